This design comes from an exercise in tuning for small area on the open sky130 flow, not from production work. In this exercise RTL edits were held to simulation tests only and were not proved equivalent to the original. Order is by start time. A run may have started before the one above it ended, and the first run may already hold edits. Some runs may be left out. An edit can pass the tests and still lose a function that they never use.

### flow/design.v
module i2c_slave (
    input clk,
    input rst,
    input sda_in,
    output reg sda_oe,
    input scl,
    output reg start,
    output reg stop,
    output reg write,
    output reg [7:0] rx_data,
    output reg rx_valid,
    output reg next,
    input tx_enable,
    input [7:0] tx_data,
    output reg ack,
    output reg enabled
  );
  localparam DEVICE_ID = 7'h50;
  reg [0:0] IO_sda_enable;
  wire [0:0] IO_sda_read;
  reg [0:0] IO_sda_write;
  assign IO_sda_read = sda_in;
  always @* sda_oe = IO_sda_enable;
  localparam IDLE_state = 4'd0;
  localparam WAIT_ID_state = 4'd1;
  localparam WAIT_STOP_state = 4'd2;
  localparam READ_BYTE_state = 4'd3;
  localparam WRITE_BYTE_state = 4'd4;
  localparam ACK_state = 4'd5;
  localparam ACK_WAIT_state = 4'd6;
  localparam READ_ACK_state = 4'd7;
  localparam READ_ACK_WAIT_state = 4'd8;
  reg [3:0] M_state_d, M_state_q;
  reg [2:0] M_sda_sync_d, M_sda_sync_q;
  reg [2:0] M_scl_sync_d, M_scl_sync_q;
  reg [2:0] M_bit_ctr_d, M_bit_ctr_q;
  reg [7:0] M_data_d, M_data_q;
  reg M_tx_flag_d, M_tx_flag_q;
  reg M_valid_d, M_valid_q;
  reg M_capture_tx_d, M_capture_tx_q;
  reg clk_rise;
  reg clk_fall;
  always @* begin
    M_state_d = M_state_q;
    M_capture_tx_d = M_capture_tx_q;
    M_valid_d = M_valid_q;
    M_tx_flag_d = M_tx_flag_q;
    M_data_d = M_data_q;
    M_sda_sync_d = M_sda_sync_q;
    M_bit_ctr_d = M_bit_ctr_q;
    M_scl_sync_d = M_scl_sync_q;
    start = 1'h0;
    stop = 1'h0;
    write = 1'h0;
    rx_data = M_data_q;
    rx_valid = M_valid_q;
    next = 1'h0;
    ack = 1'h0;
    IO_sda_enable = 1'h0;
    IO_sda_write = 1'h0;
    M_valid_d = 1'h0;
    enabled = 1'h0;
    M_sda_sync_d = {M_sda_sync_q[0+1-:2], IO_sda_read};
    M_scl_sync_d = {M_scl_sync_q[0+1-:2], scl};
    clk_rise = M_scl_sync_q[1+0-:1] && !M_scl_sync_q[2+0-:1];
    clk_fall = !M_scl_sync_q[1+0-:1] && M_scl_sync_q[2+0-:1];
    case (M_state_q)
      WAIT_ID_state: begin
        if (clk_rise) begin
          M_data_d = {M_data_q[0+6-:7], M_sda_sync_q[2+0-:1]};
          M_bit_ctr_d = M_bit_ctr_q + 1'h1;
          if (M_bit_ctr_q == 3'h7) begin
            if (M_data_q[0+6-:7] == 7'h50) begin
              start = 1'h1;
              M_capture_tx_d = 1'h1;
              write = ~M_sda_sync_q[2+0-:1];
              M_state_d = ACK_state;
            end else begin
              M_state_d = WAIT_STOP_state;
            end
          end
        end
      end
      ACK_state: begin
        if (clk_fall) begin
          M_state_d = ACK_WAIT_state;
        end
      end
      ACK_WAIT_state: begin
        if (clk_fall) begin
          M_state_d = M_tx_flag_q ? WRITE_BYTE_state : READ_BYTE_state;
        end
        IO_sda_enable = 1'h1;
        enabled = 1'h1;
      end
      READ_BYTE_state: begin
        if (clk_rise) begin
          M_data_d = {M_data_q[0+6-:7], M_sda_sync_q[2+0-:1]};
          M_bit_ctr_d = M_bit_ctr_q + 1'h1;
          if (M_bit_ctr_q == 3'h7) begin
            M_state_d = ACK_state;
            next = 1'h1;
            M_capture_tx_d = 1'h1;
            M_valid_d = 1'h1;
          end
        end
      end
      WRITE_BYTE_state: begin
        IO_sda_enable = ~M_data_q[7+0-:1];
        enabled = ~M_data_q[7+0-:1];
        if (clk_fall) begin
          M_bit_ctr_d = M_bit_ctr_q + 1'h1;
          M_data_d = {M_data_q[0+6-:7], 1'b0};
          if (M_bit_ctr_q == 3'h7) begin
            M_state_d = READ_ACK_state;
          end
        end
      end
      READ_ACK_state: begin
        if (clk_rise) begin
          ack = M_sda_sync_q[2+0-:1];
          next = 1'h1;
          M_capture_tx_d = 1'h1;
          M_state_d = READ_ACK_WAIT_state;
        end
      end
      READ_ACK_WAIT_state: begin
        if (clk_fall) begin
          M_state_d = M_tx_flag_q ? WRITE_BYTE_state : READ_BYTE_state;
        end
      end
    endcase
    if (M_capture_tx_q) begin
      M_capture_tx_d = 1'h0;
      M_tx_flag_d = tx_enable;
      if (tx_enable) begin
        M_data_d = tx_data;
      end
    end
    if (M_scl_sync_q[2+0-:1]) begin
      if (M_sda_sync_q[2+0-:1] && !M_sda_sync_q[1+0-:1]) begin
        M_state_d = WAIT_ID_state;
        M_bit_ctr_d = 1'h0;
      end else begin
        if (!M_sda_sync_q[2+0-:1] && M_sda_sync_q[1+0-:1]) begin
          M_state_d = IDLE_state;
          stop = 1'h1;
        end
      end
    end
  end
  always @(posedge clk) begin
    M_sda_sync_q <= M_sda_sync_d;
    M_scl_sync_q <= M_scl_sync_d;
    M_bit_ctr_q <= M_bit_ctr_d;
    M_data_q <= M_data_d;
    M_tx_flag_q <= M_tx_flag_d;
    M_valid_q <= M_valid_d;
    M_capture_tx_q <= M_capture_tx_d;
    if (rst == 1'b1) begin
      M_state_q <= 1'h0;
    end else begin
      M_state_q <= M_state_d;
    end
  end
endmodule
module edid_rom (
    input clk,
    input rst,
    input sda_in,
    output sda_oe,
    input scl
  );
  wire [1-1:0] M_i2c_start;
  wire [1-1:0] M_i2c_stop;
  wire [1-1:0] M_i2c_write;
  wire [8-1:0] M_i2c_rx_data;
  wire [1-1:0] M_i2c_rx_valid;
  wire [1-1:0] M_i2c_next;
  wire [1-1:0] M_i2c_ack;
  wire [1-1:0] M_i2c_enabled;
  reg [1-1:0] M_i2c_tx_enable;
  reg [8-1:0] M_i2c_tx_data;
  i2c_slave i2c (
    .clk(clk),
    .rst(rst),
    .sda_in(sda_in),
    .sda_oe(sda_oe),
    .scl(scl),
    .tx_enable(M_i2c_tx_enable),
    .tx_data(M_i2c_tx_data),
    .start(M_i2c_start),
    .stop(M_i2c_stop),
    .write(M_i2c_write),
    .rx_data(M_i2c_rx_data),
    .rx_valid(M_i2c_rx_valid),
    .next(M_i2c_next),
    .ack(M_i2c_ack),
    .enabled(M_i2c_enabled)
  );
  reg [7:0] M_addr_d, M_addr_q;
  reg M_tx_enable_d, M_tx_enable_q;
  always @* begin
    M_tx_enable_d = M_tx_enable_q;
    M_addr_d = M_addr_q;
    if (M_i2c_start) begin
      M_tx_enable_d = !M_i2c_write;
    end
    if (M_i2c_next) begin
      M_addr_d = M_addr_q + 1'h1;
    end
    if (M_i2c_rx_valid) begin
      M_addr_d = M_i2c_rx_data[0+6-:7];
    end
    M_i2c_tx_enable = M_tx_enable_q;
    M_i2c_tx_data = 8'hff;
    case (M_addr_q)
      8'h00: begin
        M_i2c_tx_data = 8'h00;
      end
      8'h01: begin
        M_i2c_tx_data = 8'hff;
      end
      8'h02: begin
        M_i2c_tx_data = 8'hff;
      end
      8'h03: begin
        M_i2c_tx_data = 8'hff;
      end
      8'h04: begin
        M_i2c_tx_data = 8'hff;
      end
      8'h05: begin
        M_i2c_tx_data = 8'hff;
      end
      8'h06: begin
        M_i2c_tx_data = 8'hff;
      end
      8'h07: begin
        M_i2c_tx_data = 8'h00;
      end
      8'h08: begin
        M_i2c_tx_data = 8'h04;
      end
      8'h09: begin
        M_i2c_tx_data = 8'h69;
      end
      8'h0a: begin
        M_i2c_tx_data = 8'ha3;
      end
      8'h0b: begin
        M_i2c_tx_data = 8'h28;
      end
      8'h0c: begin
        M_i2c_tx_data = 8'h4c;
      end
      8'h0d: begin
        M_i2c_tx_data = 8'h00;
      end
      8'h0e: begin
        M_i2c_tx_data = 8'h01;
      end
      8'h0f: begin
        M_i2c_tx_data = 8'h00;
      end
      8'h10: begin
        M_i2c_tx_data = 8'h18;
      end
      8'h11: begin
        M_i2c_tx_data = 8'h18;
      end
      8'h12: begin
        M_i2c_tx_data = 8'h01;
      end
      8'h13: begin
        M_i2c_tx_data = 8'h03;
      end
      8'h14: begin
        M_i2c_tx_data = 8'ha5;
      end
      8'h15: begin
        M_i2c_tx_data = 8'h3e;
      end
      8'h16: begin
        M_i2c_tx_data = 8'h22;
      end
      8'h17: begin
        M_i2c_tx_data = 8'h78;
      end
      8'h18: begin
        M_i2c_tx_data = 8'h3a;
      end
      8'h19: begin
        M_i2c_tx_data = 8'h1c;
      end
      8'h1a: begin
        M_i2c_tx_data = 8'hb5;
      end
      8'h1b: begin
        M_i2c_tx_data = 8'ha3;
      end
      8'h1c: begin
        M_i2c_tx_data = 8'h57;
      end
      8'h1d: begin
        M_i2c_tx_data = 8'h4f;
      end
      8'h1e: begin
        M_i2c_tx_data = 8'ha0;
      end
      8'h1f: begin
        M_i2c_tx_data = 8'h27;
      end
      8'h20: begin
        M_i2c_tx_data = 8'h0d;
      end
      8'h21: begin
        M_i2c_tx_data = 8'h50;
      end
      8'h22: begin
        M_i2c_tx_data = 8'h54;
      end
      8'h23: begin
        M_i2c_tx_data = 8'h00;
      end
      8'h24: begin
        M_i2c_tx_data = 8'h00;
      end
      8'h25: begin
        M_i2c_tx_data = 8'h00;
      end
      8'h26: begin
        M_i2c_tx_data = 8'h81;
      end
      8'h27: begin
        M_i2c_tx_data = 8'hc0;
      end
      8'h28: begin
        M_i2c_tx_data = 8'h01;
      end
      8'h29: begin
        M_i2c_tx_data = 8'h01;
      end
      8'h2a: begin
        M_i2c_tx_data = 8'h01;
      end
      8'h2b: begin
        M_i2c_tx_data = 8'h01;
      end
      8'h2c: begin
        M_i2c_tx_data = 8'h01;
      end
      8'h2d: begin
        M_i2c_tx_data = 8'h01;
      end
      8'h2e: begin
        M_i2c_tx_data = 8'h01;
      end
      8'h2f: begin
        M_i2c_tx_data = 8'h01;
      end
      8'h30: begin
        M_i2c_tx_data = 8'h01;
      end
      8'h31: begin
        M_i2c_tx_data = 8'h01;
      end
      8'h32: begin
        M_i2c_tx_data = 8'h01;
      end
      8'h33: begin
        M_i2c_tx_data = 8'h01;
      end
      8'h34: begin
        M_i2c_tx_data = 8'h01;
      end
      8'h35: begin
        M_i2c_tx_data = 8'h01;
      end
      8'h36: begin
        M_i2c_tx_data = 8'h00;
      end
      8'h37: begin
        M_i2c_tx_data = 8'h00;
      end
      8'h38: begin
        M_i2c_tx_data = 8'h00;
      end
      8'h39: begin
        M_i2c_tx_data = 8'hfe;
      end
      8'h3a: begin
        M_i2c_tx_data = 8'h00;
      end
      8'h3b: begin
        M_i2c_tx_data = 7'h44;
      end
      8'h3c: begin
        M_i2c_tx_data = 7'h75;
      end
      8'h3d: begin
        M_i2c_tx_data = 7'h6d;
      end
      8'h3e: begin
        M_i2c_tx_data = 7'h6d;
      end
      8'h3f: begin
        M_i2c_tx_data = 7'h79;
      end
      8'h40: begin
        M_i2c_tx_data = 6'h20;
      end
      8'h41: begin
        M_i2c_tx_data = 7'h54;
      end
      8'h42: begin
        M_i2c_tx_data = 7'h65;
      end
      8'h43: begin
        M_i2c_tx_data = 7'h78;
      end
      8'h44: begin
        M_i2c_tx_data = 7'h74;
      end
      8'h45: begin
        M_i2c_tx_data = 8'h0a;
      end
      8'h46: begin
        M_i2c_tx_data = 8'h20;
      end
      8'h47: begin
        M_i2c_tx_data = 8'h20;
      end
      8'h48: begin
        M_i2c_tx_data = 8'h00;
      end
      8'h49: begin
        M_i2c_tx_data = 8'h00;
      end
      8'h4a: begin
        M_i2c_tx_data = 8'h00;
      end
      8'h4b: begin
        M_i2c_tx_data = 8'hff;
      end
      8'h4c: begin
        M_i2c_tx_data = 8'h00;
      end
      8'h4d: begin
        M_i2c_tx_data = 8'h41;
      end
      8'h4e: begin
        M_i2c_tx_data = 8'h53;
      end
      8'h4f: begin
        M_i2c_tx_data = 8'h55;
      end
      8'h50: begin
        M_i2c_tx_data = 8'h53;
      end
      8'h51: begin
        M_i2c_tx_data = 8'h20;
      end
      8'h52: begin
        M_i2c_tx_data = 8'h50;
      end
      8'h53: begin
        M_i2c_tx_data = 8'h42;
      end
      8'h54: begin
        M_i2c_tx_data = 8'h32;
      end
      8'h55: begin
        M_i2c_tx_data = 8'h38;
      end
      8'h56: begin
        M_i2c_tx_data = 8'h37;
      end
      8'h57: begin
        M_i2c_tx_data = 8'h51;
      end
      8'h58: begin
        M_i2c_tx_data = 8'h0a;
      end
      8'h59: begin
        M_i2c_tx_data = 8'h20;
      end
      8'h5a: begin
        M_i2c_tx_data = 8'h00;
      end
      8'h5b: begin
        M_i2c_tx_data = 8'h00;
      end
      8'h5c: begin
        M_i2c_tx_data = 8'h00;
      end
      8'h5d: begin
        M_i2c_tx_data = 8'hfd;
      end
      8'h5e: begin
        M_i2c_tx_data = 8'h00;
      end
      8'h5f: begin
        M_i2c_tx_data = 8'h1e;
      end
      8'h60: begin
        M_i2c_tx_data = 8'h50;
      end
      8'h61: begin
        M_i2c_tx_data = 8'h18;
      end
      8'h62: begin
        M_i2c_tx_data = 8'ha0;
      end
      8'h63: begin
        M_i2c_tx_data = 8'h09;
      end
      8'h64: begin
        M_i2c_tx_data = 8'h00;
      end
      8'h65: begin
        M_i2c_tx_data = 8'h0a;
      end
      8'h66: begin
        M_i2c_tx_data = 8'h20;
      end
      8'h67: begin
        M_i2c_tx_data = 8'h20;
      end
      8'h68: begin
        M_i2c_tx_data = 8'h20;
      end
      8'h69: begin
        M_i2c_tx_data = 8'h20;
      end
      8'h6a: begin
        M_i2c_tx_data = 8'h20;
      end
      8'h6b: begin
        M_i2c_tx_data = 8'h20;
      end
      8'h6c: begin
        M_i2c_tx_data = 8'h00;
      end
      8'h6d: begin
        M_i2c_tx_data = 8'h00;
      end
      8'h6e: begin
        M_i2c_tx_data = 8'h00;
      end
      8'h6f: begin
        M_i2c_tx_data = 8'hfc;
      end
      8'h70: begin
        M_i2c_tx_data = 8'h00;
      end
      8'h71: begin
        M_i2c_tx_data = 7'h4d;
      end
      8'h72: begin
        M_i2c_tx_data = 7'h6f;
      end
      8'h73: begin
        M_i2c_tx_data = 7'h6a;
      end
      8'h74: begin
        M_i2c_tx_data = 7'h6f;
      end
      8'h75: begin
        M_i2c_tx_data = 6'h20;
      end
      8'h76: begin
        M_i2c_tx_data = 7'h4d;
      end
      8'h77: begin
        M_i2c_tx_data = 7'h6f;
      end
      8'h78: begin
        M_i2c_tx_data = 7'h6e;
      end
      8'h79: begin
        M_i2c_tx_data = 7'h69;
      end
      8'h7a: begin
        M_i2c_tx_data = 7'h74;
      end
      8'h7b: begin
        M_i2c_tx_data = 7'h6f;
      end
      8'h7c: begin
        M_i2c_tx_data = 7'h72;
      end
      8'h7d: begin
        M_i2c_tx_data = 8'h0a;
      end
      8'h7e: begin
        M_i2c_tx_data = 8'h00;
      end
      8'h7f: begin
        M_i2c_tx_data = 8'hfa;
      end
    endcase
  end
  always @(posedge clk) begin
    if (rst == 1'b1) begin
      M_addr_q <= 1'h0;
      M_tx_enable_q <= 1'h0;
    end else begin
      M_addr_q <= M_addr_d;
      M_tx_enable_q <= M_tx_enable_d;
    end
  end
endmodule
### flow/run.sh
#!/bin/bash
# synth_recipe.tcl (not shown) runs the flow's synth.tcl, then flattens the netlist and writes it again
# the make line also repeats each setting of config.mk as NAME=value (left out here)
make -C /OpenROAD-flow-scripts/flow DESIGN_CONFIG=/design/flow/config.mk WORK_HOME=/design/flow/orfs CLKGATE_MAP_FILE= SYNTH_SCRIPT=/design/flow/synth_recipe.tcl finish
### flow/config.mk
export PLATFORM = sky130hd
export DESIGN_NAME = edid_rom
export DESIGN_NICKNAME = edid_rom
export VERILOG_FILES = /design/flow/design.v
export SDC_FILE = /design/flow/constraint.sdc
export NUM_CORES = 4
export LEC_CHECK = 0
export CAP_MARGIN = 20
export CORE_MARGIN = 2
export CORE_UTILIZATION = 40
export SLEW_MARGIN = 20
### flow/constraint.sdc
create_clock -name core_clock -period 5.0 [get_ports {clk}]
set_input_delay 1.0000 -clock core_clock [delete_from_list [all_inputs] [get_ports {clk}]]
set_output_delay 1.0000 -clock core_clock [all_outputs]
set_load 0.01 [all_outputs]
==> impl_metrics.toml, run 1 <==
[detailed_routing]
routed.top_layer = "met4"
wirelength_met1_um = 4780
wl_met3_um = 926
routed-via-count = 3645
first_pass_iters = 5
wl_per_cell_um = 21.4
wl_um = 11500
route.detailed.drc = 0
wl_met2_um = 5200
via_per_inst = 6.81
drt_iter0_drc = 398
postRouteAntennaNets = 0

[logic_synthesis]
synth-seq-cells = 41
synth.avg_cell_area_um2 = 7.76
yosysSeqAreaShare_pct = 24.1
syn_area_um2 = 3450
synth_top_flop_cell = "dfxtp_1"
yosysWarnings = 2
async_flop_share_pct = 0
synth_cell_types = 80
syn_nets = 460
netlist_instances = 445
synth_edf_count = 1

[sta]
setup_tns_ns = 0
timing.fmax_ghz = 0.242
min_period_ns = 4.14
rsz0062_at_grt = "no"
slew_violations = 0
tightest_slew_ns = 0.955
slew_headroom_pct = 36.3
worst_slack_ns = 0.861
period_share_pct = 82.8
setup_viol = 0
hold_viol_final = 0
fin_worst_skew_ns = 0.00601

[final_layout]
design_area_um2 = 3600
final_cell_mix = "40 x dfxtp_1, 37 x a21oi_1, 36 x nand2_1"
nets = 444
num_antenna_cells = 0
area_growth_pct = 4.35
final_common_cell = "dfxtp_1"
stdcell_count = 535
drive_gt1_share_pct = 7.67

[clocking]
cts_buffers = 5
clock_latency_ns = 0.29
clk_transition_reported_paths_ns = 0.08
clockRootBuffer = "clkbuf_8"
h-tree-depth = 2
clockBufferDepth = 2
cts_tree = "built"
cts_setup_buffers = 0
cts_sinks = 41
postCtsHoldBufs = 0
cts_resized = 0

[critical_path]
end_kind = "flop"
cp_max_fo = 10
ff2ff_setup_slack_ns = 0.86
cp_data_required_time_ns = 5.19
r2r_cells = 13
timing.rr.start = "i2c.M_bit_ctr_q[0]"
crit_arrival_ns = 4.33
cp-startpoint = "i2c.M_bit_ctr_q[0]"
crit_path_start_kind = "flop"
critPathKind = "reg -> reg"

[place]
dp_slack_ns = 0.866
io_buffers = 4
place_congestion = 1.06
dp_cells = 527
post-dp-hpwl_um = 7970
place_area_um2 = 3480

[global_routing]
grt_pass1_vias = 3351
antenna_found_initial = 0
grtUsageTotal_pct = 23.9
grt_first_pass_wirelength_um = 18500
grt_overflow = 0
grt_max_degree = 29

[floorplan]
rows = 33
num_io_pins = 5
start_util_pct = 41.6
dieArea_um2 = 9390
coreArea_um2 = 8300
die_width_um = 96.9
dieHeight_um = 96.9

[min_path]
hold_class = "reg -> reg"

[status]
status = "complete, no violations"

[run]
maxCapViolations = 0
-- metal layers --
metal  vias to the layer above  GRT usage, %
met3                        46          2.89
met5                         -             0
met1                      1695          32.3
met4                         0          10.3
met2                       223          38.4
li1                       1681             -
-- layout make-up --
| class | count | area (um2) |
|---|---|---|
| Sequential cell | 41 | 831 |
| Timing Repair Buffer | 9 | 77.6 |
| Inverter | 16 | 62.6 |
| Fill cell | 878 | 4700 |
| Tap cell | 105 | 131 |
| Clock buffer | 7 | 86.3 |
| Multi-Input combinational cell | 356 | 2380 |
| Clock inverter | 1 | 30.0 |
-- synth_stat cells (4+ instances only) --
| library cell | count | share of area, % |
|---|---|---|
| nor2_1 | 30 | 3.3 |
| and2_1 | 4 | 0.72 |
| nor2b_1 | 9 | 1.6 |
| inv_1 | 11 | 1.2 |
| nor4_1 | 7 | 1.3 |
| buf_2 | 10 | 1.4 |
| a21o_1 | 7 | 1.5 |
| nand2b_1 | 10 | 1.8 |
| dfxtp_1 | 40 | 23 |
| nand2_1 | 36 | 3.9 |
| a32oi_1 | 4 | 1.0 |
| o221ai_1 | 5 | 1.3 |
| o31ai_1 | 5 | 1.1 |
| a31oi_1 | 11 | 2.0 |
| o22ai_1 | 4 | 0.72 |
| clkbuf_1 | 11 | 1.2 |
| nand3_1 | 16 | 2.3 |
| or3_1 | 4 | 0.72 |
| a211oi_1 | 5 | 1.1 |
| mux2i_1 | 13 | 3.8 |
| buf_4 | 6 | 1.3 |
| o32ai_1 | 5 | 1.3 |
| o211ai_1 | 7 | 1.5 |
| nor3_1 | 23 | 3.3 |
| a21oi_1 | 37 | 5.4 |
| o21ai_0 | 22 | 3.2 |
| ha_1 | 11 | 4.0 |
| a311oi_1 | 5 | 1.3 |
-- through the flow --
stage / hold slack [ns] / utilization, %
2_1_floorplan: 0.310 / -
4_1_cts: 0.328 / 43.4
3_3_place_gp: 0.310 / 42.0
5_1_grt: 0.332 / 43.4
6_report: 0.325 / 43.4
3_5_place_dp: 0.314 / 42.0
-- cell families (layout without fill, tap and decap cells) --
family,count (synthesis),count (layout),share of synthesized area [%]
buf+inv,48,33,6.96
fa+ha+maj,11,11,3.99
flops,41,41,24.1
compound gates,163,163,34.7
simple gates,163,163,24.5
xor+xnor,4,4,1.01
mux,15,15,4.75
-- critical path: stages, from the launching register on --
cell	delay, ns
dfxtp_1	0.33
ha_1	0.20
ha_1	0.26
nor2_1	0.43
nor4_1	0.16
a221oi_4	0.57
nand2_1	0.15
buf_4	0.22
ha_1	0.51
nand2_1	0.19
o211ai_1	0.22
a21boi_0	0.36
o211ai_1	0.15
a211oi_1	0.30
-- worst min-delay path by stage --
stage	startpoint	end	slack, ns	cells past startpoint
final	i2c.M_scl_sync_q[0]	i2c.M_scl_sync_q[1]	0.32	0
after global routing	i2c.M_scl_sync_q[0]	i2c.M_scl_sync_q[1]	0.33	0
after detailed placement	i2c.M_scl_sync_q[0]	i2c.M_scl_sync_q[1]	0.31	0
after CTS	i2c.M_scl_sync_q[0]	i2c.M_scl_sync_q[1]	0.33	0
after global placement	i2c.M_scl_sync_q[0]	i2c.M_scl_sync_q[1]	0.31	0
after floorplan	i2c.M_scl_sync_q[0]	i2c.M_scl_sync_q[1]	0.31	0
Power of run 1 is not shown: the default activity estimate is doubtful for this run.
==> inputs of run 2 (changes only) <==
==> flow/design.v (replaced) <==
module i2c_slave (
    input clk,
    input rst,
    input sda_in,
    input scl,
    output reg [7:0] addr,    
    output tx,                
    output [2:0] bitk,        
    output ackdrv             
  );
  localparam [1:0] M_ID = 2'd0, M_RX = 2'd1, M_TX = 2'd2, M_MISC = 2'd3;
  localparam [2:0] S_IDLE = 3'd0,    
                   S_PV   = 3'd1,    
                   S_ACKW = 3'd2,    
                   S_AWW  = 3'd3,    
                   S_ACKR = 3'd4,    
                   S_AWR  = 3'd5,    
                   S_RACK = 3'd6,    
                   S_RAW  = 3'd7;    
  reg [2:0] scl_s, sda_s;
  reg [6:0] rx;
  reg [1:0] m;
  reg [2:0] c;
  wire rise = scl_s[1] & ~scl_s[2];
  wire fall = ~scl_s[1] & scl_s[2];
  wire sb = sda_s[2];
  wire start_c = scl_s[2] & sda_s[2] & ~sda_s[1];
  wire stop_c = scl_s[2] & ~sda_s[2] & sda_s[1];
  wire [6:0] rx_n = rise ? {rx[5:0], sb} : rx;
  reg [1:0] nm;
  reg [2:0] nc;
  reg ld, inc;
  always @* begin
    nm = m;
    nc = c;
    ld = 1'b0;
    inc = 1'b0;
    case (m)
      M_ID: if (rise) begin
        nc = c + 3'd1;
        if (c == 3'd7) begin
          nm = M_MISC;
          nc = (rx == 7'h50) ? (sb ? S_ACKR : S_ACKW) : S_IDLE;
        end
      end
      M_RX: if (rise) begin
        nc = c + 3'd1;
        if (c == 3'd7) begin
          nm = M_MISC;
          nc = S_ACKW;
          ld = 1'b1;
        end
      end
      M_TX: if (fall) begin
        nc = c + 3'd1;
        if (c == 3'd7) begin
          nm = M_MISC;
          nc = S_RACK;
        end
      end
      default: case (c)
        S_PV: begin
          nc = S_IDLE;
          ld = 1'b1;
        end
        S_ACKW, S_ACKR: if (fall) nc = c + 3'd1;
        S_AWW: if (fall) begin
          nm = M_RX;
          nc = 3'd0;
        end
        S_AWR, S_RAW: if (fall) begin
          nm = M_TX;
          nc = 3'd0;
        end
        S_RACK: if (rise) begin
          nc = S_RAW;
          inc = 1'b1;
        end
        default: ;
      endcase
    endcase
    if (start_c) begin
      nm = M_ID;
      nc = 3'd0;
    end else if (stop_c) begin
      nm = M_MISC;
      nc = S_IDLE;
    end
  end
  always @(posedge clk) begin
    scl_s <= {scl_s[1:0], scl};
    sda_s <= {sda_s[1:0], sda_in};
    rx <= rx_n;
    if (rst) begin
      m <= M_MISC;
      c <= (m == M_RX && c == 3'd7 && rise) ? S_PV : S_IDLE;
      addr <= 8'd0;
    end else begin
      m <= nm;
      c <= nc;
      if (ld)
        addr <= {1'b0, rx_n};
      else if (inc)
        addr <= addr + 8'd1;
    end
  end
  assign tx = (m == M_TX);
  assign bitk = c;
  assign ackdrv = (m == M_MISC) && (c == S_AWW || c == S_AWR);
endmodule
module edid_rom (
    input clk,
    input rst,
    input sda_in,
    output sda_oe,
    input scl
  );
  wire [7:0] addr;
  wire tx;
  wire [2:0] bitk;
  wire ackdrv;
  i2c_slave i2c (
    .clk(clk),
    .rst(rst),
    .sda_in(sda_in),
    .scl(scl),
    .addr(addr),
    .tx(tx),
    .bitk(bitk),
    .ackdrv(ackdrv)
  );
  localparam [1023:0] EDID = 1024'h5f00504ef62e9676f6b204f656f6b2003f00000004040404040450009005180a7800bf00000004508aec1c4c420a04caaaca8200ff0000000404502e1ea62a049eb6b6ae22007f000000808080808080808080808080808003810000002a0ab0e405f2eac5ad385c1e447ca5c08018180080003214c5962000ffffffffffff00;
  wire bit_q = addr[7] | EDID[{addr[6:0], bitk}];
  assign sda_oe = ackdrv | (tx & ~bit_q);
endmodule
==> run 2 against run 1 <==
Compared with the run above: worst hold slack improved by 0.0080 ns; utilization fell by 0.35 points; still clean on timing, DRC and antenna; area after synthesis fell by 28%; worst setup slack got worse by 0.30 ns; cell count fell by 23%; critical path type is now reg -> out.
==> impl_metrics.toml, run 2 <==
[final_layout]
num_antenna_cells = 0
largest_reg_flops = 8
final_common_cell = "nand2_1"
final_cell_mix = "55 x nand2_1, 45 x nor2_1, 25 x a21oi_1"
area_growth_pct = 3.27
nets = 356
reg_top3 = "i2c.addr: 8 flops, i2c.rx: 7 flops"
largest_register = "i2c.addr"
drive_gt1_share_pct = 5.62
stdcell_count = 413

[run]
maxCapViolations = 0

[logic_synthesis]
synth_top_cell_area_share_pct = 18.5
syn_nets = 372
synth-seq-cells = 26
yosys-top-cells-count = "55 x nand2_1, 45 x nor2_1, 25 x a21oi_1, 23 x dfxtp_1, 23 x o21ai_0"
synth.top_cells.by_area = "dfxtp_1 19%, nand2_1 8.3%, nor2_1 6.8%, ha_1 6.5%, a21oi_1 5.0%"
synth.avg_cell_area_um2 = 7.00
syn_area_um2 = 2480
netlist_instances = 355
synth_top_flop_cell = "dfxtp_1"
async_flop_share_pct = 0
synth.most_common_cell = "nand2_1"
yosysSeqAreaShare_pct = 22.2
synth_edf_count = 3
synth_cell_types = 60
yosys.area.top_type = "dfxtp_1"
yosysWarnings = 1

[global_routing]
antenna_found_initial = 0
grt_pass1_vias = 2450
grtUsageTotal_pct = 22.9
grt_overflow = 0
grt_max_degree = 24
grt_first_pass_wirelength_um = 12000

[critical_path]
critPathKind = "reg -> out"
crit_arrival_ns = 3.44
cp_max_fo = 16
cp_data_required_time_ns = 4.00
crit_path_start_kind = "flop"
end_kind = "output pin"

[sta]
setup_tns_ns = 0
fin_worst_skew_ns = 0.00377
slew_violations = 0
tightest_slew_ns = 0.781
slew_headroom_pct = 47.8
timing.fmax_ghz = 0.225
rsz0062_at_grt = "no"
setup_viol = 0
period_share_pct = 88.9
hold_viol_final = 0
min_period_ns = 4.44
whs_ns = 0.333

[clocking]
postCtsHoldBufs = 0
cts_buffers = 3
clk_transition_reported_paths_ns = 0.08
cts_setup_buffers = 0
h-tree-depth = 1
clockBufferDepth = 2
cts_sinks = 26
cts_tree = "built"
cts_resized = 0
clock_latency_ns = 0.27
clockRootBuffer = "clkbuf_8"

[detailed_routing]
postRouteAntennaNets = 0
route.detailed.drc = 0
first_pass_iters = 5
via_per_inst = 6.45
wl_per_cell_um = 17.9
routed-via-count = 2663
wl_um = 7410
drt_iter0_drc = 337

[place]
post-dp-hpwl_um = 5330
dp_cells = 409
place_congestion = 0.990
io_buffers = 4

[floorplan]
dieArea_um2 = 6860
coreArea_um2 = 5960
die_width_um = 82.8
rows = 28
start_util_pct = 41.7
num_io_pins = 5
dieHeight_um = 82.8

[status]
status = "complete, no violations"

[min_path]
hold_class = "reg -> reg"
run 2: cells by family (layout without fill, tap and decap cells):
logic type,Yosys count,count (layout),synth area share (%)
and+or+nand+nor,150,150,27.7
AOI/OAI and AO/OA,111,111,30.5
buffers and inverters,42,25,7.66
DFF,26,26,22.2
adders and majority gates,13,13,6.55
xor gates and xnor gates,7,7,2.47
muxes,6,6,3.02
run 2: final timing paths:
path | start | end | slack, ns | cells past startpoint
max reg2reg | i2c.c[2] | i2c.addr[0] | 2.23 | 8
min | i2c.sda_s[0] | i2c.sda_s[1] | 0.33 | 0
max | i2c.c[0] | sda_oe | 0.56 | 9
min reg2reg | i2c.sda_s[0] | i2c.sda_s[1] | 0.33 | 0
run 2: worst max-delay path, stage by stage (launching register included):
cell and delay, ns:
edfxtp_1 0.60, inv_1 0.21, ha_1 0.38, and2_1 0.48, o21ai_0 0.18, a2111oi_0 0.42, o32ai_1 0.14, a31oi_1 0.19
o41ai_2 0.09, clkdlybuf4s50_1 0.48
run 2: stage by stage:
step / setup WS (ns) / util [%] / area (um2)
3_5_place_dp: 0.909 / 42.1 / 2510
5_1_grt: 0.313 / 43.1 / 2560
3_3_place_gp: 0.922 / 42.1 / 2510
6_report: 0.556 / 43.1 / 2560
2_1_floorplan: 1.75 / - / 2480
4_1_cts: 0.606 / 43.1 / 2560
run 2: final cells by class:
type,instances,area [um2]
clock buffer,4,55.1
fill,648,3390
inverter,12,45.0
timing repair buffer,9,77.6
tap,75,93.8
sequential,26,551
multi-input combinational,287,1740
run 2: per-layer routing:
layer | up-vias | routed length (um) | track usage, %
met2 | 142 | 3240 | 36.4
met4 | 0 | 437 | 14.6
met1 | 1225 | 3190 | 29.4
met3 | 42 | 539 | 2.38
met5 | - | 0 | 0
li1 | 1254 | - | -
Power of run 2 is not shown: the default activity estimate is doubtful for this run.
==> inputs of run 3 (changes only) <==
--- a/flow/design.v
+++ b/flow/design.v
@@ -10,7 +10,6 @@
   );
   localparam [1:0] M_ID = 2'd0, M_RX = 2'd1, M_TX = 2'd2, M_MISC = 2'd3;
   localparam [2:0] S_IDLE = 3'd0,    
-                   S_PV   = 3'd1,    
                    S_ACKW = 3'd2,    
                    S_AWW  = 3'd3,    
                    S_ACKR = 3'd4,    
@@ -18,7 +17,7 @@
                    S_RACK = 3'd6,    
                    S_RAW  = 3'd7;    
   reg [2:0] scl_s, sda_s;
-  reg [6:0] rx;
+  reg [5:0] rx;           
   reg [1:0] m;
   reg [2:0] c;
   wire rise = scl_s[1] & ~scl_s[2];
@@ -26,7 +25,8 @@
   wire sb = sda_s[2];
   wire start_c = scl_s[2] & sda_s[2] & ~sda_s[1];
   wire stop_c = scl_s[2] & ~sda_s[2] & sda_s[1];
-  wire [6:0] rx_n = rise ? {rx[5:0], sb} : rx;
+  wire [5:0] rx_n = rise ? {rx[4:0], sb} : rx;
+  wire id_bit = (c == 3'd0) || (c == 3'd2);
   reg [1:0] nm;
   reg [2:0] nc;
   reg ld, inc;
@@ -40,7 +40,10 @@
         nc = c + 3'd1;
         if (c == 3'd7) begin
           nm = M_MISC;
-          nc = (rx == 7'h50) ? (sb ? S_ACKR : S_ACKW) : S_IDLE;
+          nc = sb ? S_ACKR : S_ACKW;
+        end else if (sb != id_bit) begin
+          nm = M_MISC;
+          nc = S_IDLE;
         end
       end
       M_RX: if (rise) begin
@@ -59,10 +62,6 @@
         end
       end
       default: case (c)
-        S_PV: begin
-          nc = S_IDLE;
-          ld = 1'b1;
-        end
         S_ACKW, S_ACKR: if (fall) nc = c + 3'd1;
         S_AWW: if (fall) begin
           nm = M_RX;
@@ -93,16 +92,17 @@
     rx <= rx_n;
     if (rst) begin
       m <= M_MISC;
-      c <= (m == M_RX && c == 3'd7 && rise) ? S_PV : S_IDLE;
-      addr <= 8'd0;
+      c <= S_IDLE;
     end else begin
       m <= nm;
       c <= nc;
-      if (ld)
-        addr <= {1'b0, rx_n};
-      else if (inc)
-        addr <= addr + 8'd1;
     end
+    if (ld)
+      addr <= {1'b0, rx[5:0], sb};
+    else if (rst)
+      addr <= 8'd0;
+    else if (inc)
+      addr <= addr + 8'd1;
   end
   assign tx = (m == M_TX);
   assign bitk = c;
==> flow/flow/run.sh (new file) <==
#!/bin/bash
set -euo pipefail
W=$(pwd)
# synthesis script: ORFS's synth.tcl with the abc call pointed at our script
sed 's|  log_cmd abc {\*}\$abc_args|  log_cmd abc -script $::env(MY_ABC_SCRIPT) {*}[lrange $abc_args 2 end]|' \
  "$FLOW_HOME/scripts/synth.tcl" > "$W/synth_mod.tcl"
grep -q 'MY_ABC_SCRIPT' "$W/synth_mod.tcl"
sed 's|source \$::env(SCRIPTS_DIR)/synth.tcl|source $::env(MY_SYNTH_TCL)|' "$W/synth_recipe.tcl" > "$W/my_synth.tcl"
grep -q 'MY_SYNTH_TCL' "$W/my_synth.tcl"
export MY_SYNTH_TCL="$W/synth_mod.tcl"
export MY_ABC_SCRIPT="$W/flow/abc.script"
# an empty ADDER_MAP_FILE skips extract_fa and the adder techmap
sed "s#SYNTH_SCRIPT=[^ ]*#SYNTH_SCRIPT=$W/my_synth.tcl ADDER_MAP_FILE=#" "$W/standard.sh" > "$W/my_standard.sh"
grep -q 'my_synth.tcl' "$W/my_standard.sh"
bash "$W/my_standard.sh" finish > "$W/flow_make.log" 2>&1
==> flow/flow/abc.script (new file) <==
strash
balance
rewrite
refactor
balance
rewrite
rewrite -z
balance
refactor -z
rewrite -z
balance
&get -n
&deepsyn -T 60
&dch
&nf -R 1000
&put
topo
==> flow/standard.sh (new file) <==
#!/bin/bash
# synth_recipe.tcl (not shown) runs the flow's synth.tcl, then flattens the netlist and writes it again
# the make line also repeats each setting of config.mk as NAME=value (left out here)
make -C /OpenROAD-flow-scripts/flow DESIGN_CONFIG=/design/flow/config.mk WORK_HOME=/design/flow/orfs CLKGATE_MAP_FILE= SYNTH_SCRIPT=/design/flow/synth_recipe.tcl "${@:-finish}"
removed: flow/run.sh
==> run 3 against run 2 <==
Compared with the run above: worst setup slack lost 0.099 ns; clock-buffer cell count is the same; routed wire length is 32% lower; utilization is 4.8 points higher; first-iteration DRC count is 24% lower; fmax down 2.2%; non-clock buffer count is 5 higher; die area down 29%; worst hold slack lost 0.0022 ns; design area decreased by 24%; register-to-register slack got worse by 0.02 ns; synthesized cell count fell by 35%; largest cell class unchanged; highest routed layer unchanged.
==> impl_metrics.toml, run 3 <==
[status]
status = "complete, no violations"

[clocking]
cts_buffers = 3
cts_setup_buffers = 0
postCtsHoldBufs = 0
clockRootBuffer = "clkbuf_8"
cts_sinks = 25
clock_latency_ns = 0.26
cts_tree = "built"
clk_transition_reported_paths_ns = 0.08
clockBufferDepth = 2
h-tree-depth = 1
cts_resized = 0

[final_layout]
num_antenna_cells = 0
final_common_cell = "nand2_1"
area_growth_pct = 13.0
final_util_pct = 47.9
final_cell_mix = "38 x nand2_1, 36 x nor2_1, 23 x o21ai_0"
largest_reg_flops = 8
reg_top3 = "i2c.addr: 8 flops, i2c.rx: 6 flops"
nets = 253
largest_register = "i2c.addr"
drive_gt1_share_pct = 5.24

[critical_path]
regToRegEndpoint = "i2c.addr[1]"
cp_slowest_cell = "dfxtp_1"
r2r_cells = 8
cp_num_buf_inv = 1
end_kind = "output pin"
cp_top_family = "compound AO/OA/AOI/OAI gates"
cp_data_required_time_ns = 4.00
timing.rr.start = "i2c.c[2]"
crit_path_start_kind = "flop"
critPathKind = "reg -> out"
crit_arrival_ns = 3.54
cp_max_fo = 20
ff2ff_setup_slack_ns = 2.21
crit_chain = "nand2b_1 -> a21oi_1 -> o21ai_0 -> nand2_1 -> a221o_1 -> nand3b_1 -> a21oi_1 -> o311ai_0 -> nand3_1 -> o21ai_0 -> clkdlybuf4s50_1"
critical-path-max-stage-delay_ns = 0.76

[detailed_routing]
drt_iter0_drc = 255
route.detailed.drc = 0
wl_per_cell_um = 16.9
first_pass_iters = 6
wl_um = 5040
routed-via-count = 1887
via_per_inst = 6.33
postRouteAntennaNets = 0

[sta]
tightest_slew_ns = 0.676
min_period_ns = 4.54
hold_viol_final = 0
rsz0062_at_grt = "no"
slew_headroom_pct = 54.8
slew_violations = 0
period_share_pct = 90.8
setup_viol = 0
fin_worst_skew_ns = 0.00455
timing.fmax_ghz = 0.220
setup_tns_ns = 0

[global_routing]
grt_pass1_vias = 1687
antenna_found_initial = 0
grt_overflow = 0
grt_first_pass_wirelength_um = 8310
grtUsageTotal_pct = 20.9
grt_max_degree = 21

[floorplan]
die_width_um = 69.6
rows = 23
start_util_pct = 42.4
dieHeight_um = 69.6
num_io_pins = 5
dieArea_um2 = 4840
coreArea_um2 = 4060

[logic_synthesis]
yosysWarnings = 1
synth_top_family_by_area = "simple AND/OR/NAND/NOR gates"
syn_area_um2 = 1720
yosys.area.top_type = "edfxtp_1"
synth_top_cell_area_share_pct = 22.7
syn_nets = 234
synth-compound-area-share_pct = 29.8
synth.avg_cell_area_um2 = 7.47
synth_cell_types = 39
synth_edf_count = 13
yosys-top-cells-count = "38 x nand2_1, 36 x nor2_1, 23 x o21ai_0, 21 x a21oi_1, 13 x edfxtp_1"
yosysSeqAreaShare_pct = 36.7
synth-seq-cells = 25
synth_xor_area_share_pct = 2.55
yosys.area_share.adder_pct = 0
synth_mux_area_share_pct = 0
async_flop_share_pct = 0
netlist_instances = 230
synth.most_common_cell = "nand2_1"
synth.top_cells.by_area = "edfxtp_1 23%, dfxtp_1 14%, nand2_1 8.3%, nor2_1 7.9%, o21ai_0 6.7%"
synth-simple-area-share_pct = 30.3
synth_top_flop_cell = "edfxtp_1"

[min_path]
worstHoldStart = "i2c.scl_s[0]"
holdPathEnd = "i2c.scl_s[1]"
hold_class = "reg -> reg"
whs_path_depth = 0

[run]
maxCapViolations = 0

[place]
post-dp-hpwl_um = 3710
place_congestion = 0.962
io_buffers = 4
-- run 3: cell count changes after synthesis, sizes merged, moves of 4 or more --
cell     change
clkbuf      -18
nand2       -17
ha          -13
buf         -12
dfxtp       -11
inv         -11
edfxtp      +10
nor2         -9
o211ai       -6
or2          +5
a21oi        -4
a311oi       -4
a31oi        +4
o2111ai      -4
-- run 3: layout make-up --
| class | count | area, um2 |
|---|---|---|
| multi-input cells | 202 | 1080 |
| clock buffers | 4 | 45.0 |
| inverters | 3 | 11.3 |
| fillers | 401 | 2120 |
| well taps | 50 | 62.6 |
| flip-flops and latches | 25 | 631 |
| repair buffers | 14 | 115 |
-- run 3: worst max-delay path by stage --
| stage | from | end | slack, ns | cells past startpoint |
|---|---|---|---|---|
| after global routing | i2c.c[0] | sda_oe | 0.23 | 11 |
| after detailed placement | i2c.c[0] | sda_oe | 0.85 | 12 |
| after floorplan | i2c.c[0] | sda_oe | 1.58 | 11 |
| after global placement | i2c.addr[2] | sda_oe | 0.81 | 12 |
| after CTS | i2c.c[0] | sda_oe | 0.51 | 12 |
| final | i2c.c[0] | sda_oe | 0.46 | 11 |
-- run 3: per-stage QoR --
stage          instance area [um2]  hold WS [ns]  std cells  worst slack, ns
2_1_floorplan                 1720         0.310        230             1.58
3_3_place_gp                  1900         0.311        294            0.815
3_5_place_dp                  1900         0.313        294            0.854
4_1_cts                       1940         0.334        298            0.506
5_1_grt                       1940         0.345        298            0.234
6_report                      1940         0.330        298            0.458
-- run 3: worst register-to-register path, stage by stage (launching register included) --
cell and delay, ns:
dfxtp_1 0.61, nor2b_1 0.46, nand3_1 0.15, nand2_1 0.10
and2_0 0.20, nand2_1 0.07, nor2_1 0.43, nor2_1 0.17
nand2_1 0.29
-- run 3: routing by layer --
layer / vias up / global-route usage (%) / share of wire [%]
met4: 0 / 5.66 / 2.0
met1: 854 / 30.6 / 45
met3: 19 / 2.91 / 9.1
li1: 906 / - / -
met2: 108 / 32.1 / 44
met5: - / 0 / 0
-- run 3: cell families after synthesis --
| group | count (synthesis) |
|---|---|
| buf+inv | 3 |
| xor+xnor | 5 |
| flops | 25 |
| simple gates | 115 |
| compound gates | 82 |
Power of run 3 is not shown: the default activity estimate is doubtful for this run.
==> inputs of run 4 (changes only) <==
--- a/flow/flow/run.sh
+++ b/flow/flow/run.sh
@@ -9,7 +9,13 @@
 grep -q 'MY_SYNTH_TCL' "$W/my_synth.tcl"
 export MY_SYNTH_TCL="$W/synth_mod.tcl"
 export MY_ABC_SCRIPT="$W/flow/abc.script"
-# an empty ADDER_MAP_FILE skips extract_fa and the adder techmap
-sed "s#SYNTH_SCRIPT=[^ ]*#SYNTH_SCRIPT=$W/my_synth.tcl ADDER_MAP_FILE=#" "$W/standard.sh" > "$W/my_standard.sh"
+# An empty ADDER_MAP_FILE skips extract_fa and the adder techmap.
+# The ports are buffered as in the standard flow, with the smallest
+# buffer (buf_1) instead of the delay buffer that buffer_ports picks.
+EXTRA="ADDER_MAP_FILE= 'BUFFER_PORTS_ARGS=-buffer_cell sky130_fd_sc_hd__buf_1'"
+if [[ -f "$W/flow/cts_args" ]]; then
+  EXTRA="$EXTRA 'CTS_ARGS=$(cat "$W/flow/cts_args")'"
+fi
+sed "s#SYNTH_SCRIPT=[^ ]*#SYNTH_SCRIPT=$W/my_synth.tcl $EXTRA#" "$W/standard.sh" > "$W/my_standard.sh"
 grep -q 'my_synth.tcl' "$W/my_standard.sh"
 bash "$W/my_standard.sh" finish > "$W/flow_make.log" 2>&1
--- a/flow/config.mk
+++ b/flow/config.mk
@@ -8,4 +8,5 @@
 export CAP_MARGIN = 20
 export CORE_MARGIN = 2
 export CORE_UTILIZATION = 40
+export GPL_TIMING_DRIVEN = 0
 export SLEW_MARGIN = 20
==> run 4 against run 3 <==
Compared with the run above: still clean; design area is 5.2% lower; cell count is 3.4% lower; sequential cell count stayed put; fmax is 0.41% higher; global-route usage is 0.76 points lower; clock-buffer cell count stayed put; clock skew is 0.0010 ns lower; register-to-register slack worse by 0.24 ns; critical path depth is 2 higher; die area stayed put; critical path type unchanged.
==> impl_metrics.toml, run 4 <==
[final_layout]
fill_cells = 410
nets = 243
final_cell_mix = "38 x nand2_1, 36 x nor2_1, 23 x o21ai_0"
area_growth_pct = 7.13
largest_reg_flops = 8
final_common_cell = "nand2_1"
largest_register = "i2c.addr"
drive_gt1_share_pct = 1.26
reg_top3 = "i2c.addr: 8 flops, i2c.rx: 6 flops"
num_antenna_cells = 0

[clocking]
clock_latency_ns = 0.27
h-tree-depth = 1
cts_setup_buffers = 0
clk_transition_reported_paths_ns = 0.08
cts_resized = 0
postCtsHoldBufs = 0
cts_sinks = 25
cts_tree = "built"
clockRootBuffer = "clkbuf_8"
clockBufferDepth = 2
cts_buffers = 3

[global_routing]
grt_pass1_vias = 1603
grt_util_met1_pct = 30.3
grt_overflow = 0
grt_util_met3_pct = 4.22
gr-usage-met2_pct = 28.2
grt_first_pass_wirelength_um = 7910
grt_max_degree = 30
antenna_found_initial = 0
grt_busiest_layer = "met1"
grtUsageTotal_pct = 20.1

[floorplan]
coreArea_um2 = 4060
dieArea_um2 = 4840
rows = 23
dieHeight_um = 69.6
num_io_pins = 5
die_width_um = 69.6
start_util_pct = 42.4

[place]
dp_slack_ns = 0.854
io_buffers = 4
place_congestion = 0.961
post-dp-hpwl_um = 3470

[logic_synthesis]
synth.avg_cell_area_um2 = 7.47
synth-seq-cells = 25
yosysWarnings = 1
syn_nets = 234
synth_cell_types = 39
synth.most_common_cell = "nand2_1"
synth_top_flop_cell = "edfxtp_1"
async_flop_share_pct = 0
synth_edf_count = 13
yosysSeqAreaShare_pct = 36.7
syn_area_um2 = 1720
netlist_instances = 230
synth.top_cells.by_area = "edfxtp_1 23%, dfxtp_1 14%, nand2_1 8.3%, nor2_1 7.9%, o21ai_0 6.7%"
yosys.area.top_type = "edfxtp_1"
synth_top_cell_area_share_pct = 22.7
yosys-top-cells-count = "38 x nand2_1, 36 x nor2_1, 23 x o21ai_0, 21 x a21oi_1, 13 x edfxtp_1"

[critical_path]
end_kind = "output pin"
crit_arrival_ns = 3.52
crit_path_start_kind = "flop"
cp_max_fo = 21
cp_data_required_time_ns = 4.00
critPathKind = "reg -> out"

[run]
maxCapViolations = 0

[detailed_routing]
routed-via-count = 1810
wl_per_cell_um = 16.7
drt_iter0_drc = 149
postRouteAntennaNets = 0
first_pass_iters = 5
wl_um = 4820
via_per_inst = 6.28
route.detailed.drc = 0

[sta]
timing.fmax_ghz = 0.221
tightest_slew_ns = 1.01
rsz0062_at_grt = "no"
fin_worst_skew_ns = 0.00354
min_period_ns = 4.52
slew_violations = 0
hold_viol_final = 0
setup_tns_ns = 0
worst_slack_ns = 0.476
period_share_pct = 90.5
setup_viol = 0
slew_headroom_pct = 32.8

[status]
status = "complete, no violations"

[min_path]
hold_class = "reg -> reg"
[run 4: cell counts after synthesis]
Identical to the previous run, type by type.
[run 4: path summary, 6_finish.rpt]
check	startpoint	endpoint	slack [ns]	cells after the start
worst min-delay path	i2c.scl_s[0]	i2c.scl_s[1]	0.33	0
worst max-delay path	i2c.addr[0]	sda_oe	0.48	13
worst min register to register	i2c.scl_s[0]	i2c.scl_s[1]	0.33	0
worst max register to register	i2c.c[2]	i2c.addr[3]	1.97	8
[run 4: cell families after synthesis]
family	after synthesis	synth area share (%)
AND/OR/NAND/NOR	115	30.3
AO/OA/AOI/OAI	82	29.8
XOR/XNOR	5	2.55
buffers and inverters	3	0.655
flip-flops	25	36.7
[run 4: per-stage QoR]
stage / hold slack, ns / cells / util, % / cell area, um2
finish: 0.334 / 288 / 45.4 / 1840
global route: 0.344 / 288 / 45.4 / 1840
CTS: 0.339 / 288 / 45.4 / 1840
detailed placement: 0.319 / 284 / 44.3 / 1800
global placement: 0.311 / 284 / 44.3 / 1800
floorplan: 0.310 / 230 / - / 1720
[run 4: worst max-delay path: stages (launching register included)]
cell and delay, ns:
edfxtp_1 0.78, or2_0 0.42, nor2_1 0.11, or2_0 0.34
nor2_1 0.12, a21oi_1 0.09, nand2_1 0.10, nor2_1 0.05
a31oi_1 0.22, a21oi_1 0.11, o311ai_0 0.41, nand3_1 0.12
o21ai_0 0.21, buf_1 0.18
[run 4: layout make-up]
class / count / area (um2) / share of cell area (%)
Multi-Input combinational cell: 202 / 1080 / 58.5
Timing Repair Buffer: 4 / 15.0 / 0.815
Inverter: 3 / 11.3 / 0.611
Sequential cell: 25 / 631 / 34.2
Tap cell: 50 / 62.6 / 3.40
Clock buffer: 4 / 45.0 / 2.45
[run 4: layer usage]
layer | wire [um] | share of wire (%)
met5 | 0 | 0
met1 | 2170 | 45
met4 | 105 | 2.2
met2 | 2140 | 44
met3 | 409 | 8.5
Power of run 4 is not shown: the default activity estimate is doubtful for this run.
==> inputs of run 5 (changes only) <==
==> flow/flow/cts_args (new file) <==
-buf_list sky130_fd_sc_hd__clkbuf_8 -root_buf sky130_fd_sc_hd__clkbuf_8 -sink_clustering_enable -sink_clustering_size 30 -dont_use_dummy_load -repair_clock_nets
==> run 5 against run 4 <==
Compared with the run above: still clean; worst hold slack got worse by 0.0023 ns; critical path type unchanged; critical endpoint unchanged; worst setup slack lost 0.0056 ns; clock skew up 0.0041 ns.
==> impl_metrics.toml, run 5 <==
[global_routing]
grt_util_met3_pct = 4.22
grtUsageTotal_pct = 20.0
grt_max_degree = 30
grt_util_met1_pct = 30.2
grt_first_pass_wirelength_um = 7870
grt_busiest_layer = "met1"
grt_pass1_vias = 1598
antenna_found_initial = 0
gr-usage-met2_pct = 28.0
grt_overflow = 0

[final_layout]
reg_top3 = "i2c.addr: 8 flops, i2c.rx: 6 flops"
area_growth_pct = 6.91
nets = 243
num_antenna_cells = 0
final_cell_mix = "38 x nand2_1, 36 x nor2_1, 23 x o21ai_0"
largest_register = "i2c.addr"
largest_reg_flops = 8
drive_gt1_share_pct = 1.27
final_common_cell = "nand2_1"

[min_path]
holdPathEnd = "i2c.scl_s[1]"
hold_class = "reg -> reg"
whs_path_depth = 0
worstHoldStart = "i2c.scl_s[0]"

[logic_synthesis]
async_flop_share_pct = 0
yosys.area.top_type = "edfxtp_1"
synth.top_cells.by_area = "edfxtp_1 23%, dfxtp_1 14%, nand2_1 8.3%, nor2_1 7.9%, o21ai_0 6.7%"
synth.avg_cell_area_um2 = 7.47
yosysWarnings = 1
netlist_instances = 230
syn_area_um2 = 1720
synth_edf_count = 13
synth_top_cell_area_share_pct = 22.7
synth.most_common_cell = "nand2_1"
yosys-top-cells-count = "38 x nand2_1, 36 x nor2_1, 23 x o21ai_0, 21 x a21oi_1, 13 x edfxtp_1"
syn_nets = 234
synth-seq-cells = 25
yosysSeqAreaShare_pct = 36.7
synth_top_flop_cell = "edfxtp_1"
synth_cell_types = 39

[floorplan]
num_io_pins = 5
die_width_um = 69.6
rows = 23
coreArea_um2 = 4060
dieHeight_um = 69.6
start_util_pct = 42.4
dieArea_um2 = 4840

[clocking]
h-tree-depth = 1
cts_buffers = 3
cts_setup_buffers = 0
cts_tree = "built"
postCtsHoldBufs = 0
clockRootBuffer = "clkbuf_8"
clock_latency_ns = 0.26
clockBufferDepth = 2
cts_resized = 0
cts_sinks = 25
clk_transition_reported_paths_ns = 0.08

[run]
maxCapViolations = 0

[detailed_routing]
via_per_inst = 6.34
wl_um = 4800
drt_iter0_drc = 176
first_pass_iters = 5
wl_per_cell_um = 16.7
route.detailed.drc = 0
routed-via-count = 1820
postRouteAntennaNets = 0

[sta]
min_period_ns = 4.53
setup_viol = 0
slew_headroom_pct = 32.1
slew_violations = 0
fin_worst_skew_ns = 0.00765
period_share_pct = 90.6
setup_tns_ns = 0
hold_viol_final = 0
rsz0062_at_grt = "no"
tightest_slew_ns = 1.02
timing.fmax_ghz = 0.221

[critical_path]
ff2ff_setup_slack_ns = 1.97
crit_arrival_ns = 3.53
crit_path_start_kind = "flop"
end_kind = "output pin"
r2r_cells = 8
regToRegEndpoint = "i2c.addr[3]"
cp_max_fo = 21
cp_data_required_time_ns = 4.00
timing.rr.start = "i2c.c[2]"
critPathKind = "reg -> out"

[status]
status = "complete, no violations"

[place]
post-dp-hpwl_um = 3470
place_congestion = 0.961
io_buffers = 4
[run 5: cells by family (layout without fill, tap and decap cells)]
group / Yosys count / in the layout / share of synthesized area [%]
AO/OA/AOI/OAI: 82 / 82 / 29.8
buffers and inverters: 3 / 10 / 0.655
flip-flops: 25 / 25 / 36.7
XOR/XNOR: 5 / 5 / 2.55
AND/OR/NAND/NOR: 115 / 115 / 30.3
[run 5: cell type report]
type                       count  area (um2)
fill                         410        2220
tap                           50        62.6
sequential                    25         631
multi-input combinational    202        1080
inverter                       3        11.3
clock buffer                   3        41.3
timing repair buffer           4        15.0
[run 5: worst max-delay path, cell delays in order, from the launching register on]
cell,delay (ns)
edfxtp_1,0.78
or2_0,0.42
nor2_1,0.11
or2_0,0.34
nor2_1,0.12
a21oi_1,0.09
nand2_1,0.10
nor2_1,0.05
a31oi_1,0.21
a21oi_1,0.11
o311ai_0,0.44
nand3_1,0.12
o21ai_0,0.19
buf_1,0.18
[run 5: stage by stage]
stage	setup slack [ns]	util, %	instances	hold slack [ns]	instance area [um2]
final	0.470	45.3	287	0.332	1840
after global placement	0.628	44.3	284	0.311	1800
after detailed placement	0.854	44.3	284	0.319	1800
after floorplan	1.58	-	230	0.310	1720
after global routing	0.247	45.3	287	0.343	1840
after CTS	0.533	45.3	287	0.338	1840
[run 5: worst max-delay path by stage]
| stage | endpoint | slack [ns] | startpoint |
|---|---|---|---|
| finish | sda_oe | 0.47 | i2c.addr[0] |
| CTS | sda_oe | 0.53 | i2c.addr[0] |
| floorplan | sda_oe | 1.58 | i2c.c[0] |
| global route | sda_oe | 0.25 | i2c.c[0] |
| detailed placement | sda_oe | 0.85 | i2c.c[0] |
| global placement | sda_oe | 0.63 | i2c.addr[0] |
[run 5: per-layer routing]
metal,share of wire (%),vias to the layer above
met1,45,819
li1,-,884
met2,44,102
met3,9.0,15
met5,0,-
met4,2.3,0
Power of run 5 is not shown: the default activity estimate is doubtful for this run.
==> inputs of run 6 (changes only) <==
--- a/flow/design.v
+++ b/flow/design.v
@@ -97,12 +97,7 @@
       m <= nm;
       c <= nc;
     end
-    if (ld)
-      addr <= {1'b0, rx[5:0], sb};
-    else if (rst)
-      addr <= 8'd0;
-    else if (inc)
-      addr <= addr + 8'd1;
+    addr <= ld ? {1'b0, rx[5:0], sb} : rst ? 8'd0 : addr + {7'd0, inc};
   end
   assign tx = (m == M_TX);
   assign bitk = c;
==> flow/flow/run.sh (replaced) <==
#!/bin/bash
# Own layout flow: the standard ORFS flow (standard.sh) with these changes:
# * synthesis maps the logic with an area-oriented ABC script (flow/abc.script),
#   run once per &deepsyn seed, keeping the smallest result (patch_synth.py);
#   Yosys's adder extraction is skipped (ADDER_MAP_FILE empty). Registers, their
#   names and cell types are those of the standard synthesis.
# * the ports are buffered as in the standard flow, with buf_1 cells;
# * clock tree synthesis uses clkbuf_8 and no dummy loads (flow/cts_args).
set -euo pipefail
W=$(pwd)
python3 "$W/flow/patch_synth.py" "$FLOW_HOME/scripts/synth.tcl" "$W/synth_mod.tcl" > "$W/patch_synth.log" 2>&1
sed 's|source \$::env(SCRIPTS_DIR)/synth.tcl|source $::env(MY_SYNTH_TCL)|' "$W/synth_recipe.tcl" > "$W/my_synth.tcl"
grep -q 'MY_SYNTH_TCL' "$W/my_synth.tcl"
export MY_SYNTH_TCL="$W/synth_mod.tcl"
export MY_ABC_SCRIPT="$W/flow/abc.script"
export MY_ABC_SEEDS="0 1 2 3 4 5"
EXTRA="ADDER_MAP_FILE= 'BUFFER_PORTS_ARGS=-buffer_cell sky130_fd_sc_hd__buf_1'"
if [[ -f "$W/flow/cts_args" ]]; then
  EXTRA="$EXTRA 'CTS_ARGS=$(cat "$W/flow/cts_args")'"
fi
sed "s#SYNTH_SCRIPT=[^ ]*#SYNTH_SCRIPT=$W/my_synth.tcl $EXTRA#" "$W/standard.sh" > "$W/my_standard.sh"
grep -q 'my_synth.tcl' "$W/my_standard.sh"
bash "$W/my_standard.sh" finish > "$W/flow_make.log" 2>&1
==> flow/flow/abc.script (replaced) <==
strash
balance
rewrite
refactor
balance
rewrite
rewrite -z
balance
refactor -z
rewrite -z
balance
&get -n
&deepsyn -T 45 -S @SEED@
&dch
&nf -R 1000
&put
topo
==> flow/flow/patch_synth.py (new file) <==
# Writes synth_mod.tcl: ORFS's synth.tcl (argv[1]) with its abc call replaced
# by a loop that maps with flow/abc.script once per seed in MY_ABC_SEEDS
# (the @SEED@ in the script is the seed of &deepsyn) and keeps the result
# with the smallest cell area.
import sys
s = open(sys.argv[1]).read()
old = "  log_cmd abc {*}$abc_args\n"
assert s.count(old) == 1
new = '''  design -save my_pre_abc
  set my_best ""
  foreach my_seed $::env(MY_ABC_SEEDS) {
    design -load my_pre_abc
    set my_in [open $::env(MY_ABC_SCRIPT) r]
    set my_text [string map [list @SEED@ $my_seed] [read $my_in]]
    close $my_in
    set my_script $::env(OBJECTS_DIR)/my_abc_$my_seed.script
    set my_out [open $my_script w]
    puts -nonewline $my_out $my_text
    close $my_out
    log_cmd abc -script $my_script {*}[lrange $abc_args 2 end]
    set my_stat [tee -q -s result.string stat {*}$lib_args]
    regexp {Chip area for module[^:]*:\\s*([0-9.eE+]+)} $my_stat -> my_area
    puts "MY_ABC seed $my_seed area $my_area"
    if { $my_best eq "" || $my_area < $my_best } {
      set my_best $my_area
      design -save my_best_abc
    }
  }
  design -load my_best_abc
  puts "MY_ABC best area $my_best"
'''
s = s.replace(old, new)
open(sys.argv[2], 'w').write(s)
==> run 6 against run 5 <==
Compared with the run above: area after synthesis decreased by 2.4%; global-route usage increased by 2.2 points; cell count decreased by 3.1%; design area decreased by 2.2%; fmax decreased by 3.9%; synthesized cell count decreased by 3.9%; die area decreased by 2.3%; largest cell class unchanged; via count about the same; worst hold slack got worse by 0.0025 ns; first-iteration DRC count increased by 61%; still clean on timing, DRC and antenna; clock-buffer cell count unchanged.
==> impl_metrics.toml, run 6 <==
[floorplan]
coreArea_um2 = 4030
rows = 23
dieHeight_um = 68.8
start_util_pct = 41.6
num_io_pins = 5
dieArea_um2 = 4730
die_width_um = 68.8

[sta]
tightest_slew_ns = 0.983
min_period_ns = 4.71
setup_viol = 0
setup_tns_ns = 0
slew_headroom_pct = 34.0
timing.fmax_ghz = 0.212
worst_slack_ns = 0.289
rsz0062_at_grt = "no"
slew_violations = 0
fin_worst_skew_ns = 0.0239
hold_viol_final = 0
period_share_pct = 94.2

[detailed_routing]
postRouteAntennaNets = 0
first_pass_iters = 4
route.detailed.drc = 0
routed-via-count = 1819
drt_iter0_drc = 283
wl_um = 4730
via_per_inst = 6.54
wl_per_cell_um = 17.0

[final_layout]
largest_reg_flops = 8
drive_gt1_share_pct = 1.32
reg_top3 = "i2c.addr: 8 flops, i2c.rx: 6 flops"
final_common_cell = "nor2_1"
final_cell_mix = "31 x nor2_1, 27 x nand2_1, 21 x a21oi_1"
largest_register = "i2c.addr"
fill_cells = 418
area_growth_pct = 7.08
num_antenna_cells = 0
nets = 234

[critical_path]
crit_arrival_ns = 3.71
cp_data_required_time_ns = 4.00
cp_max_fo = 15
end_kind = "output pin"
crit_chain = "clkinv_1 -> nand2_1 -> nor2_1 -> a31oi_1 -> o211ai_1 -> o211a_1 -> o41ai_1 -> a41oi_1 -> nor4b_1 -> o21ai_0 -> o31ai_1 -> buf_1"
critical-path-max-stage-delay_ns = 0.70
critPathKind = "reg -> out"
r2r_cells = 7
cp_slowest_cell = "dfxtp_1"
crit_path_start_kind = "flop"

[clocking]
cts_tree = "built"
cts_setup_buffers = 0
clockBufferDepth = 2
cts_sinks = 25
cts_resized = 0
h-tree-depth = 1
clock_latency_ns = 0.28
clockRootBuffer = "clkbuf_8"
cts_buffers = 3
postCtsHoldBufs = 0
clk_transition_reported_paths_ns = 0.09

[logic_synthesis]
yosysSeqAreaShare_pct = 33.4
yosys-top-cells-count = "31 x nor2_1, 27 x nand2_1, 21 x a21oi_1, 19 x dfxtp_1, 17 x o21ai_0"
synth.most_common_cell = "nor2_1"
yosysWarnings = 1
syn_nets = 225
synth_cell_types = 47
synth.top_cells.by_area = "dfxtp_1 23%, edfxtp_1 11%, nor2_1 6.9%, a21oi_1 6.3%, nand2_1 6.0%"
yosys.area.top_type = "dfxtp_1"
async_flop_share_pct = 0
netlist_instances = 221
synth.avg_cell_area_um2 = 7.59
synth-seq-cells = 25
syn_area_um2 = 1680
synth_top_cell_area_share_pct = 22.7
synth_top_flop_cell = "dfxtp_1"
synth_edf_count = 6

[min_path]
whs_path_depth = 0
hold_class = "reg -> reg"

[global_routing]
grt_first_pass_wirelength_um = 7850
grtUsageTotal_pct = 22.2
antenna_found_initial = 0
grt_pass1_vias = 1614
grt_max_degree = 28
grt_overflow = 0

[place]
post-dp-hpwl_um = 3380
place_congestion = 0.963
dp_slack_ns = 0.797
io_buffers = 4

[status]
status = "complete, no violations"

[run]
maxCapViolations = 0
[run 6: changes by cell type in the layout (fill, tap and decap cells not counted), moves of 4 or more]
cell | before | now
nand2_1 | 38 | 27
nor2_1 | 36 | 31
dfxtp_1 | 12 | 19
nand3_1 | 8 | 4
edfxtp_1 | 13 | 6
o21ai_0 | 23 | 17
[run 6: logic make-up (layout without fill, tap and decap cells)]
logic type	count (synthesis)	after routing	share of synthesized area, %
AOI/OAI and AO/OA	83	83	33.2
xor gates and xnor gates	4	4	2.09
buffers and inverters	6	13	1.34
DFF	25	25	33.4
and+or+nand+nor	103	103	30.0
[run 6: layer usage]
layer  vias to the layer above  global-route usage, %  wire length, um
li1                        879                      -                -
met4                         0                   8.82              144
met3                        17                   2.76              398
met2                        95                   34.6             2070
met5                         -                      0                0
met1                       828                   31.2             2110
[run 6: critical path, delay by kind of cell, from the launching register on]
family          cells  cell delay (ns)
simple gates        3             0.66
compound gates      7             1.43
flops               1             0.70
buf+inv             2             0.64
[run 6: layout make-up]
| class | count | area, um2 | area share, % |
|---|---|---|---|
| Multi-Input combinational cell | 190 | 1090 | 60.9 |
| Sequential cell | 25 | 561 | 31.2 |
| Tap cell | 50 | 62.6 | 3.48 |
| Clock buffer | 3 | 41.3 | 2.30 |
| Inverter | 6 | 22.5 | 1.25 |
| Timing Repair Buffer | 4 | 15.0 | 0.836 |
[run 6: final timing paths]
check            endpoint  slack [ns]          from
max                sda_oe        0.29   i2c.addr[1]
min reg2reg  i2c.scl_s[1]        0.33  i2c.scl_s[0]
max reg2reg   i2c.addr[4]        1.55      i2c.c[1]
min          i2c.scl_s[1]        0.33  i2c.scl_s[0]
[run 6: through the flow]
step                      util (%)  hold slack (ns)  cells  cell area (um2)
after floorplan                  -            0.310    221             1680
after global placement        43.6            0.315    275             1760
after detailed placement      43.6            0.315    275             1760
after CTS                     44.6            0.334    278             1800
after global routing          44.6            0.347    278             1800
final                         44.6            0.329    278             1800
Power of run 6 is not shown: the default activity estimate is doubtful for this run.
==> inputs of run 7 (changes only) <==
--- a/flow/flow/run.sh
+++ b/flow/flow/run.sh
@@ -13,7 +13,7 @@
 grep -q 'MY_SYNTH_TCL' "$W/my_synth.tcl"
 export MY_SYNTH_TCL="$W/synth_mod.tcl"
 export MY_ABC_SCRIPT="$W/flow/abc.script"
-export MY_ABC_SEEDS="0 1 2 3 4 5"
+export MY_ABC_SEEDS="0 1 2 3 4 5 6 7 8 9"
 EXTRA="ADDER_MAP_FILE= 'BUFFER_PORTS_ARGS=-buffer_cell sky130_fd_sc_hd__buf_1'"
 if [[ -f "$W/flow/cts_args" ]]; then
   EXTRA="$EXTRA 'CTS_ARGS=$(cat "$W/flow/cts_args")'"
==> run 7 against run 6 <==
Compared with the run above: cell count shrank 1.1%; sequential cell count is the same; die area shrank 1.3%; critical path type unchanged; fmax grew 2.6%; highest routed layer unchanged; register-to-register slack lost 0.06 ns; global-route usage shrank 0.62 points.
==> impl_metrics.toml, run 7 <==
[status]
status = "complete, no violations"

[sta]
timing.fmax_ghz = 0.218
slew_headroom_pct = 47.6
slew_violations = 0
fin_worst_skew_ns = 0.0153
tightest_slew_ns = 0.785
period_share_pct = 91.8
min_period_ns = 4.59
setup_tns_ns = 0
setup_viol = 0
hold_viol_final = 0
rsz0062_at_grt = "no"

[detailed_routing]
route.detailed.drc = 0
first_pass_iters = 6
routed-via-count = 1804
postRouteAntennaNets = 0
drt_iter0_drc = 406
wl_um = 4590
wl_per_cell_um = 16.7
via_per_inst = 6.56

[global_routing]
grtUsageTotal_pct = 21.6
antenna_found_initial = 0
grt_overflow = 0
grt_max_degree = 25
grt_pass1_vias = 1654
grt_first_pass_wirelength_um = 7640

[logic_synthesis]
synth_edf_count = 6
yosysSeqAreaShare_pct = 33.9
syn_area_um2 = 1650
synth_mux_area_share_pct = 0
synth_top_cell_area_share_pct = 23.0
netlist_instances = 218
synth.top_cells.by_area = "dfxtp_1 23%, edfxtp_1 11%, nand2_1 7.0%, nor2_1 5.9%, a21oi_1 4.8%"
async_flop_share_pct = 0
yosys-top-cells-count = "31 x nand2_1, 26 x nor2_1, 19 x dfxtp_1, 16 x a21oi_1, 15 x o21ai_0"
synth-seq-cells = 25
yosys.area.top_type = "dfxtp_1"
synth_top_family_by_area = "compound AO/OA/AOI/OAI gates"
synth.avg_cell_area_um2 = 7.59
yosys.area_share.adder_pct = 0
syn_nets = 222
synth_top_flop_cell = "dfxtp_1"
yosysWarnings = 1
synth_xor_area_share_pct = 1.59
synth_cell_types = 46
synth.most_common_cell = "nand2_1"
synth-compound-area-share_pct = 32.4
synth-simple-area-share_pct = 30.8

[clocking]
clockBufferDepth = 2
clock_latency_ns = 0.27
cts_resized = 0
cts_sinks = 25
h-tree-depth = 1
clockRootBuffer = "clkbuf_8"
cts_setup_buffers = 0
clk_transition_reported_paths_ns = 0.07
cts_buffers = 3
postCtsHoldBufs = 0
cts_tree = "built"

[critical_path]
cp_common_cell = "o21ai_0"
cp_slowest_cell = "dfxtp_1"
cp_top_family = "simple AND/OR/NAND/NOR gates"
crit_chain = "clkinv_1 -> nor2_1 -> nand2_1 -> o22ai_1 -> o311ai_0 -> o41ai_1 -> o21ai_0 -> nand3_1 -> nand4_1 -> nand2_1 -> o21ai_0 -> nand3_1 -> o21ai_0 -> buf_1"
critical-path-max-stage-delay_ns = 0.74
crit_arrival_ns = 3.59
cp_max_fo = 19
critPathKind = "reg -> out"
cp_num_buf_inv = 2
crit_path_start_kind = "flop"
cp_data_required_time_ns = 4.00
end_kind = "output pin"

[place]
place_congestion = 0.921
post-dp-hpwl_um = 3220
io_buffers = 4

[final_layout]
final_cell_mix = "31 x nand2_1, 26 x nor2_1, 19 x dfxtp_1"
drive_gt1_share_pct = 1.33
final_common_cell = "nand2_1"
ff_latch_area_um2 = 561
largest_reg_flops = 8
largest_register = "i2c.addr"
num_antenna_cells = 0
area_growth_pct = 7.19
fill_cells = 416
multi_input_area_um2 = 1070
reg_top3 = "i2c.addr: 8 flops, i2c.rx: 6 flops"
nets = 231

[run]
maxCapViolations = 0

[min_path]
hold_class = "reg -> reg"

[floorplan]
rows = 23
dieHeight_um = 68.3
die_width_um = 68.3
dieArea_um2 = 4670
coreArea_um2 = 4000
start_util_pct = 41.4
num_io_pins = 5
==> run 7: cell families after synthesis <==
kind of cell | count (synthesis)
AOI/OAI and AO/OA | 78
xor gates and xnor gates | 3
buffers and inverters | 6
DFF | 25
and+or+nand+nor | 106
==> run 7: worst paths after layout <==
check | start | to | slack, ns | cells past startpoint
setup / recovery | i2c.c[1] | sda_oe | 0.41 | 14
hold / removal | i2c.scl_s[0] | i2c.scl_s[1] | 0.33 | 0
setup reg to reg | i2c.c[2] | i2c.addr[5] | 1.49 | 12
hold reg to reg | i2c.scl_s[0] | i2c.scl_s[1] | 0.33 | 0
==> run 7: stage by stage <==
stage / util, % / hold WS, ns / std cells / worst slack [ns] / cell area [um2]
2_1_floorplan: - / 0.310 / 218 / 1.64 / 1650
3_3_place_gp: 43.3 / 0.313 / 272 / 0.774 / 1730
3_5_place_dp: 43.3 / 0.315 / 272 / 0.797 / 1730
4_1_cts: 44.3 / 0.332 / 275 / 0.515 / 1770
5_1_grt: 44.3 / 0.335 / 275 / 0.0957 / 1770
6_report: 44.3 / 0.331 / 275 / 0.409 / 1770
==> run 7: layer usage <==
layer / up-vias / GRT usage, % / routed length [um]
met5: - / 0 / 0
met4: 0 / 10.0 / 174
met3: 22 / 3.95 / 377
met2: 113 / 32.9 / 1990
met1: 804 / 29.5 / 2040
li1: 865 / - / -
==> run 7: layout make-up <==
| type | count | area share [%] |
|---|---|---|
| well taps | 50 | 3.53 |
| multi-input cells | 187 | 60.4 |
| flip-flops and latches | 25 | 31.6 |
| inverters | 6 | 1.27 |
| repair buffers | 4 | 0.847 |
| clock buffers | 3 | 2.33 |
==> run 7: worst register-to-register path, stage by stage, from the launching register on <==
cell and delay (ns):
dfxtp_1 0.83, nor2b_1 0.46, nand3_1 0.13, nand2_1 0.12, and2_0 0.18, a21o_1 0.14
and2_0 0.26, nand3_1 0.16, nor2_1 0.55, nor2_1 0.24, o21ai_0 0.14, a21oi_1 0.06
a21o_1 0.16
Power of run 7 is not shown: the default activity estimate is doubtful for this run.

re-timing with driven ports:
The results above use ideal ports. As a check the final layouts listed here were re-extracted and re-timed, cells and wires unchanged.
Step 1 assumes that a clkbuf_16 drives the clock port and a buf_2 every other input.
Step 2 moves the port delays by t, midway between the first and last clock arrival at a register: inputs arrive t later, outputs are due t later. That takes back most of the time a late clock gives input paths.
a / b / c = ideal / step 1 / step 2; a / b = the first two.
run	t (ns)	slack for setup (ns)	hold WS [ns]
run 1	0.320	0.861 / 0.861 / 0.769	0.325 / 0.325 / 0.325
run 2	0.290	0.556 / 0.533 / 0.823	0.333 / 0.333 / 0.333
run 3	0.282	0.458 / 0.434 / 0.716	0.330 / 0.330 / 0.330
run 4	0.291	0.476 / 0.449 / 0.740	0.334 / 0.334 / 0.334
run 5	0.288	0.470 / 0.442 / 0.730	0.332 / 0.332 / 0.332
run 6	0.288	0.289 / 0.267 / 0.555	0.329 / 0.329 / 0.329
run 7	0.285	0.409 / 0.383 / 0.668	0.331 / 0.331 / 0.331
After both steps every run listed still meets setup and hold. For run 1, which loses most, drivers alone change the setup slack by 0.000 ns; drivers and shift together by -0.092 ns.
